This design comes from an exercise in tuning for small area on the open sky130 flow, not from production work. At most, simulation tests tie the RTL to the original design; equivalence was not proved. Runs are listed by start time; runs that overlapped did not see each other's results, and the first one shown may already differ from the original design. Some runs may be left out. An edit can pass the tests and still lose a function that they never use. For run 3, only the layout was checked, not whether the RTL still works. In runs 6 to 11 and 13 to 15 the design's own scripts or RTL, not TritonCTS, make the clock network. The flow treats the clock pin as an ideal source. Dropping or thinning the clock tree relies on that and would not hold on a real chip. Power and IR drop assume default switching activity.

`run.sh`:
```
#!/bin/bash
# synth_recipe.tcl (not shown) runs the flow's synth.tcl, then flattens the netlist and writes it again
# the make line also repeats each setting of config.mk as NAME=value (left out here)
make -C /OpenROAD-flow-scripts/flow DESIGN_CONFIG=/design/flow/config.mk WORK_HOME=/design/flow/orfs CLKGATE_MAP_FILE= SYNTH_SCRIPT=/design/flow/synth_recipe.tcl finish
```
`config.mk`:
```
export PLATFORM = sky130hd
export DESIGN_NAME = example
export DESIGN_NICKNAME = example
export VERILOG_FILES = /design/flow/design.v
export SDC_FILE = /design/flow/constraint.sdc
export NUM_CORES = 4
export LEC_CHECK = 0
export CAP_MARGIN = 20
export CORE_MARGIN = 2
export CORE_UTILIZATION = 40
export SLEW_MARGIN = 20
```
`constraint.sdc`:
```
create_clock -name core_clock -period 10.0 [get_ports {clk}]
set_input_delay 2.0000 -clock core_clock [delete_from_list [all_inputs] [get_ports {clk}]]
set_output_delay 2.0000 -clock core_clock [all_outputs]
set_load 0.01 [all_outputs]
```
`design.v`:
```
module example(input wire clk,output reg a,output tog,input fl,input start,input reset ,input B0,input B9,input B1,input B2,input B3,input B4,input B5,input B6,input B7,input B8,output leda,output ledb,output ledc,output ledd,output lede,output ledf,output ledg);
reg [9:0] number;
reg [7:0] delay1 ;
reg [5:0] tmp_hour, tmp_minute, tmp_second,counter; 
reg [5:0] f_hour, f_minute, f_second; 
reg [5:0] c_hour, c_minute, c_second; 
 reg [3:0] c_hour1,a_hour1; 
 reg [3:0] c_hour0,a_hour0;
 reg [3:0] c_min1,a_min1;
 reg [3:0] c_min0,a_min0;
 reg [3:0] c_sec1,a_sec1;
 reg [3:0] c_sec0,a_sec0;
reg [6:0] seg_data;
assign tog=1'b0;
assign leda=1'b0;
assign ledb=1'b0;
assign ledc=1'b0;
assign ledd=1'b0;
assign lede=1'b0;
assign ledf=1'b0;
assign ledg=1'b0;
reg [3:0] cten,cunit;
reg  [5:0] tempdata;
integer take;
integer set;
integer count;
integer onetime;
integer datataken;
integer index;
integer finished;
always@(posedge clk) begin
if(reset==1)
begin
a=1'b0;
number=10'd0;
delay1=8'd0;
finished=0;
c_second=6'd0;
c_minute=6'd0;
c_hour=6'd0;
cunit=4'd0;
cten=4'd0;
take=0;
count=0;
tempdata=6'd0;
tmp_hour=6'd0;
tmp_minute=6'd0;
tmp_second=6'd0;
f_hour=6'd0;
f_minute=6'd0;
f_second=6'd0;
counter=6'd0;
end
else
begin
if(fl==1 && start==0)
begin
f_hour=5'd0;
 f_minute=5'd0;
  f_second=5'd0;
number[0]=B0;
number[1]=B1;
number[2]=B2;
number[3]=B3;
number[4]=B4;
number[5]=B5;
number[6]=B6;
number[7]=B7;
number[8]=B8;
number[9]=B9;
delay1=delay1+1;
if(delay1==8'd27)
begin
if(number==10'b0000000001)
begin
tempdata=5'd0;
  take=1;
end
if(number==10'b0000000010)
begin
tempdata=6'd1;
  take=1;
end
if(number==10'b0000000100)
begin
tempdata=6'd2;
  take=1;
end
if(number==10'b0000001000)
begin
tempdata=6'd3;
  take=1;
end
if(number==10'b0000010000)
begin
tempdata=6'd4;
  take=1;
end
if(number==10'b0000100000)
begin
tempdata=6'd5;
  take=1;
end
if(number==10'b0001000000)
begin
tempdata=6'd6;
  take=1;
  take=1;
end
if(number==10'b0010000000)
begin
tempdata=6'd7;
  take=1;
end
if(number==10'b0100000000)
begin
tempdata=6'd8;
  take=1;
end
if(number==10'b1000000000)
begin
tempdata=6'd9;
  take=1;
end
if(count==0 && take==1)
begin
a=!a;
  tmp_hour=tempdata;
   take=0;
count=1;
 tempdata=6'd0;
end
if(count==1 && take==1)
begin
a=!a;
  tmp_hour=tmp_hour*6'd10+tempdata;
 take=0;
 count=2;
  tempdata=6'd0;
end
if(count==2 && take==1)
begin
a=!a;
  tmp_minute=tempdata;
   take=0;
count=3;
 tempdata=6'd0;
end
if(count==3 && take==1)
begin
a=!a;
  tmp_minute=tmp_minute*6'd10+tempdata;
 take=0;
 count=4;
  tempdata=6'd0;
end
if(count==4 && take==1)
begin
a=!a;
  tmp_second=tempdata;
   take=0;
count=5;
 tempdata=6'd0;
end
if(count==5 && take==1)
begin
a=!a;
  tmp_second=tmp_second*6'd10+tempdata;
 take=0;
 count=6;
 tempdata=6'd0;
datataken=1;
end  
delay1=0;
end
end
if(start==1 && fl==0)
begin
delay1=delay1+1;
if(delay1==8'd40)
begin
c_second=tmp_second-f_second;
c_minute=tmp_minute-f_minute;
c_hour=tmp_hour-f_hour;
if(c_second==6'd0 && c_minute==6'd0 && c_hour==6'd0)
  begin
  a=!a;
  finished=1;
  end
f_second = f_second + 1;
 if(f_second >=59) begin 
 f_second = 0;
 f_minute=f_minute+1;
  if(f_minute>=59) 
 begin
 f_minute=0;
 f_hour=f_hour+1;
 end
 end
 delay1=0;
end
end
end
end
endmodule
```
==> results of run 1 <==
-- state kept, by name, indices dropped and copies added (netlist names) --
| register | cells |
|---|---|
| tmp_hour | 6 |
| tmp_second | 6 |
| count | 32 |
| tmp_minute | 6 |
| tempdata | 6 |
| f_second | 6 |
| take | 32 |
| f_minute | 6 |
| a | 1 |
| delay1 | 8 |
| f_hour | 6 |
-- how the worst min path moves through the flow --
stage	start	endpoint	slack, ns	depth (start not counted)
3_5_place_dp	take[16]$_SDFFE_PP0P_	take[16]$_SDFFE_PP0P_	0.44	1
3_3_place_gp	take[3]$_SDFFE_PP0P_	take[3]$_SDFFE_PP0P_	0.44	1
2_1_floorplan	take[8]$_SDFFE_PP0P_	take[8]$_SDFFE_PP0P_	0.42	1
4_1_cts	take[3]$_SDFFE_PP0P_	take[3]$_SDFFE_PP0P_	0.46	1
6_report	take[8]$_SDFFE_PP0P_	take[8]$_SDFFE_PP0P_	0.45	1
5_1_grt	take[17]$_SDFFE_PP0P_	take[17]$_SDFFE_PP0P_	0.47	1
-- placed cells by master, fill, tap and decap left out, drive strengths merged, types with 27 or more instances in the layout --
| master | Yosys | final |
|---|---|---|
| dfxtp | 115 | 115 |
| nand2 | 88 | 88 |
| nor2 | 77 | 77 |
| a21oi | 59 | 59 |
| nor2b | 51 | 51 |
| ha | 44 | 44 |
| o21ai | 43 | 43 |
| and2 | 40 | 40 |
| inv | 28 | 40 |
| xnor2 | 32 | 32 |
| nand3 | 27 | 27 |
-- cell type report --
type	count	area share (%)
Sequential cell	115	28.45
Multi-Input combinational cell	719	57.27
Timing Repair Buffer	23	2.505
Inverter	28	1.299
Clock buffer	17	5.257
Clock inverter	15	1.685
Tap cell	229	3.541
-- critical path: cells and delay by family --
kind | cells | cell delay (ns)
buffers and inverters | 2 | 0.80
xor gates and xnor gates | 1 | 0.16
and+or+nand+nor | 6 | 2.31
AOI/OAI and AO/OA | 8 | 1.88
adders and majority gates | 4 | 1.20
-- cells in the mapped netlist, drive strengths merged (3+ instances only) --
library cell	number	area, um2
a211oi	5	37.54
or4	12	97.59
or3b	3	26.28
o31a	3	26.28
a31oi	10	62.56
o41ai	4	35.03
a41oi	5	43.79
dfxtp	115	2302
and4	5	43.79
nand4	11	68.82
inv	28	105.1
o22ai	3	18.77
ha	44	550.5
a22oi	10	75.07
xnor2	32	280.3
nor2	77	289.0
mux2	5	56.30
a21oi	59	295.3
o211ai	4	30.03
nor4	22	171.4
and2	40	251.5
o21ai	43	215.2
mux2i	11	110.1
o21bai	5	37.54
clkbuf	32	120.1
a31o	3	26.28
and3	11	68.82
buf	15	90.08
or3	11	71.31
o21a	4	30.03
o31ai	4	30.03
nand2b	12	75.07
nand3	27	135.1
fa	3	60.06
nor2b	51	319.1
nand2	88	330.3
nor3	24	120.1
a21o	12	90.09
nor4b	4	35.03
xor2	19	166.4
-- per-layer routing --
metal  up-vias  GRT usage [%]
met5         -              0
met4         0          8.002
met3        32          3.637
met2       126          27.88
met1      2851          24.91
li1       3211              -
-- cells by family (layout without fill, tap and decap cells) --
family,after synthesis,after routing,share of synthesized area [%]
xor gates and xnor gates,51,51,6.182
buffers and inverters,75,83,4.364
DFF,115,115,31.86
adders and majority gates,48,48,8.589
other,1,8,0.05190
muxes,16,16,2.303
and+or+nand+nor,406,406,30.01
AOI/OAI and AO/OA,190,190,16.64
-- power groups by stage --
stage | registers (mW) | logic (mW) | clock network [mW]
after floorplan | 0.471 | 0.0309 | 0
after global routing | 0.462 | 0.0467 | 0.620
after global placement | 0.472 | 0.0415 | 0
after detailed placement | 0.472 | 0.0414 | 0
final | 0.462 | 0.0415 | 0.582
after CTS | 0.462 | 0.0416 | 0.598
-- metrics by stage --
stage          setup WS (ns)  std cells  hold WS, ns
2_1_floorplan          2.581        909       0.4205
3_3_place_gp           1.569       1114       0.4353
3_5_place_dp           1.565       1114       0.4403
4_1_cts                1.994       1146       0.4551
5_1_grt                1.390       1146       0.4723
6_report               1.946       1146       0.4505
==> impl_metrics.py, run 1 <==
metrics = {
    "floorplanning": {
        "die_w_um": 138.4,
        "die_h_um": 138.4,
        "fp-row-count": 49,
        "die-area_um2": 19160,
        "start_util_pct": 40.50,
        "core_um2": 17840,
        "ios": 23,
    },
    "clocking": {
        "cts_resized": 0,
        "cts-root-buf": "clkbuf_16",
        "post_cts_buffers": 0,
        "htree_levels": 4,
        "clock-sinks": 115,
        "cts-hold-fix-buffers": 0,
        "cts.clk_slew.worst_paths_ns": 0.06,
        "cts-buffers-inserted": 17,
        "cts_buffer_depth": 2,
        "clk_latency_ns": 0.43,
        "tritoncts": "yes",
    },
    "global_route": {
        "grt_pass1_vias": 5928,
        "grt.total_usage_pct": 18.20,
        "gr-total-overflow": 0,
        "antenna_found_initial": 0,
        "grt_pass1_wl_um": 28660,
        "grt_max_degree": 84,
    },
    "critical_path": {
        "slowest_delay_ns": 0.66,
        "crit_path_start_kind": "input pin",
        "reg2reg_to": "a$_SDFF_PP0_",
        "cp-endpoint": "a$_SDFF_PP0_",
        "cp-end-kind": "register",
        "r2r_slack_ns": 3.52,
        "path_max_fanout": 11,
        "path_common_cell": "ha_1",
        "crit_chain": "clkdlybuf4s50_1, nor4_2, and2_1, o21ai_0, a41oi_1, buf_4, nand3b_1, o31ai_1, ha_1, ha_1, ha_1, xnor2_1, o22ai_1, a21oi_1, ha_1, nor2_1, a22oi_1, or4_1, or4_1, a2111o_1, a21oi_1",
        "cp.arrival_ns": 8.40,
        "critPathKind": "in -> reg",
        "crit_slowest_cell": "nor4_2",
        "worstReg2RegStart": "take[9]$_SDFFE_PP0P_",
        "startpoint": "B3",
        "worstPathRequired_ns": 10.35,
        "worst-r2r-cell-count": 20,
    },
    "timing": {
        "fmax_mhz": 124.2,
        "worstMarginPinSlew_ns": 1.116,
        "fin_crit_ns": 8.054,
        "grt_setup_unrepaired": "no",
        "tns_ns": 0,
        "post-route-period-util_pct": 80.54,
        "slew_viol_final": 0,
        "skew_ns": 0.01191,
        "hold_viol_final": 0,
        "setup_viol": 0,
        "relSlewSlack_pct": 25.32,
    },
    "detailed_routing": {
        "dr_wl_met2_um": 7400,
        "highest-signal-layer": "met4",
        "first_pass_iters": 5,
        "vias_per_cell": 5.428,
        "drc_errors": 0,
        "routed_wl_um": 16870,
        "vias": 6220,
        "wl_met1_um": 8453,
        "first_iter_violations": 458,
        "post_drt_wl_per_cell_um": 14.72,
        "final_antenna_net_count": 0,
        "met3_length_um": 687,
    },
    "power": {
        "irDropWorstVdd_mv": 0.1040,
        "power.static_leakage_nw": 3.333,
        "seq_power_share_pct": 42.6,
        "switching_share_pct": 26.10,
        "intPower_mw": 0.8020,
        "power_mw": 1.085,
        "powerDensity_nw_per_um2": 134.1,
        "clock_power_share_pct": 53.6,
        "pwr-share-comb_pct": 3.8,
        "switchingPower_mw": 0.2833,
    },
    "placement": {
        "post_dp_cell_area_um2": 7531,
        "port_buffers": 14,
        "post-dp-hpwl_um": 12290,
        "gp_congestion": 0.9094,
    },
    "synth": {
        "syn_inst": 902,
        "avgSynthCellArea_um2": 8.011,
        "synth_flop_cell": "dfxtp_1",
        "synth_edf_count": 0,
        "synthArstFlopShare_pct": 0,
        "syn-cell-area_um2": 7226,
        "synth_warnings": 1,
        "ys_ff_latch": 115,
        "synth.distinct_cells": 70,
        "yosysSeqAreaShare_pct": 31.86,
    },
    "layout": {
        "drive_above_1_share_pct": 6.979,
        "multi_input_area_um2": 4634,
        "fill_cells": 1743,
        "final_area_um2": 8093,
        "regArea_um2": 2302,
        "finish.utilization_pct": 45.36,
        "nets": 965,
        "antenna_cells": 0,
        "syn2layout_area_growth_pct": 12.00,
    },
    "outcome": {
        "status": "complete, no violations",
    },
    "run": {
        "drv_cap": 0,
    },
    "worst_hold_path": {
        "hold_class": "reg -> reg",
    },
}
==> run 2, diff against run 1 <==
==> design.v (replaced) <==
module example(input wire clk,output reg a,output tog,input fl,input start,input reset ,input B0,input B9,input B1,input B2,input B3,input B4,input B5,input B6,input B7,input B8,output leda,output ledb,output ledc,output ledd,output lede,output ledf,output ledg);
assign tog=1'b0;
assign leda=1'b0;
assign ledb=1'b0;
assign ledc=1'b0;
assign ledd=1'b0;
assign lede=1'b0;
assign ledf=1'b0;
assign ledg=1'b0;
reg [7:0] delay1;           
reg [2:0] count;            
reg [5:0] tmp_hour, tmp_minute, tmp_second;    
reg [5:0] f_hour, f_minute, f_second;          
wire entry = fl & ~start;
wire cnt   = start & ~fl;
wire run   = fl ^ start;
wire tick_e = entry & (delay1 == 8'd26);
wire tick_c = cnt   & (delay1 == 8'd39);
wire [9:0] B = {B9,B8,B7,B6,B5,B4,B3,B2,B1,B0};
reg        one;
reg  [3:0] d;
integer i;
always @* begin
  one = 1'b0; d = 4'd0;
  case (B)
    10'b0000000001: begin one = 1'b1; d = 4'd0; end
    10'b0000000010: begin one = 1'b1; d = 4'd1; end
    10'b0000000100: begin one = 1'b1; d = 4'd2; end
    10'b0000001000: begin one = 1'b1; d = 4'd3; end
    10'b0000010000: begin one = 1'b1; d = 4'd4; end
    10'b0000100000: begin one = 1'b1; d = 4'd5; end
    10'b0001000000: begin one = 1'b1; d = 4'd6; end
    10'b0010000000: begin one = 1'b1; d = 4'd7; end
    10'b0100000000: begin one = 1'b1; d = 4'd8; end
    10'b1000000000: begin one = 1'b1; d = 4'd9; end
    default: ;
  endcase
end
wire accept = tick_e & one & ~(count[2] & count[1]);
wire [3:0] cur = count[2] ? tmp_second[3:0] : count[1] ? tmp_minute[3:0] : tmp_hour[3:0];
wire [5:0] newval = count[0] ? ({cur,3'b000} + {1'b0,cur,1'b0} + {2'b00,d}) : {2'b00,d};
wire match = (f_second == tmp_second) & (f_minute == tmp_minute) & (f_hour == tmp_hour);
wire s_wrap = (f_second == 6'd58);
wire m_wrap = (f_minute == 6'd58);
always @(posedge clk) begin
  if (reset) begin
    a <= 1'b0;
    delay1 <= 8'd0;
    count <= 3'd0;
    tmp_hour <= 6'd0; tmp_minute <= 6'd0; tmp_second <= 6'd0;
    f_hour <= 6'd0; f_minute <= 6'd0; f_second <= 6'd0;
  end else begin
    if (run) delay1 <= (tick_e | tick_c) ? 8'd0 : delay1 + 8'd1;
    if (accept) begin
      count <= count + 3'd1;
      case (count[2:1])
        2'd0: tmp_hour <= newval;
        2'd1: tmp_minute <= newval;
        default: tmp_second <= newval;
      endcase
    end
    if (accept | (tick_c & match)) a <= ~a;
    if (entry) begin
      f_hour <= 6'd0; f_minute <= 6'd0; f_second <= 6'd0;
    end else if (tick_c) begin
      if (s_wrap) begin
        f_second <= 6'd0;
        if (m_wrap) begin
          f_minute <= 6'd0;
          f_hour <= f_hour + 6'd1;
        end else
          f_minute <= f_minute + 6'd1;
      end else
        f_second <= f_second + 6'd1;
    end
  end
end
endmodule
==> run 2 against run 1 <==
Net effect: combinational power is 35% lower; die area down 58%; still clean on timing, DRC and antenna; sequential share of layout area increased by 1.5 points; count of clock-buffer cells in the layout down 9; clock power down about 80%; sequential cell count shrank 67; non-clock buffer count is 9 lower; critical endpoint is now tmp_second[5]$_SDFFE_PP0P_; core utilization is 0.88 points lower; highest routed layer unchanged; design area is 60% lower; critical path type unchanged.
==> impl_metrics.py, run 2 <==
metrics = {
    "floorplanning": {
        "ios": 23,
        "start_util_pct": 41.14,
        "fp-row-count": 31,
        "die_h_um": 90.14,
        "die_w_um": 90.14,
        "core_um2": 7214,
        "die-area_um2": 8124,
    },
    "layout": {
        "drive_above_1_share_pct": 5.831,
        "final_cell_mix": "48 x dfxtp_1, 45 x nor2_1, 27 x xnor2_1",
        "finish.utilization_pct": 44.48,
        "fill_cells": 760,
        "largest_reg_flops": 8,
        "final-instance-count-excl-fill": 442,
        "final_common_cell": "dfxtp_1",
        "syn2layout_area_growth_pct": 8.137,
        "antenna_cells": 0,
        "regMostFlops": "delay1",
        "nets": 374,
    },
    "synth": {
        "synth.distinct_cells": 46,
        "yosys-top-cells-count": "48 x dfxtp_1, 45 x nor2_1, 27 x xnor2_1, 23 x xor2_1, 18 x nand2_1",
        "ys_ff_latch": 48,
        "synthArstFlopShare_pct": 0,
        "yosysSeqAreaShare_pct": 32.38,
        "synth_edf_count": 0,
        "synth_flop_cell": "dfxtp_1",
        "yosysMostFrequentCell": "dfxtp_1",
        "synth_area_leaders": "dfxtp_1 32%, xnor2_1 8.0%, xor2_1 6.8%, ha_1 6.7%, nor2_1 5.7%",
        "syn-cell-area_um2": 2968,
        "syn_inst": 340,
        "yosysTopAreaCell": "dfxtp_1",
        "avgSynthCellArea_um2": 8.729,
        "synth_top_area_share_pct": 32.38,
        "synth_warnings": 1,
    },
    "critical_path": {
        "path_delay_family": "simple AND/OR/NAND/NOR gates",
        "path_common_cell": "ha_1",
        "slowest_delay_ns": 0.59,
        "cp.arrival_ns": 5.14,
        "r2r_slack_ns": 7.06,
        "cp-endpoint": "tmp_second[5]$_SDFFE_PP0P_",
        "startpoint": "B9",
        "crit_path_start_kind": "input pin",
        "cp-end-kind": "register",
        "worstPathRequired_ns": 10.22,
        "crit_chain": "clkdlybuf4s50_1, or3_1, or4_2, nor2_1, ha_1, ha_1, a21o_1, a21oi_1, xor2_1, xnor2_1, nand3b_1, o21ai_0",
        "worst-path-stages": 12,
        "reg2reg_to": "tmp_second[5]$_SDFFE_PP0P_",
        "worst-r2r-cell-count": 10,
        "path_max_fanout": 7,
        "worstReg2RegStart": "count[1]$_SDFFE_PP0P_",
        "crit_slowest_cell": "or4_2",
        "critPathBufInv": 1,
        "critPathKind": "in -> reg",
    },
    "timing": {
        "fmax_mhz": 203.2,
        "slew_viol_final": 0,
        "skew_ns": 0.009903,
        "hold_viol_final": 0,
        "grt_setup_unrepaired": "no",
        "relSlewSlack_pct": 37.54,
        "post-route-period-util_pct": 49.21,
        "whs_ns": 0.5209,
        "fin_crit_ns": 4.921,
        "tns_ns": 0,
        "worstMarginPinSlew_ns": 0.9340,
        "setup_viol": 0,
    },
    "power": {
        "switchingPower_mw": 0.07821,
        "powerDensity_nw_per_um2": 105.5,
        "irDropWorstVdd_mv": 0.08335,
        "pwr-share-comb_pct": 7.9,
        "intPower_mw": 0.2603,
        "switching_share_pct": 23.11,
        "clock_power_share_pct": 34.9,
        "power.static_leakage_nw": 1.183,
        "seq_power_share_pct": 57.2,
    },
    "detailed_routing": {
        "final_antenna_net_count": 0,
        "first_pass_iters": 5,
        "vias": 2216,
        "routed_wl_um": 5785,
        "vias_per_cell": 5.014,
        "first_iter_violations": 81,
        "dr_wl_met2_um": 2618,
        "met3_length_um": 139,
        "wl_met1_um": 2977,
        "drc_errors": 0,
        "highest-signal-layer": "met4",
        "post_drt_wl_per_cell_um": 13.09,
    },
    "clocking": {
        "cts_buffer_depth": 2,
        "post_cts_buffers": 0,
        "cts-root-buf": "clkbuf_8",
        "cts-hold-fix-buffers": 0,
        "htree_levels": 2,
        "clock-sinks": 48,
        "cts.clk_slew.worst_paths_ns": 0.09,
        "clk_latency_ns": 0.30,
        "cts_resized": 0,
        "tritoncts": "yes",
        "cts-buffers-inserted": 5,
    },
    "global_route": {
        "grt_max_degree": 29,
        "antenna_found_initial": 0,
        "gr-total-overflow": 0,
        "grt_pass1_wl_um": 10060,
        "grt_pass1_vias": 2132,
        "grt.total_usage_pct": 15.19,
    },
    "placement": {
        "post-dp-hpwl_um": 4491,
        "gp_congestion": 0.7948,
        "dp.cells": 434,
        "port_buffers": 14,
    },
    "outcome": {
        "status": "complete, no violations",
    },
    "run": {
        "drv_cap": 0,
    },
    "worst_hold_path": {
        "hold_class": "reg -> reg",
    },
}
run 2: changes by cell type after synthesis, sizes merged, moves of 22 or more:
cell / change
a21oi: -54
and2: -38
dfxtp: -67
ha: -28
nand2: -70
nand3: -22
nor2: -32
nor2b: -49
run 2: routing by layer:
metal / GRT usage [%] / up-vias
met5: 0 / -
met4: 2.949 / 0
met3: 3.856 / 6
met2: 24.75 / 31
met1: 20.48 / 1032
li1: - / 1147
run 2: tightest hold or removal path: cells and delay by family (launching register included):
kind | cells | cell delay [ns]
AOI/OAI and AO/OA | 1 | 0.06
DFF | 1 | 0.34
and+or+nand+nor | 1 | 0.08
run 2: cell type report:
class	count	area, um2	share of cell area [%]
clock buffers	8	90.09	2.807
flip-flops and latches	48	960.9	29.94
inverters	11	41.29	1.287
well taps	99	123.9	3.860
multi-input cells	262	1853	57.74
repair buffers	14	140.1	4.366
run 2: per-stage QoR:
step           cell area [um2]  setup slack [ns]  total power, mW
2_1_floorplan             2994             5.508           0.2186
3_3_place_gp              3119             4.869           0.2249
3_5_place_dp              3119             4.775           0.2252
4_1_cts                   3209             5.079           0.3435
5_1_grt                   3209             4.909           0.3540
6_report                  3209             5.079           0.3385
run 2: worst min path at each step:
stage / startpoint / to / slack, ns / cells after the start
final: tmp_hour[5]$_SDFFE_PP0P_ / tmp_hour[5]$_SDFFE_PP0P_ / 0.52 / 2
after global routing: tmp_hour[5]$_SDFFE_PP0P_ / tmp_hour[5]$_SDFFE_PP0P_ / 0.55 / 2
after CTS: tmp_hour[5]$_SDFFE_PP0P_ / tmp_hour[5]$_SDFFE_PP0P_ / 0.52 / 2
after detailed placement: tmp_hour[5]$_SDFFE_PP0P_ / tmp_hour[5]$_SDFFE_PP0P_ / 0.50 / 2
after global placement: f_minute[5]$_SDFFE_PP0P_ / f_minute[5]$_SDFFE_PP0P_ / 0.51 / 2
after floorplan: tmp_minute[5]$_SDFFE_PP0P_ / tmp_minute[5]$_SDFFE_PP0P_ / 0.47 / 2
run 2: cell families (layout without fill, tap and decap cells):
logic type	after synthesis	count (layout)	synth area share, %
AOI/OAI and AO/OA	45	45	10.79
xor gates and xnor gates	50	50	14.76
adders and majority gates	18	18	8.094
buffers and inverters	37	33	6.071
DFF	48	48	32.38
muxes	15	15	5.059
other	1	8	0.1264
and+or+nand+nor	126	126	22.72
run 2: power by group through the flow:
stage	registers (mW)	clock network, mW	logic (mW)
after floorplan	0.198	0	0.0208
after global placement	0.198	0	0.0268
after detailed placement	0.198	0	0.0270
after CTS	0.194	0.123	0.0270
after global routing	0.194	0.130	0.0303
final	0.194	0.118	0.0269
==> run 3, diff against run 2 <==
==> design.v (replaced) <==
module example(input wire clk,output reg a,output tog,input fl,input start,input reset ,input B0,input B9,input B1,input B2,input B3,input B4,input B5,input B6,input B7,input B8,output leda,output ledb,output ledc,output ledd,output lede,output ledf,output ledg);
assign tog=1'b0;
assign leda=1'b0;
assign ledb=1'b0;
assign ledc=1'b0;
assign ledd=1'b0;
assign lede=1'b0;
assign ledf=1'b0;
assign ledg=1'b0;
reg [7:0] delay1;                              
reg [2:0] count;                               
reg [5:0] tmp_hour, tmp_minute, tmp_second;    
reg [5:0] f_hour, f_minute, f_second;          
wire entry = fl & ~start;
wire cnt   = start & ~fl;
wire run   = fl ^ start;
wire hi0    = ~(delay1[7] | delay1[6]);
wire tick_e = entry & hi0 & (delay1[5:0] == 6'd26);
wire tick_c = cnt   & hi0 & (delay1[5:0] == 6'd39);
wire       clr_d = reset | tick_e | tick_c;
wire [7:0] d_inc = delay1 + {7'd0, run};
always @(posedge clk) delay1 <= clr_d ? 8'd0 : d_inc;
wire p01 = B0 | B1, p23 = B2 | B3, p45 = B4 | B5, p67 = B6 | B7, p89 = B8 | B9;
wire x01 = B0 ^ B1, x23 = B2 ^ B3, x45 = B4 ^ B5, x67 = B6 ^ B7, x89 = B8 ^ B9;
wire m01 = B0 & B1, m23 = B2 & B3, m45 = B4 & B5, m67 = B6 & B7, m89 = B8 & B9;
wire dbl = m01 | m23 | m45 | m67 | m89;
wire lo_any = p01 | p23, lo_two = p01 & p23;
wire mid_any = p45 | p67, mid_two = p45 & p67;
wire cnt4_any = lo_any | mid_any, cnt4_two = lo_two | mid_two | (lo_any & mid_any);
wire one = ~dbl & ~cnt4_two & (cnt4_any ^ p89);
wire [3:0] d;
assign d[0] = B1 | B3 | B5 | B7 | B9;
assign d[1] = p23 | p67;
assign d[2] = p45 | p67;
assign d[3] = p89;
wire accept = tick_e & one & ~(count[2] & count[1]);
always @(posedge clk)
  if (reset) count <= 3'd0;
  else if (accept) count <= count + 3'd1;
wire [3:0] cur = count[2] ? tmp_second[3:0] : count[1] ? tmp_minute[3:0] : tmp_hour[3:0];
wire [5:0] nv  = count[0] ? ({cur[2:0],3'b000} + {1'b0,cur,1'b0} + {2'b00,d}) : {2'b00,d};
wire [5:0] nvz = nv & {6{~reset}};
wire ld_h = reset | (accept & ~count[2] & ~count[1]);
wire ld_m = reset | (accept & count[1]);
wire ld_s = reset | (accept & count[2]);
always @(posedge clk) begin
  if (ld_h) tmp_hour   <= nvz;
  if (ld_m) tmp_minute <= nvz;
  if (ld_s) tmp_second <= nvz;
end
wire match  = (f_second == tmp_second) & (f_minute == tmp_minute) & (f_hour == tmp_hour);
wire s_wrap = (f_second == 6'd58);
wire m_wrap = (f_minute == 6'd58);
always @(posedge clk)
  a <= ~reset & (a ^ (accept | (tick_c & match)));
wire clr_f = reset | entry;
wire [5:0] s_inc = f_second + {5'd0, tick_c};
wire       cs    = tick_c & s_wrap;
wire [5:0] m_inc = f_minute + {5'd0, cs};
wire       cm    = cs & m_wrap;
wire [5:0] h_inc = f_hour + {5'd0, cm};
always @(posedge clk) begin
  f_second <= (clr_f | cs) ? 6'd0 : s_inc;
  f_minute <= (clr_f | cm) ? 6'd0 : m_inc;
  f_hour   <= clr_f ? 6'd0 : h_inc;
end
endmodule
==> run 3 against run 2 <==
Net effect: via count shrank 19%; critical path type unchanged; combinational power grew 72%; hold slack gained 0.028 ns; sequential cell count unchanged; synthesized cell count fell by 21%; sequential share of layout area rose by 8.8 points; first-iteration DRC count is 9.9% lower; critical endpoint is now tmp_minute[5]$_DFFE_PP_; register-to-register slack got worse by 0.04 ns; clock skew about the same; die area shrank 9.8%; core utilization is 1.7 points higher.
==> impl_metrics.py, run 3 <==
metrics = {
    "global_route": {
        "grt_pass1_vias": 1679,
        "grt_pass1_wl_um": 8211,
        "antenna_found_initial": 0,
        "grt_max_degree": 23,
        "gr-total-overflow": 0,
        "grt.total_usage_pct": 14.28,
    },
    "critical_path": {
        "slowest_delay_ns": 0.55,
        "worstPathRequired_ns": 10.06,
        "path_delay_family": "adder cells",
        "critPathKind": "in -> reg",
        "cp-end-kind": "register",
        "crit_chain": "clkdlybuf4s50_1, or2_1, fa_1, ha_1, a21o_1, a21oi_1, xnor2_1, xnor2_1, nor2_1",
        "reg2reg_to": "tmp_minute[5]$_DFFE_PP_",
        "worstReg2RegStart": "count[1]$_SDFFE_PP0P_",
        "cp.arrival_ns": 4.34,
        "crit_path_start_kind": "input pin",
        "path_max_fanout": 4,
        "worst-r2r-cell-count": 9,
        "critPathBufInv": 1,
        "r2r_slack_ns": 7.02,
        "path_common_cell": "xnor2_1",
        "crit_slowest_cell": "fa_1",
    },
    "clocking": {
        "cts-root-buf": "clkbuf_8",
        "cts-buffers-inserted": 5,
        "clock-sinks": 48,
        "tritoncts": "yes",
        "post_cts_buffers": 0,
        "htree_levels": 2,
        "cts_resized": 0,
        "clk_latency_ns": 0.30,
        "cts.clk_slew.worst_paths_ns": 0.09,
        "cts-hold-fix-buffers": 0,
        "cts_buffer_depth": 2,
    },
    "detailed_routing": {
        "first_pass_iters": 5,
        "drc_errors": 0,
        "first_iter_violations": 73,
        "post_drt_wl_per_cell_um": 13.65,
        "final_antenna_net_count": 0,
        "vias": 1803,
        "vias_per_cell": 5.022,
        "routed_wl_um": 4899,
    },
    "worst_hold_path": {
        "whs_endpoint": "a$_DFF_P_",
        "min-delay-start": "a$_DFF_P_",
        "holdPathStages": 2,
        "hold_class": "reg -> reg",
    },
    "floorplanning": {
        "start_util_pct": 41.71,
        "die_h_um": 85.61,
        "die_w_um": 85.61,
        "fp-row-count": 29,
        "ios": 23,
        "core_um2": 6386,
        "die-area_um2": 7328,
    },
    "synth": {
        "synth_area_leaders": "dfxtp_1 23%, edfxtp_1 20%, xnor2_1 9.2%, ha_1 8.0%, nor2_1 5.6%",
        "synth.distinct_cells": 47,
        "avgSynthCellArea_um2": 9.903,
        "synth_flop_cell": "dfxtp_1",
        "synthArstFlopShare_pct": 0,
        "yosysTopAreaCell": "dfxtp_1",
        "synth_edf_count": 18,
        "synth_top_area_share_pct": 22.55,
        "ys_ff_latch": 48,
        "yosys-top-cells-count": "40 x nor2_1, 30 x dfxtp_1, 28 x xnor2_1, 18 x edfxtp_1, 17 x ha_1",
        "yosysMostFrequentCell": "nor2_1",
        "syn_inst": 269,
        "yosysSeqAreaShare_pct": 42.84,
        "synth_warnings": 1,
        "syn-cell-area_um2": 2664,
    },
    "placement": {
        "gp_congestion": 0.7645,
        "post-dp-hpwl_um": 3734,
        "port_buffers": 14,
    },
    "layout": {
        "final_common_cell": "nor2_1",
        "regMostFlops": "delay1",
        "nets": 314,
        "finish.utilization_pct": 46.16,
        "largest_reg_flops": 8,
        "final_cell_mix": "40 x nor2_1, 30 x dfxtp_1, 28 x xnor2_1",
        "syn2layout_area_growth_pct": 10.66,
        "antenna_cells": 0,
        "drive_above_1_share_pct": 5.674,
    },
    "timing": {
        "setup_viol": 0,
        "post-route-period-util_pct": 42.88,
        "worstMarginPinSlew_ns": 0.7598,
        "fin_crit_ns": 4.288,
        "slew_viol_final": 0,
        "tns_ns": 0,
        "skew_ns": 0.01021,
        "grt_setup_unrepaired": "no",
        "hold_viol_final": 0,
        "relSlewSlack_pct": 49.19,
        "fmax_mhz": 233.2,
    },
    "power": {
        "irDropWorstVdd_mv": 0.07443,
        "powerDensity_nw_per_um2": 134.9,
        "power.static_leakage_nw": 1.106,
    },
    "outcome": {
        "status": "complete, no violations",
    },
    "run": {
        "drv_cap": 0,
    },
}
run 3: changes by cell type after synthesis, moves of 8 or more:
cell,previous run,this run
edfxtp_1,0,18
nand3b_1,10,0
clkbuf_1,14,5
xor2_1,23,11
o21ai_0,17,6
nand2_1,18,10
dfxtp_1,48,30
mux2i_1,15,5
o21ai_1,8,0
run 3: worst reg2reg max path: stages, from the launching register on:
cell	delay (ns)
dfxtp_1	0.58
mux2i_1	0.13
o21ai_0	0.45
fa_1	0.56
ha_1	0.32
a21o_1	0.16
a21oi_1	0.17
xnor2_1	0.16
xnor2_1	0.14
nor2_1	0.09
run 3: per-layer routing:
layer | GRT usage, % | part of all wire, % | wire length [um] | vias to the layer above
met1 | 19.59 | 50 | 2447 | 846
met3 | 3.176 | 2.0 | 99 | 5
li1 | - | - | - | 937
met5 | 0 | 0 | 0 | -
met4 | 4.329 | 0.82 | 40 | 0
met2 | 22.59 | 47 | 2312 | 15
run 3: worst max path at each step:
stage	from	slack, ns	to	cells after the start
after detailed placement	B9	5.41	tmp_minute[5]$_DFFE_PP_	9
after CTS	B9	5.72	tmp_minute[5]$_DFFE_PP_	9
final	B9	5.71	tmp_minute[5]$_DFFE_PP_	9
after floorplan	B9	5.99	tmp_hour[5]$_DFFE_PP_	8
after global routing	B9	5.63	tmp_minute[5]$_DFFE_PP_	9
after global placement	B9	5.45	tmp_hour[5]$_DFFE_PP_	9
run 3: per-stage QoR:
stage | cells | power (mW) | hold slack, ns | worst slack (ns) | cell area, um2
finish | 359 | 0.3975 | 0.5486 | 5.712 | 2948
global route | 359 | 0.4185 | 0.5982 | 5.633 | 2948
CTS | 359 | 0.4033 | 0.5514 | 5.723 | 2948
detailed placement | 351 | 0.2645 | 0.5247 | 5.409 | 2831
global placement | 351 | 0.2644 | 0.5122 | 5.447 | 2831
floorplan | 276 | 0.2524 | 0.5123 | 5.995 | 2690
run 3: cell type report:
type | count | area [um2]
clock buffer | 7 | 107.6
clock inverter | 1 | 8.758
fill | 620 | 3438
inverter | 12 | 45.04
multi-input combinational | 200 | 1409
sequential | 48 | 1141
tap | 77 | 96.34
timing repair buffer | 14 | 140.1
run 3: cell families after synthesis:
family                   share of synthesized area, %
AND/OR/NAND/NOR                                 19.30
flip-flops                                      42.84
XOR/XNOR                                        12.82
AO/OA/AOI/OAI                                   7.844
buffers and inverters                           5.260
adder cells (fa/ha/maj)                         9.488
multiplexers                                    2.302
other                                          0.1408
run 3: power breakdown:
group | leakage (nW) | total (mW) | internal (mW) | switching, mW
sequential | 0.421 | 0.214 | 0.209 | 0.00473
combinational | 0.625 | 0.0463 | 0.0223 | 0.0239
clock | 0.0596 | 0.137 | 0.0718 | 0.0654
total | 1.11 | 0.398 | 0.303 | 0.0941
==> run 4, diff against run 3 <==
--- a/design.v
+++ b/design.v
@@ -37,8 +37,8 @@
 always @(posedge clk)
   if (reset) count <= 3'd0;
   else if (accept) count <= count + 3'd1;
-wire [3:0] cur = count[2] ? tmp_second[3:0] : count[1] ? tmp_minute[3:0] : tmp_hour[3:0];
-wire [5:0] nv  = count[0] ? ({cur[2:0],3'b000} + {1'b0,cur,1'b0} + {2'b00,d}) : {2'b00,d};
+wire [3:0] cur = ({4{~count[2] & ~count[1]}} & tmp_hour[3:0]) | ({4{~count[2]}} & tmp_minute[3:0]) | tmp_second[3:0];
+wire [5:0] nv  = {cur[2:0],3'b000} + {1'b0,cur,1'b0} + {2'b00,d};
 wire [5:0] nvz = nv & {6{~reset}};
 wire ld_h = reset | (accept & ~count[2] & ~count[1]);
 wire ld_m = reset | (accept & count[1]);
==> run 4 against run 3 <==
Net effect: first-iteration DRC count down 18%; register-to-register slack better by 0.18 ns; die area fell by 4.0%; combinational power grew 18%; core utilization shrank 0.32 points; largest cell class unchanged; final cell count fell by 5.0%.
==> impl_metrics.py, run 4 <==
metrics = {
    "outcome": {
        "status": "complete, no violations",
    },
    "timing": {
        "post-route-period-util_pct": 45.96,
        "setup_viol": 0,
        "slew_viol_final": 0,
        "tns_ns": 0,
        "skew_ns": 0.01228,
        "worstMarginPinSlew_ns": 0.6956,
        "relSlewSlack_pct": 53.48,
        "hold_viol_final": 0,
        "fin_crit_ns": 4.596,
        "fmax_mhz": 217.6,
        "grt_setup_unrepaired": "no",
    },
    "clocking": {
        "cts_buffer_depth": 2,
        "post_cts_buffers": 0,
        "tritoncts": "yes",
        "cts_resized": 0,
        "htree_levels": 2,
        "cts-buffers-inserted": 5,
        "cts-hold-fix-buffers": 0,
        "cts.clk_slew.worst_paths_ns": 0.09,
        "cts-root-buf": "clkbuf_8",
        "clock-sinks": 48,
        "clk_latency_ns": 0.30,
    },
    "detailed_routing": {
        "first_iter_violations": 60,
        "met3_length_um": 121,
        "final_antenna_net_count": 0,
        "first_pass_iters": 4,
        "highest-signal-layer": "met4",
        "vias_per_cell": 4.927,
        "wl_met1_um": 2035,
        "vias": 1680,
        "post_drt_wl_per_cell_um": 13.21,
        "routed_wl_um": 4503,
        "dr_wl_met2_um": 2276,
        "drc_errors": 0,
    },
    "floorplanning": {
        "die_w_um": 83.88,
        "core_um2": 6277,
        "die_h_um": 83.88,
        "fp-row-count": 29,
        "ios": 23,
        "die-area_um2": 7036,
        "start_util_pct": 40.66,
    },
    "power": {
        "power.static_leakage_nw": 1.106,
        "irDropWorstVdd_mv": 0.07089,
        "powerDensity_nw_per_um2": 154.6,
        "intPower_mw": 0.3436,
        "switchingPower_mw": 0.1012,
        "seq_power_share_pct": 50.3,
        "clock_power_share_pct": 37.4,
        "pwr-share-comb_pct": 12.3,
        "switching_share_pct": 22.75,
    },
    "placement": {
        "post-dp-hpwl_um": 3646,
        "port_buffers": 14,
        "gp_congestion": 0.7621,
    },
    "layout": {
        "drive_above_1_share_pct": 5.682,
        "final_common_cell": "nor2_1",
        "syn2layout_area_growth_pct": 12.75,
        "regMostFlops": "delay1",
        "finish.utilization_pct": 45.84,
        "final_cell_mix": "32 x nor2_1, 30 x dfxtp_1, 24 x xor2_1",
        "largest_reg_flops": 8,
        "nets": 296,
        "antenna_cells": 0,
    },
    "global_route": {
        "antenna_found_initial": 0,
        "gr-total-overflow": 0,
        "grt.total_usage_pct": 14.22,
        "grt_max_degree": 20,
        "grt_pass1_wl_um": 7983,
        "grt_pass1_vias": 1666,
    },
    "synth": {
        "synth.distinct_cells": 39,
        "synth_area_leaders": "dfxtp_1 24%, edfxtp_1 21%, ha_1 8.3%, xor2_1 8.2%, xnor2_1 5.8%",
        "synth_top_area_share_pct": 23.53,
        "yosys-top-cells-count": "32 x nor2_1, 30 x dfxtp_1, 24 x xor2_1, 18 x edfxtp_1",
        "syn-cell-area_um2": 2552,
        "synth_warnings": 1,
        "yosysSeqAreaShare_pct": 44.71,
        "yosysTopAreaCell": "dfxtp_1",
        "yosysMostFrequentCell": "nor2_1",
        "synthArstFlopShare_pct": 0,
        "synth_flop_cell": "dfxtp_1",
        "syn_inst": 247,
        "ys_ff_latch": 48,
        "synth_edf_count": 18,
        "avgSynthCellArea_um2": 10.33,
    },
    "critical_path": {
        "path_max_fanout": 6,
        "cp-end-kind": "register",
        "crit_path_start_kind": "input pin",
        "worstPathRequired_ns": 9.95,
        "critPathKind": "in -> reg",
        "cp.arrival_ns": 4.54,
    },
    "worst_hold_path": {
        "hold_class": "reg -> reg",
    },
    "run": {
        "drv_cap": 0,
    },
}
## run 4: cell count changes after synthesis, sizes merged, moves of 4 or more
cell and delta:
xor2 +13, xnor2 -11, nor2 -8, a21o -6
o21bai +6, mux2i -5, o21ai -4
## run 4: worst paths after layout
check | start | endpoint | slack, ns | depth (start not counted)
max | B3 | tmp_hour[5]$_DFFE_PP_ | 5.40 | 7
min | delay1[7]$_SDFF_PP0_ | delay1[7]$_SDFF_PP0_ | 0.55 | 2
max reg2reg | count[1]$_SDFFE_PP0P_ | tmp_hour[5]$_DFFE_PP_ | 7.20 | 10
min reg2reg | delay1[7]$_SDFF_PP0_ | delay1[7]$_SDFF_PP0_ | 0.55 | 2
## run 4: per-layer routing
layer  GRT usage, %  vias to the layer above
met5              0                        -
met4          4.839                        0
met3          3.066                        6
met2          24.29                       24
met1          17.78                      777
li1               -                      873
## run 4: metrics by stage
step                      setup slack, ns  instance area [um2]  cells  power, mW  hold WS (ns)
final                               5.404                 2878    341     0.4449        0.5453
after floorplan                     5.835                 2579    254     0.2684        0.4855
after global placement              5.072                 2740    333     0.2836        0.5081
after CTS                           5.369                 2878    341     0.4508        0.5428
after global routing                5.194                 2878    341     0.4659        0.5537
after detailed placement            5.038                 2740    333     0.2842        0.5193
## run 4: layout make-up
class | instances | area (um2)
fill | 594 | 3400
multi-input combinational | 184 | 1325
sequential | 48 | 1141
timing repair buffer | 14 | 140.1
tap | 77 | 96.34
clock buffer | 5 | 68.82
clock inverter | 3 | 68.82
inverter | 10 | 37.54
## run 4: cells by family after synthesis
family                     Yosys count  share of synthesized area, %
buffers and inverters               22                         4.412
DFF                                 48                         44.71
AOI/OAI and AO/OA                   26                         8.480
other                                1                        0.1469
adders and majority gates           19                         9.902
and+or+nand+nor                     90                         18.28
xor gates and xnor gates            41                         14.07
## run 4: worst max-delay path: stages
cell and delay (ns):
clkdlybuf4s50_1 0.46, or4_4 0.60, a2111oi_4 0.36, nor3_1 0.14, nor3_2 0.37, nand2_1 0.13, o21bai_1 0.48
## run 4: power groups by stage
stage / Sequential (mW) / Clock (mW) / Combinational (mW)
final: 0.224 / 0.166 / 0.0547
after global routing: 0.225 / 0.178 / 0.0628
after CTS: 0.224 / 0.171 / 0.0556
after detailed placement: 0.229 / 0 / 0.0555
after global placement: 0.229 / 0 / 0.0551
after floorplan: 0.227 / 0 / 0.0418
==> run 5, diff against run 4 <==
==> flow/run.sh (new file) <==
#!/bin/bash
# Own layout flow: the standard synthesis, then an area-oriented ABC remap of the
# combinational logic only (flip-flops keep their cells and names), then the
# standard ORFS layout with small port buffers and a small clock tree.
set -euo pipefail
here=$(pwd)
R=$here/orfs/results/$FLOW_PLATFORM/example/base

bash standard.sh synth > "$here/log_synth.txt" 2>&1

cp "$R/1_2_yosys.v" "$here/std_netlist.v"
LIB=$FLOW_HOME/platforms/$FLOW_PLATFORM/lib/sky130_fd_sc_hd__tt_025C_1v80.lib \
IN="$here/std_netlist.v" OUT="$here/remap_netlist.v" ABCSCRIPT="$here/flow/remap.abc" \
  yosys -c "$here/flow/remap.tcl" > "$here/log_remap.txt" 2>&1
cp "$here/remap_netlist.v" "$R/1_2_yosys.v"
rm -f "$R/1_synth.odb" "$R/1_synth.sdc"

bash standard.sh \
  "BUFFER_PORTS_ARGS=-buffer_cell sky130_fd_sc_hd__buf_1" \
  "CTS_ARGS=$(cat "$here/flow/cts_args.txt")" \
  finish > "$here/log_layout.txt" 2>&1
==> flow/cts_args.txt (new file) <==
-sink_clustering_enable -repair_clock_nets -buf_list sky130_fd_sc_hd__clkbuf_8 -root_buf sky130_fd_sc_hd__clkbuf_8 -dont_use_dummy_load
==> flow/remap.abc (new file) <==
strash
&get -n
&deepsyn -T 30
&put
dch -f
amap
topo
==> flow/remap.tcl (new file) <==
# Remap the combinational cells of the standard synthesis netlist for area.
yosys read_liberty -ignore_miss_func $::env(LIB)
yosys read_verilog $::env(IN)
yosys hierarchy -top example
# keep the flip-flops as they are (cell and instance name)
yosys setattr -mod -set keep_hierarchy 1 sky130_fd_sc_hd__*df*
yosys flatten
yosys opt_clean
yosys stat
set dont {}
foreach c {probe_p_8 probec_p_8 lpflow_*} { lappend dont -dont_use sky130_fd_sc_hd__$c }
yosys abc -liberty $::env(LIB) {*}$dont -script $::env(ABCSCRIPT)
yosys opt_clean -purge
# one tie cell per constant output, as the standard flow ends up with
yosys hilomap -hicell sky130_fd_sc_hd__conb_1 HI -locell sky130_fd_sc_hd__conb_1 LO
yosys opt_clean -purge
yosys blackbox =sky130_fd_sc_hd__*
yosys stat -liberty $::env(LIB)
yosys write_verilog -noattr -nohex -nodec $::env(OUT)
==> standard.sh (new file) <==
#!/bin/bash
# synth_recipe.tcl (not shown) runs the flow's synth.tcl, then flattens the netlist and writes it again
# the make line also repeats each setting of config.mk as NAME=value (left out here)
make -C /OpenROAD-flow-scripts/flow DESIGN_CONFIG=/design/flow/config.mk WORK_HOME=/design/flow/orfs CLKGATE_MAP_FILE= SYNTH_SCRIPT=/design/flow/synth_recipe.tcl "${@:-finish}"
removed: run.sh
==> run 5 against run 4 <==
Net effect: still clean on timing, DRC and antenna; first-iteration DRC count up 95%; worst setup slack worse by 0.23 ns; sequential cell count unchanged; die area down 12%; largest power group unchanged; critical path type unchanged; clock power down 39%.
==> impl_metrics.py, run 5 <==
metrics = {
    "clocking": {
        "clk_latency_ns": 0.30,
        "clock-sinks": 48,
        "cts-root-buf": "clkbuf_8",
        "post_cts_buffers": 0,
        "cts.clk_slew.worst_paths_ns": 0.07,
        "cts-hold-fix-buffers": 0,
        "htree_levels": 2,
        "cts-buffers-inserted": 5,
        "cts_buffer_depth": 2,
        "tritoncts": "yes",
        "cts_resized": 0,
    },
    "layout": {
        "regMostFlops": "delay1",
        "drive_above_1_share_pct": 1.767,
        "final-instance-count-excl-fill": 355,
        "antenna_cells": 0,
        "nets": 299,
        "final_cell_mix": "48 x nor2_1, 36 x clkinv_1, 30 x dfxtp_1",
        "final_common_cell": "nor2_1",
        "fill_cells": 536,
        "syn2layout_area_growth_pct": 9.468,
        "largest_reg_flops": 8,
    },
    "worst_hold_path": {
        "hold_class": "reg -> reg",
    },
    "placement": {
        "port_buffers": 14,
        "post-dp-hpwl_um": 3742,
        "gp_congestion": 0.8904,
        "dp.cells": 350,
    },
    "global_route": {
        "antenna_found_initial": 0,
        "use_met3_pct": 3.864,
        "grt.total_usage_pct": 16.95,
        "met2_usage_pct": 29.06,
        "busiest_layer": "met2",
        "use_met1_pct": 21.00,
        "grt_max_degree": 15,
        "gr-total-overflow": 0,
        "grt_pass1_wl_um": 8245,
        "grt_pass1_vias": 1792,
    },
    "timing": {
        "tns_ns": 0,
        "slew_viol_final": 0,
        "relSlewSlack_pct": 26.59,
        "fmax_mhz": 207.2,
        "skew_ns": 0.01866,
        "hold_viol_final": 0,
        "fin_crit_ns": 4.827,
        "grt_setup_unrepaired": "no",
        "post-route-period-util_pct": 48.27,
        "worstMarginPinSlew_ns": 1.090,
        "setup_viol": 0,
    },
    "critical_path": {
        "slowest_delay_ns": 0.85,
        "crit_path_start_kind": "input pin",
        "path_max_fanout": 7,
        "path_delay_family": "compound AO/OA/AOI/OAI gates",
        "worstPathRequired_ns": 9.91,
        "crit_chain": "buf_1, or2_0, nor3_1, a21oi_1, a2111oi_0, a21oi_1, a311o_1, or2_0, o21ai_0",
        "cp.arrival_ns": 4.73,
        "cp-end-kind": "register",
        "critPathBufInv": 1,
        "crit_slowest_cell": "o21ai_0",
        "critPathKind": "in -> reg",
    },
    "synth": {
        "synth_warnings": 1,
        "syn-cell-area_um2": 2233,
        "syn_inst": 264,
        "avgSynthCellArea_um2": 8.460,
    },
    "floorplanning": {
        "fp-row-count": 27,
        "die_h_um": 78.72,
        "ios": 23,
        "die_w_um": 78.72,
        "die-area_um2": 6197,
        "core_um2": 5439,
        "start_util_pct": 41.06,
    },
    "power": {
        "powerDensity_nw_per_um2": 144.4,
        "switching_share_pct": 24.07,
        "intPower_mw": 0.2680,
        "irDropWorstVdd_mv": 0.05114,
        "power.static_leakage_nw": 0.7442,
        "seq_power_share_pct": 61.4,
        "switchingPower_mw": 0.08497,
        "pwr-share-comb_pct": 9.6,
        "clock_power_share_pct": 29.0,
    },
    "detailed_routing": {
        "routed_wl_um": 4663,
        "first_iter_violations": 117,
        "first_pass_iters": 4,
        "final_antenna_net_count": 0,
        "post_drt_wl_per_cell_um": 13.14,
        "drc_errors": 0,
        "vias": 1800,
        "vias_per_cell": 5.070,
    },
    "run": {
        "drv_cap": 0,
    },
    "outcome": {
        "status": "complete, no violations",
    },
}
[run 5: changes by cell type in the layout (fill, tap and decap cells not counted), moves of 16 or more]
cell and change:
nor2_1 +16, xnor2_1 -17, ha_1 -17, xor2_1 -24
o21ai_0 +17, clkinv_1 +36, a211oi_1 +23
[run 5: metrics by stage]
| stage | cell area (um2) | util [%] | hold WS, ns | total power, mW | worst slack, ns |
|---|---|---|---|---|---|
| floorplan | 2233 | - | 0.4293 | 0.2434 | 5.534 |
| global placement | 2376 | 43.69 | 0.4471 | 0.2542 | 4.868 |
| detailed placement | 2376 | 43.69 | 0.4537 | 0.2548 | 4.898 |
| CTS | 2445 | 44.95 | 0.4674 | 0.3551 | 5.186 |
| global route | 2445 | 44.95 | 0.4973 | 0.3696 | 4.838 |
| finish | 2445 | 44.95 | 0.4618 | 0.3530 | 5.173 |
[run 5: layer usage]
metal,vias to the layer above,wire [um]
met5,-,0
met4,0,74
met3,8,123
met2,28,2263
met1,780,2202
li1,984,-
[run 5: cell type report]
type | instances | area [um2] | share of cell area, %
clock buffers | 5 | 68.82 | 2.815
inverters | 36 | 135.1 | 5.527
multi-input cells | 180 | 957.2 | 39.15
flip-flops and latches | 48 | 1141 | 46.67
well taps | 72 | 90.09 | 3.685
repair buffers | 14 | 52.55 | 2.149
[run 5: power groups by stage]
| stage | sequential, mW | clock (mW) | combinational [mW] |
|---|---|---|---|
| 3_3_place_gp | 0.221 | 0 | 0.0333 |
| 5_1_grt | 0.217 | 0.113 | 0.0390 |
| 6_report | 0.217 | 0.102 | 0.0340 |
| 3_5_place_dp | 0.221 | 0 | 0.0338 |
| 4_1_cts | 0.216 | 0.105 | 0.0339 |
| 2_1_floorplan | 0.219 | 0 | 0.0241 |
[run 5: final timing paths]
kind / end / depth (start not counted) / slack, ns / from
setup / recovery: tmp_minute[4]$_DFFE_PP_ / 9 / 5.17 / B7
hold / removal: delay1[7]$_SDFF_PP0_ / 1 / 0.46 / delay1[7]$_SDFF_PP0_
setup reg to reg: tmp_minute[5]$_DFFE_PP_ / 14 / 6.85 / count[1]$_SDFFE_PP0P_
hold reg to reg: delay1[7]$_SDFF_PP0_ / 1 / 0.46 / delay1[7]$_SDFF_PP0_
==> run 6, diff against run 5 <==
--- a/flow/run.sh
+++ b/flow/run.sh
@@ -1,7 +1,7 @@
 #!/bin/bash
 # Own layout flow: the standard synthesis, then an area-oriented ABC remap of the
 # combinational logic only (flip-flops keep their cells and names), then the
-# standard ORFS layout with small port buffers and a small clock tree.
+# standard ORFS layout with small port buffers and a flat clock tree (post_cts.tcl).
 set -euo pipefail
 here=$(pwd)
 R=$here/orfs/results/$FLOW_PLATFORM/example/base
@@ -18,4 +18,5 @@
 bash standard.sh \
   "BUFFER_PORTS_ARGS=-buffer_cell sky130_fd_sc_hd__buf_1" \
   "CTS_ARGS=$(cat "$here/flow/cts_args.txt")" \
+  "POST_CTS_TCL=$here/flow/post_cts.tcl" \
   finish > "$here/log_layout.txt" 2>&1
==> flow/post_cts.tcl (new file) <==
# Replace the clock tree that CTS built with a flat one: the clock port drives NB
# clock buffers, each driving one group of flip-flops close to it (k-means on the
# flip-flop positions). Every flip-flop then sees the same single buffer stage.
set NB 3
set BUFCELL sky130_fd_sc_hd__clkbuf_8
set block [ord::get_db_block]
set db [ord::get_db]
set clknet [[$block findBTerm clk] getNet]

# flip-flop clock pins
set sinks {}
foreach inst [$block getInsts] {
  if {[[$inst getMaster] isSequential]} {
    set it [$inst findITerm CLK]
    lassign [$inst getLocation] x y
    lappend sinks [list $it $x $y]
  }
}
# the tree CTS built: every buffer reached from the clock port through clock nets
set front [list $clknet]
set old_insts {}
set old_nets {}
while {[llength $front]} {
  set net [lindex $front 0]
  set front [lrange $front 1 end]
  foreach it [$net getITerms] {
    set inst [$it getInst]
    if {[[$inst getMaster] isSequential]} { continue }
    if {[$it isOutputSignal]} { continue }
    lappend old_insts $inst
    foreach o [$inst getITerms] {
      if {[$o isOutputSignal] && [$o getNet] ne "NULL"} {
        lappend old_nets [$o getNet]
        lappend front [$o getNet]
      }
    }
  }
}
foreach s $sinks { [lindex $s 0] disconnect }
foreach inst $old_insts { odb::dbInst_destroy $inst }
foreach net [lsort -unique $old_nets] { odb::dbNet_destroy $net }

# k-means on the flip-flop positions
set n [llength $sinks]
set sorted [lsort -integer -index 1 $sinks]
set cents {}
for {set g 0} {$g < $NB} {incr g} {
  set s [lindex $sorted [expr {int(($g + 0.5) * $n / $NB)}]]
  lappend cents [list [lindex $s 1] [lindex $s 2]]
}
for {set iter 0} {$iter < 20} {incr iter} {
  set groups {}
  for {set g 0} {$g < $NB} {incr g} { lappend groups {} }
  foreach s $sinks {
    set best 0; set bd 1e30
    for {set g 0} {$g < $NB} {incr g} {
      lassign [lindex $cents $g] cx cy
      set d [expr {abs([lindex $s 1] - $cx) + abs([lindex $s 2] - $cy)}]
      if {$d < $bd} { set bd $d; set best $g }
    }
    lset groups $best [concat [lindex $groups $best] [list $s]]
  }
  set cents {}
  foreach grp $groups {
    set sx 0; set sy 0
    foreach s $grp { set sx [expr {$sx + [lindex $s 1]}]; set sy [expr {$sy + [lindex $s 2]}] }
    set k [expr {max(1, [llength $grp])}]
    lappend cents [list [expr {int($sx / $k)}] [expr {int($sy / $k)}]]
  }
}
set master [$db findMaster $BUFCELL]
set g 0
foreach grp $groups cent $cents {
  if {![llength $grp]} { continue }
  set buf [odb::dbInst_create $block $master "clkbuf_flat_$g"]
  $buf setLocation {*}$cent
  $buf setPlacementStatus PLACED
  set net [odb::dbNet_create $block "clknet_flat_$g"]
  $net setSigType CLOCK
  [$buf findITerm A] connect $clknet
  [$buf findITerm X] connect $net
  foreach s $grp { [lindex $s 0] connect $net }
  puts "flat clock tree: buffer $g drives [llength $grp] flip-flops"
  incr g
}
detailed_placement
check_placement -verbose
estimate_parasitics -placement
==> run 6 against run 5 <==
Net effect: via count up 0.67%; combinational power about the same; worst setup slack worse by 0.11 ns; hold slack better by 0.0013 ns; sequential cell count unchanged; clock power down 27%; core utilization down 0.51 points; sequential power about the same; die area unchanged; critical path type unchanged; critical endpoint is now tmp_minute[2]$_DFFE_PP_; largest cell class unchanged.
==> impl_metrics.py, run 6 <==
metrics = {
    "timing": {
        "whs_ns": 0.4631,
        "worstMarginPinSlew_ns": 1.082,
        "hold_viol_final": 0,
        "fin_crit_ns": 4.941,
        "setup_ws_ns": 5.059,
        "slew_viol_final": 0,
        "setup_viol": 0,
        "tns_ns": 0,
        "skew_ns": 0.02539,
        "post-route-period-util_pct": 49.41,
        "fmax_mhz": 202.4,
        "relSlewSlack_pct": 27.13,
        "grt_setup_unrepaired": "no",
    },
    "global_route": {
        "grt_pass1_wl_um": 8266,
        "antenna_found_initial": 0,
        "gr-total-overflow": 0,
        "grt.total_usage_pct": 17.06,
        "grt_max_degree": 19,
        "grt_pass1_vias": 1773,
    },
    "placement": {
        "dp.cells": 350,
        "gp_congestion": 0.8904,
        "post_dp_cell_area_um2": 2376,
        "pre_cts_slack_ns": 4.898,
        "port_buffers": 14,
        "post-dp-hpwl_um": 3742,
    },
    "layout": {
        "nets": 297,
        "finish.utilization_pct": 44.44,
        "regArea_um2": 1141,
        "multi_input_area_um2": 957.2,
        "syn2layout_area_growth_pct": 8.235,
        "antenna_cells": 0,
        "final_cell_mix": "48 x nor2_1, 36 x clkinv_1, 30 x dfxtp_1",
        "regMostFlops": "delay1",
        "drive_above_1_share_pct": 1.068,
        "final_common_cell": "nor2_1",
        "final-instance-count-excl-fill": 353,
        "fill_cells": 537,
        "largest_reg_flops": 8,
        "final_area_um2": 2417,
    },
    "detailed_routing": {
        "first_iter_violations": 142,
        "first_pass_iters": 4,
        "final_antenna_net_count": 0,
        "routed_wl_um": 4683,
        "vias_per_cell": 5.133,
        "post_drt_wl_per_cell_um": 13.27,
        "vias": 1812,
        "drc_errors": 0,
    },
    "floorplanning": {
        "core_um2": 5439,
        "die_h_um": 78.72,
        "fp-row-count": 27,
        "ios": 23,
        "start_util_pct": 41.06,
        "die-area_um2": 6197,
        "die_w_um": 78.72,
    },
    "critical_path": {
        "slowest_delay_ns": 0.85,
        "r2r_slack_ns": 6.88,
        "critPathKind": "in -> reg",
        "cp.arrival_ns": 4.73,
        "crit_path_start_kind": "input pin",
        "critPathBufInv": 1,
        "worstPathRequired_ns": 9.79,
        "path_delay_family": "compound AO/OA/AOI/OAI gates",
        "crit_chain": "buf_1, or2_0, nor3_1, a21oi_1, a2111oi_0, a21oi_1, a311o_1, or2_0, o21ai_0",
        "crit_slowest_cell": "o21ai_0",
        "cp-end-kind": "register",
        "path_max_fanout": 7,
    },
    "clocking": {
        "clk_latency_ns": 0.16,
        "cts.clk_slew.worst_paths_ns": 0.10,
        "clock-sinks": 48,
    },
    "power": {
        "power_mw": 0.3256,
        "power.static_leakage_nw": 0.7298,
        "powerDensity_nw_per_um2": 134.7,
        "switching_share_pct": 23.04,
        "pwr-share-comb_pct": 10.5,
        "switchingPower_mw": 0.07502,
        "clock_power_share_pct": 23.0,
        "seq_power_share_pct": 66.5,
        "intPower_mw": 0.2506,
        "irDropWorstVdd_mv": 0.06347,
    },
    "run": {
        "drv_cap": 0,
    },
    "worst_hold_path": {
        "hold_class": "reg -> reg",
    },
    "synth": {
        "syn-cell-area_um2": 2233,
        "avgSynthCellArea_um2": 8.460,
        "synth_warnings": 1,
        "syn_inst": 264,
    },
    "outcome": {
        "status": "complete, no violations",
    },
}
-- run 6: layout make-up --
cell class,count,area share [%]
plain buffers,3,1.708
inverters,36,5.590
multi-input cells,180,39.60
flip-flops and latches,48,47.20
well taps,72,3.727
repair buffers,14,2.174
-- run 6: power groups by stage --
stage / sequential, mW / clock (mW) / combinational (mW)
floorplan: 0.219 / 0 / 0.0241
detailed placement: 0.221 / 0 / 0.0338
global placement: 0.221 / 0 / 0.0333
finish: 0.217 / 0.0749 / 0.0341
global route: 0.218 / 0.0840 / 0.0391
-- run 6: per-layer routing --
metal | up-vias | GRT usage (%) | wire (um)
met5 | - | 0 | 0
met1 | 788 | 21.40 | 2146
met3 | 6 | 3.864 | 164
li1 | 981 | - | -
met4 | 0 | 4.737 | 63
met2 | 37 | 29.49 | 2308
-- run 6: final timing paths --
| check | start | to | depth (start not counted) |
|---|---|---|---|
| hold / removal | delay1[7]$_SDFF_PP0_ | delay1[7]$_SDFF_PP0_ | 1 |
| hold reg to reg | delay1[7]$_SDFF_PP0_ | delay1[7]$_SDFF_PP0_ | 1 |
| setup / recovery | B7 | tmp_minute[2]$_DFFE_PP_ | 9 |
| setup reg to reg | count[1]$_SDFFE_PP0P_ | tmp_hour[5]$_DFFE_PP_ | 14 |
==> run 7, diff against run 6 <==
--- a/flow/run.sh
+++ b/flow/run.sh
@@ -9,9 +9,20 @@
 bash standard.sh synth > "$here/log_synth.txt" 2>&1
 
 cp "$R/1_2_yosys.v" "$here/std_netlist.v"
-LIB=$FLOW_HOME/platforms/$FLOW_PLATFORM/lib/sky130_fd_sc_hd__tt_025C_1v80.lib \
-IN="$here/std_netlist.v" OUT="$here/remap_netlist.v" ABCSCRIPT="$here/flow/remap.abc" \
-  yosys -c "$here/flow/remap.tcl" > "$here/log_remap.txt" 2>&1
+# four remaps with different ABC seeds in parallel; keep the smallest
+for seed in 1 2 3 4; do
+  sed "s/@SEED@/$seed/" "$here/flow/remap.abc.in" > "$here/remap_$seed.abc"
+  LIB=$FLOW_HOME/platforms/$FLOW_PLATFORM/lib/sky130_fd_sc_hd__tt_025C_1v80.lib \
+  IN="$here/std_netlist.v" OUT="$here/remap_$seed.v" ABCSCRIPT="$here/remap_$seed.abc" \
+    yosys -c "$here/flow/remap.tcl" > "$here/log_remap_$seed.txt" 2>&1 &
+done
+wait
+best=$(for seed in 1 2 3 4; do
+  printf '%s %s\n' "$(grep -o "Chip area for module '.example': [0-9.]*" "$here/remap_$seed.v.stat" | awk '{print $NF}')" $seed
+done | sort -n | head -1 | awk '{print $2}')
+echo "remap: seed $best chosen" > "$here/log_remap_choice.txt"
+cat "$here"/remap_*.v.stat | grep "Chip area" >> "$here/log_remap_choice.txt"
+cp "$here/remap_$best.v" "$here/remap_netlist.v"
 cp "$here/remap_netlist.v" "$R/1_2_yosys.v"
 rm -f "$R/1_synth.odb" "$R/1_synth.sdc"
 
@@ -19,4 +30,5 @@
   "BUFFER_PORTS_ARGS=-buffer_cell sky130_fd_sc_hd__buf_1" \
   "CTS_ARGS=$(cat "$here/flow/cts_args.txt")" \
   "POST_CTS_TCL=$here/flow/post_cts.tcl" \
+  "SKIP_REPAIR_TIE_FANOUT=1" \
   finish > "$here/log_layout.txt" 2>&1
--- a/flow/post_cts.tcl
+++ b/flow/post_cts.tcl
@@ -1,8 +1,8 @@
 # Replace the clock tree that CTS built with a flat one: the clock port drives NB
 # clock buffers, each driving one group of flip-flops close to it (k-means on the
 # flip-flop positions). Every flip-flop then sees the same single buffer stage.
-set NB 3
-set BUFCELL sky130_fd_sc_hd__clkbuf_8
+set NB 4
+set BUFCELL sky130_fd_sc_hd__buf_4
 set block [ord::get_db_block]
 set db [ord::get_db]
 set clknet [[$block findBTerm clk] getNet]
==> flow/remap.abc.in (new file) <==
strash
&get -n
&deepsyn -T 30 -S @SEED@
&put
dch -f
amap
topo
--- a/flow/remap.tcl
+++ b/flow/remap.tcl
@@ -11,9 +11,9 @@
 foreach c {probe_p_8 probec_p_8 lpflow_*} { lappend dont -dont_use sky130_fd_sc_hd__$c }
 yosys abc -liberty $::env(LIB) {*}$dont -script $::env(ABCSCRIPT)
 yosys opt_clean -purge
-# one tie cell per constant output, as the standard flow ends up with
-yosys hilomap -hicell sky130_fd_sc_hd__conb_1 HI -locell sky130_fd_sc_hd__conb_1 LO
+# one tie cell drives all the constant outputs
+yosys hilomap -singleton -hicell sky130_fd_sc_hd__conb_1 HI -locell sky130_fd_sc_hd__conb_1 LO
 yosys opt_clean -purge
 yosys blackbox =sky130_fd_sc_hd__*
-yosys stat -liberty $::env(LIB)
+yosys tee -o $::env(OUT).stat stat -liberty $::env(LIB)
 yosys write_verilog -noattr -nohex -nodec $::env(OUT)
removed: flow/remap.abc
==> run 7 against run 6 <==
Net effect: hold slack lost 0.0037 ns; register-to-register slack got worse by 0.03 ns; critical path type unchanged; core utilization rose by 1.0 points; combinational power decreased by 2%; clock skew grew 0.0047 ns; critical endpoint is now tmp_minute[5]$_DFFE_PP_; fmax decreased by 0.22%; power decreased by 3.4%; highest routed layer unchanged; via count fell by 3.1%; sequential cell count is the same.
==> impl_metrics.py, run 7 <==
metrics = {
    "timing": {
        "skew_ns": 0.03008,
        "post-route-period-util_pct": 49.52,
        "tns_ns": 0,
        "grt_setup_unrepaired": "no",
        "fin_crit_ns": 4.952,
        "setup_viol": 0,
        "worstMarginPinSlew_ns": 0.9936,
        "relSlewSlack_pct": 33.06,
        "slew_viol_final": 0,
        "fmax_mhz": 201.9,
        "hold_viol_final": 0,
    },
    "floorplanning": {
        "die_w_um": 77.86,
        "die-area_um2": 6062,
        "core_um2": 5172,
        "die_h_um": 77.86,
        "start_util_pct": 42.19,
        "ios": 23,
        "fp-row-count": 26,
    },
    "outcome": {
        "status": "complete, no violations",
    },
    "power": {
        "power.static_leakage_nw": 0.7287,
        "power_mw": 0.3146,
        "irDropWorstVdd_mv": 0.06949,
        "powerDensity_nw_per_um2": 133.7,
    },
    "global_route": {
        "grt_max_degree": 16,
        "grt_pass1_wl_um": 7327,
        "antenna_found_initial": 0,
        "grt_pass1_vias": 1576,
        "grt.total_usage_pct": 15.36,
        "gr-total-overflow": 0,
    },
    "critical_path": {
        "worst-path-stages": 11,
        "critPathKind": "in -> reg",
        "cp.arrival_ns": 4.73,
        "crit_chain": "buf_1, clkinv_1, nand2_1, o21ai_0, nand2_1, nor2_1, nor2_1, nand2_1, a2111oi_0, o21ai_0, o21ai_0",
        "crit_slowest_cell": "o21ai_0",
        "path_max_fanout": 7,
        "worst-r2r-cell-count": 6,
        "startpoint": "start",
        "reg2reg_to": "tmp_minute[5]$_DFFE_PP_",
        "worstReg2RegStart": "delay1[7]$_SDFF_PP0_",
        "r2r_slack_ns": 6.85,
        "worstPathRequired_ns": 9.77,
        "crit_path_start_kind": "input pin",
        "slowest_delay_ns": 0.88,
        "path_delay_family": "compound AO/OA/AOI/OAI gates",
        "cp-end-kind": "register",
        "cp-endpoint": "tmp_minute[5]$_DFFE_PP_",
        "critPathBufInv": 2,
    },
    "layout": {
        "drive_above_1_share_pct": 1.471,
        "final_common_cell": "nor2_1",
        "final_area_um2": 2352,
        "regMostFlops": "delay1",
        "finish.utilization_pct": 45.48,
        "nets": 288,
        "final-instance-count-excl-fill": 342,
        "final_cell_mix": "47 x nor2_1, 30 x dfxtp_1, 29 x clkinv_1, 29 x nand2_1, 22 x a211oi_1",
        "largest_reg_flops": 8,
        "syn2layout_area_growth_pct": 7.798,
        "antenna_cells": 0,
    },
    "run": {
        "drv_cap": 0,
    },
    "detailed_routing": {
        "vias": 1755,
        "final_antenna_net_count": 0,
        "post_drt_wl_per_cell_um": 12.50,
        "drc_errors": 0,
        "first_iter_violations": 72,
        "routed_wl_um": 4276,
        "first_pass_iters": 5,
        "vias_per_cell": 5.132,
    },
    "synth": {
        "syn_inst": 254,
        "syn-cell-area_um2": 2182,
        "avgSynthCellArea_um2": 8.591,
        "synth_warnings": 1,
    },
    "placement": {
        "post_dp_cell_area_um2": 2322,
        "dp.cells": 338,
        "gp_congestion": 0.8278,
        "port_buffers": 14,
        "post-dp-hpwl_um": 3429,
    },
    "clocking": {
        "clk_latency_ns": 0.15,
        "cts.clk_slew.worst_paths_ns": 0.10,
        "clock-sinks": 48,
    },
    "worst_hold_path": {
        "hold_class": "reg -> reg",
    },
}
run 7: cell types whose count changed in the layout (fill, tap and decap cells not counted), moves of 4 or more:
cell	previous run	this run
nand2_1	16	29
or2_0	6	2
conb_1	8	1
buf_4	0	4
clkinv_1	36	29
o22ai_1	5	1
run 7: where the power goes:
group          total, mW  switching (mW)  internal (mW)
Clock             0.0647          0.0436         0.0211
Combinational     0.0333          0.0217         0.0116
Sequential         0.217         0.00454          0.212
Total              0.315          0.0699          0.245
run 7: cell type report:
class	instances	area, um2
fillers	486	2820
flip-flops and latches	48	1141
plain buffers	4	30.03
well taps	70	87.58
multi-input cells	177	932.1
inverters	29	108.9
repair buffers	14	52.55
run 7: metrics by stage:
| stage | hold slack, ns | setup slack (ns) |
|---|---|---|
| final | 0.4595 | 5.048 |
| after global routing | 0.4919 | 4.619 |
| after detailed placement | 0.4477 | 4.983 |
| after global placement | 0.4467 | 4.945 |
| after floorplan | 0.4283 | 5.602 |
run 7: worst register-to-register path: cells and delay by family (launching register included):
family | cells | cell delay (ns)
compound gates | 3 | 1.89
simple gates | 3 | 0.59
flops | 1 | 0.33
run 7: metal layers:
layer  routed length, um  global-route usage [%]  vias up
li1                    -                       -      961
met1                2173                   21.43      747
met2                1826                   23.28       41
met3                 208                   3.953        6
met4                  67                   4.821        0
met5                   0                       0        -
run 7: worst min path at each step:
stage	startpoint	end	slack, ns	cells after the start
3_3_place_gp	count[0]$_SDFFE_PP0P_	count[0]$_SDFFE_PP0P_	0.45	2
2_1_floorplan	delay1[7]$_SDFF_PP0_	delay1[7]$_SDFF_PP0_	0.43	1
3_5_place_dp	count[0]$_SDFFE_PP0P_	count[0]$_SDFFE_PP0P_	0.45	2
5_1_grt	delay1[7]$_SDFF_PP0_	delay1[7]$_SDFF_PP0_	0.49	1
6_report	count[0]$_SDFFE_PP0P_	count[0]$_SDFFE_PP0P_	0.46	2
==> run 8, diff against run 7 <==
--- a/flow/run.sh
+++ b/flow/run.sh
@@ -9,16 +9,19 @@
 bash standard.sh synth > "$here/log_synth.txt" 2>&1
 
 cp "$R/1_2_yosys.v" "$here/std_netlist.v"
-# four remaps with different ABC seeds in parallel; keep the smallest
-for seed in 1 2 3 4; do
+# eight remaps with different ABC seeds, four at a time; keep the smallest
+SEEDS="1 2 3 4 5 6 7 8"
+for seed in $SEEDS; do
+  if [[ $seed == 5 ]]; then wait; fi
   sed "s/@SEED@/$seed/" "$here/flow/remap.abc.in" > "$here/remap_$seed.abc"
   LIB=$FLOW_HOME/platforms/$FLOW_PLATFORM/lib/sky130_fd_sc_hd__tt_025C_1v80.lib \
   IN="$here/std_netlist.v" OUT="$here/remap_$seed.v" ABCSCRIPT="$here/remap_$seed.abc" \
     yosys -c "$here/flow/remap.tcl" > "$here/log_remap_$seed.txt" 2>&1 &
 done
 wait
-best=$(for seed in 1 2 3 4; do
-  printf '%s %s\n' "$(grep -o "Chip area for module '.example': [0-9.]*" "$here/remap_$seed.v.stat" | awk '{print $NF}')" $seed
+best=$(for seed in $SEEDS; do
+  area=$(grep -o "Chip area for module '.example': [0-9.]*" "$here/remap_$seed.v.stat" 2>/dev/null | awk '{print $NF}' || true)
+  if [[ -n "$area" && -s "$here/remap_$seed.v" ]]; then printf '%s %s\n' "$area" $seed; fi
 done | sort -n | head -1 | awk '{print $2}')
 echo "remap: seed $best chosen" > "$here/log_remap_choice.txt"
 cat "$here"/remap_*.v.stat | grep "Chip area" >> "$here/log_remap_choice.txt"
==> run 8 against run 7 <==
Net effect: still clean; sequential power hardly changed; routed wire length is 0.42% lower; clock skew is 0.00075 ns higher; sequential cell count stayed put; critical path depth is 3 lower; global-route usage stayed put; critical endpoint unchanged.
==> impl_metrics.py, run 8 <==
metrics = {
    "outcome": {
        "status": "complete, no violations",
    },
    "timing": {
        "setup_ws_ns": 5.085,
        "whs_ns": 0.4593,
        "grt_setup_unrepaired": "no",
        "fmax_mhz": 203.5,
        "post-route-period-util_pct": 49.15,
        "slew_viol_final": 0,
        "fin_crit_ns": 4.915,
        "skew_ns": 0.03082,
        "relSlewSlack_pct": 32.82,
        "setup_viol": 0,
        "worstMarginPinSlew_ns": 0.9972,
        "hold_viol_final": 0,
        "tns_ns": 0,
    },
    "critical_path": {
        "path_delay_family": "compound AO/OA/AOI/OAI gates",
        "crit_slowest_cell": "o21ai_0",
        "crit_path_start_kind": "input pin",
        "cp-end-kind": "register",
        "worstReg2RegStart": "delay1[7]$_SDFF_PP0_",
        "cp.arrival_ns": 4.69,
        "crit_chain": "buf_1, nor2_1, nand2_1, nor2_1, o221ai_1, a2111oi_0, o21ai_0, o21ai_0",
        "slowest_delay_ns": 0.88,
        "critPathBufInv": 1,
        "reg2reg_to": "tmp_minute[5]$_DFFE_PP_",
        "worstPathRequired_ns": 9.78,
        "path_max_fanout": 7,
        "worst-r2r-cell-count": 6,
        "r2r_slack_ns": 6.88,
        "critPathKind": "in -> reg",
    },
    "clocking": {
        "cts.clk_slew.worst_paths_ns": 0.10,
        "clk_latency_ns": 0.15,
        "clock-sinks": 48,
    },
    "worst_hold_path": {
        "min-delay-start": "count[0]$_SDFFE_PP0P_",
        "holdPathStages": 2,
        "hold_class": "reg -> reg",
        "whs_endpoint": "count[0]$_SDFFE_PP0P_",
    },
    "floorplanning": {
        "core_um2": 5172,
        "die_h_um": 77.86,
        "ios": 23,
        "die_w_um": 77.86,
        "fp-row-count": 26,
        "die-area_um2": 6062,
        "start_util_pct": 42.19,
    },
    "layout": {
        "antenna_cells": 0,
        "regMostFlops": "delay1",
        "finish.utilization_pct": 45.48,
        "final_area_um2": 2352,
        "final_cell_mix": "47 x nor2_1, 30 x dfxtp_1, 29 x clkinv_1, 29 x nand2_1, 22 x a211oi_1",
        "nets": 288,
        "syn2layout_area_growth_pct": 7.798,
        "final-instance-count-excl-fill": 342,
        "drive_above_1_share_pct": 1.471,
        "final_common_cell": "nor2_1",
        "fill_cells": 486,
        "largest_reg_flops": 8,
    },
    "synth": {
        "avgSynthCellArea_um2": 8.591,
        "syn_inst": 254,
        "synth_warnings": 1,
        "syn-cell-area_um2": 2182,
    },
    "power": {
        "switching_share_pct": 22.27,
        "pwr-share-comb_pct": 10.6,
        "switchingPower_mw": 0.07012,
        "clock_power_share_pct": 20.6,
        "power_mw": 0.3149,
        "intPower_mw": 0.2448,
        "irDropWorstVdd_mv": 0.06954,
        "powerDensity_nw_per_um2": 133.9,
        "power.static_leakage_nw": 0.7287,
        "seq_power_share_pct": 68.8,
    },
    "global_route": {
        "grt_max_degree": 16,
        "gr-total-overflow": 0,
        "grt_pass1_vias": 1576,
        "grt.total_usage_pct": 15.36,
        "antenna_found_initial": 0,
        "grt_pass1_wl_um": 7327,
    },
    "detailed_routing": {
        "first_pass_iters": 4,
        "drc_errors": 0,
        "final_antenna_net_count": 0,
        "routed_wl_um": 4258,
        "first_iter_violations": 79,
        "post_drt_wl_per_cell_um": 12.45,
        "vias_per_cell": 5.132,
        "vias": 1755,
    },
    "placement": {
        "gp_congestion": 0.8278,
        "port_buffers": 14,
        "dp.cells": 338,
        "post-dp-hpwl_um": 3429,
        "post_dp_cell_area_um2": 2322,
        "pre_cts_slack_ns": 4.983,
    },
    "run": {
        "drv_cap": 0,
    },
}
-- run 8: area by class of cell --
cell class / count / area [um2] / area share, %
Timing Repair Buffer: 14 / 52.55 / 2.234
Multi-Input combinational cell: 177 / 932.1 / 39.63
Buffer: 4 / 30.03 / 1.277
Sequential cell: 48 / 1141 / 48.51
Tap cell: 70 / 87.58 / 3.723
Inverter: 29 / 108.9 / 4.628
-- run 8: worst min-delay path: cells and delay by family (launching register included) --
kind / cells / cell delay (ns)
AOI/OAI and AO/OA: 1 / 0.05
DFF: 1 / 0.31
buffers and inverters: 1 / 0.05
-- run 8: per-layer routing --
metal / wire, um / global-route usage [%] / up-vias
met5: 0 / 0 / -
met3: 195 / 3.953 / 6
met2: 1816 / 23.28 / 39
li1: - / - / 966
met4: 67 / 4.821 / 0
met1: 2179 / 21.43 / 744
-- run 8: worst max path at each step --
stage	from	to	slack, ns	cells past startpoint
after floorplan	start	f_hour[5]$_SDFF_PP0_	5.60	15
after global placement	start	tmp_minute[3]$_DFFE_PP_	4.94	11
after detailed placement	start	tmp_minute[3]$_DFFE_PP_	4.98	11
after global routing	start	tmp_minute[5]$_DFFE_PP_	4.62	11
final	B7	tmp_minute[5]$_DFFE_PP_	5.09	8
-- run 8: power by group through the flow --
| stage | logic (mW) | clock network (mW) | registers [mW] |
|---|---|---|---|
| 6_report | 0.0334 | 0.0649 | 0.217 |
| 3_5_place_dp | 0.0335 | 0 | 0.221 |
| 5_1_grt | 0.0391 | 0.0753 | 0.218 |
| 2_1_floorplan | 0.0247 | 0 | 0.219 |
| 3_3_place_gp | 0.0332 | 0 | 0.221 |
==> run 9, diff against run 8 <==
--- a/design.v
+++ b/design.v
@@ -39,15 +39,17 @@
   else if (accept) count <= count + 3'd1;
 wire [3:0] cur = ({4{~count[2] & ~count[1]}} & tmp_hour[3:0]) | ({4{~count[2]}} & tmp_minute[3:0]) | tmp_second[3:0];
 wire [5:0] nv  = {cur[2:0],3'b000} + {1'b0,cur,1'b0} + {2'b00,d};
-wire [5:0] nvz = nv & {6{~reset}};
-wire ld_h = reset | (accept & ~count[2] & ~count[1]);
-wire ld_m = reset | (accept & count[1]);
-wire ld_s = reset | (accept & count[2]);
-always @(posedge clk) begin
-  if (ld_h) tmp_hour   <= nvz;
-  if (ld_m) tmp_minute <= nvz;
-  if (ld_s) tmp_second <= nvz;
-end
+wire ld_h = accept & ~count[2] & ~count[1];
+wire ld_m = accept & count[1];
+wire ld_s = accept & count[2];
+always @(posedge clk)
+  if (reset) begin
+    tmp_hour <= 6'd0; tmp_minute <= 6'd0; tmp_second <= 6'd0;
+  end else begin
+    if (ld_h) tmp_hour   <= nv;
+    if (ld_m) tmp_minute <= nv;
+    if (ld_s) tmp_second <= nv;
+  end
 wire match  = (f_second == tmp_second) & (f_minute == tmp_minute) & (f_hour == tmp_hour);
 wire s_wrap = (f_second == 6'd58);
 wire m_wrap = (f_minute == 6'd58);
--- a/flow/run.sh
+++ b/flow/run.sh
@@ -1,7 +1,7 @@
 #!/bin/bash
 # Own layout flow: the standard synthesis, then an area-oriented ABC remap of the
 # combinational logic only (flip-flops keep their cells and names), then the
-# standard ORFS layout with small port buffers and a flat clock tree (post_cts.tcl).
+# standard ORFS layout with small port buffers and a flat, slew-sized clock tree (post_cts.tcl).
 set -euo pipefail
 here=$(pwd)
 R=$here/orfs/results/$FLOW_PLATFORM/example/base
==> flow/post_cts.tcl (replaced) <==
# Replace the clock tree that CTS built with a flat one: the clock port drives NB
# buffers, each driving an equal share of the flip-flops that lie close to it
# (k-means with a cap on the group size). Each buffer is then sized up until the
# estimated clock slew at its flip-flops is at most SLEW_LIMIT.
set NB 4
set SIZES {sky130_fd_sc_hd__buf_4 sky130_fd_sc_hd__buf_6 sky130_fd_sc_hd__buf_8 sky130_fd_sc_hd__clkbuf_16}
set SLEW_LIMIT 0.105
set block [ord::get_db_block]
set db [ord::get_db]
set clknet [[$block findBTerm clk] getNet]

set sinks {}
foreach inst [$block getInsts] {
  if {[[$inst getMaster] isSequential]} {
    set it [$inst findITerm CLK]
    lassign [$inst getLocation] x y
    lappend sinks [list $it $x $y [$inst getName]]
  }
}
# the tree CTS built: every buffer reached from the clock port through clock nets
set front [list $clknet]
set old_insts {}
set old_nets {}
while {[llength $front]} {
  set net [lindex $front 0]
  set front [lrange $front 1 end]
  foreach it [$net getITerms] {
    set inst [$it getInst]
    if {[[$inst getMaster] isSequential]} { continue }
    if {[$it isOutputSignal]} { continue }
    lappend old_insts $inst
    foreach o [$inst getITerms] {
      if {[$o isOutputSignal] && [$o getNet] ne "NULL"} {
        lappend old_nets [$o getNet]
        lappend front [$o getNet]
      }
    }
  }
}
foreach s $sinks { [lindex $s 0] disconnect }
foreach inst [lsort -unique $old_insts] { odb::dbInst_destroy $inst }
foreach net [lsort -unique $old_nets] { odb::dbNet_destroy $net }

# k-means with capped group sizes
set n [llength $sinks]
set cap [expr {($n + $NB - 1) / $NB}]
set sorted [lsort -integer -index 1 $sinks]
set cents {}
for {set g 0} {$g < $NB} {incr g} {
  set s [lindex $sorted [expr {int(($g + 0.5) * $n / $NB)}]]
  lappend cents [list [lindex $s 1] [lindex $s 2]]
}
for {set iter 0} {$iter < 30} {incr iter} {
  set pairs {}
  set i 0
  foreach s $sinks {
    for {set g 0} {$g < $NB} {incr g} {
      lassign [lindex $cents $g] cx cy
      lappend pairs [list [expr {abs([lindex $s 1] - $cx) + abs([lindex $s 2] - $cy)}] $i $g]
    }
    incr i
  }
  set pairs [lsort -integer -index 0 $pairs]
  set assign [lrepeat $n -1]
  set size [lrepeat $NB 0]
  foreach p $pairs {
    lassign $p d i g
    if {[lindex $assign $i] >= 0 || [lindex $size $g] >= $cap} { continue }
    lset assign $i $g
    lset size $g [expr {[lindex $size $g] + 1}]
  }
  set groups [lrepeat $NB {}]
  set i 0
  foreach s $sinks {
    set g [lindex $assign $i]
    lset groups $g [concat [lindex $groups $g] [list $s]]
    incr i
  }
  set cents {}
  foreach grp $groups {
    set sx 0; set sy 0
    foreach s $grp { set sx [expr {$sx + [lindex $s 1]}]; set sy [expr {$sy + [lindex $s 2]}] }
    set k [expr {max(1, [llength $grp])}]
    lappend cents [list [expr {int($sx / $k)}] [expr {int($sy / $k)}]]
  }
}
set bufs {}
set g 0
foreach grp $groups cent $cents {
  if {![llength $grp]} { continue }
  set buf [odb::dbInst_create $block [$db findMaster [lindex $SIZES 0]] "clkbuf_flat_$g"]
  $buf setLocation {*}$cent
  $buf setPlacementStatus PLACED
  set net [odb::dbNet_create $block "clknet_flat_$g"]
  $net setSigType CLOCK
  [$buf findITerm A] connect $clknet
  [$buf findITerm X] connect $net
  foreach s $grp { [lindex $s 0] connect $net }
  lappend bufs [list $buf 0 $grp]
  incr g
}
detailed_placement
estimate_parasitics -placement

proc group_slew {grp} {
  set mx 0
  foreach s $grp {
    set sl [get_property [get_pins "[lindex $s 3]/CLK"] slew_max]
    if {$sl > $mx} { set mx $sl }
  }
  return $mx
}
for {set round 0} {$round < 4} {incr round} {
  set changed 0
  set nb {}
  foreach b $bufs {
    lassign $b buf si grp
    set sl [group_slew $grp]
    if {$sl > $SLEW_LIMIT && $si + 1 < [llength $SIZES]} {
      incr si
      $buf swapMaster [$db findMaster [lindex $SIZES $si]]
      set changed 1
    }
    lappend nb [list $buf $si $grp]
  }
  set bufs $nb
  if {!$changed} { break }
  detailed_placement
  estimate_parasitics -placement
}
foreach b $bufs {
  lassign $b buf si grp
  puts "flat clock tree: [$buf getName] ([lindex $SIZES $si]) drives [llength $grp] flip-flops, estimated slew [format %.1f [expr {[group_slew $grp] * 1e3}]] ps"
}
check_placement -verbose
==> run 9 against run 8 <==
Net effect: still clean on timing, DRC and antenna; synthesized area fell by 1.4%; critical path depth rose by 10; sequential share of layout area fell by 7.4 points; worst setup slack improved by 0.15 ns; core utilization barely moved; clock skew fell by 0.024 ns; first-iteration DRC count rose by 24%; register-to-register slack improved by 0.13 ns; sequential power fell by 12%; synthesized cell count rose by 10%; via count rose by 13%; final cell count rose by 7.6%; largest cell class is now multi-input gates; highest routed layer unchanged.
==> impl_metrics.py, run 9 <==
metrics = {
    "timing": {
        "worstMarginPinSlew_ns": 0.7811,
        "slew_viol_final": 0,
        "fmax_mhz": 209.8,
        "skew_ns": 0.006476,
        "setup_ws_ns": 5.233,
        "relSlewSlack_pct": 47.38,
        "grt_setup_unrepaired": "no",
        "hold_viol_final": 0,
        "post-route-period-util_pct": 47.67,
        "tns_ns": 0,
        "setup_viol": 0,
        "fin_crit_ns": 4.767,
    },
    "placement": {
        "dp.cells": 364,
        "pre_cts_slack_ns": 5.109,
        "gp_congestion": 0.8137,
        "post-dp-hpwl_um": 3982,
        "port_buffers": 14,
    },
    "floorplanning": {
        "core_um2": 5140,
        "die_w_um": 77.35,
        "ios": 23,
        "die-area_um2": 5983,
        "start_util_pct": 41.87,
        "die_h_um": 77.35,
        "fp-row-count": 26,
    },
    "clocking": {
        "clk_latency_ns": 0.12,
        "clock-sinks": 48,
        "cts.clk_slew.worst_paths_ns": 0.08,
    },
    "layout": {
        "final-instance-count-excl-fill": 368,
        "regArea_um2": 960.9,
        "syn2layout_area_growth_pct": 8.605,
        "nets": 314,
        "drive_above_1_share_pct": 1.342,
        "regMostFlops": "delay1",
        "multi_input_area_um2": 1033,
        "largest_reg_flops": 8,
        "antenna_cells": 0,
        "final_common_cell": "dfxtp_1",
        "fill_cells": 561,
        "final_cell_mix": "48 x dfxtp_1, 42 x clkinv_1, 38 x nor2_1",
    },
    "critical_path": {
        "worstReg2RegStart": "delay1[3]$_SDFF_PP0_",
        "slowest_delay_ns": 0.34,
        "path_max_fanout": 6,
        "crit_slowest_cell": "nor3_1",
        "critPathKind": "in -> reg",
        "path_delay_family": "simple AND/OR/NAND/NOR gates",
        "critPathBufInv": 3,
        "cp-end-kind": "register",
        "reg2reg_to": "f_hour[5]$_SDFF_PP0_",
        "crit_path_start_kind": "input pin",
        "r2r_slack_ns": 7.01,
        "crit_chain": "buf_1, clkinv_1, nand2_1, o21ai_0, nand2_1, nor2_1, nand2_1, nor3_1, nand4_1, nor4_1, clkinv_1, nor2_1, nand2_1, nor2_1, nand2_1, nor2_1, nor2_1, a211oi_1",
        "cp.arrival_ns": 4.80,
        "worst-r2r-cell-count": 12,
        "worstPathRequired_ns": 10.03,
    },
    "run": {
        "drv_cap": 0,
    },
    "detailed_routing": {
        "first_iter_violations": 98,
        "vias_per_cell": 5.399,
        "post_drt_wl_per_cell_um": 13.64,
        "first_pass_iters": 4,
        "final_antenna_net_count": 0,
        "vias": 1987,
        "routed_wl_um": 5018,
        "drc_errors": 0,
    },
    "global_route": {
        "grt_pass1_wl_um": 8556,
        "grt.total_usage_pct": 17.52,
        "grt_pass1_vias": 1792,
        "grt_max_degree": 14,
        "gr-total-overflow": 0,
        "antenna_found_initial": 0,
    },
    "power": {
        "power_mw": 0.2877,
        "irDropWorstVdd_mv": 0.07105,
        "powerDensity_nw_per_um2": 123.1,
        "power.static_leakage_nw": 0.7272,
    },
    "worst_hold_path": {
        "whs_endpoint": "delay1[7]$_SDFF_PP0_",
        "holdPathStages": 1,
        "min-delay-start": "delay1[7]$_SDFF_PP0_",
        "hold_class": "reg -> reg",
    },
    "synth": {
        "syn_inst": 280,
        "synth_warnings": 1,
        "avgSynthCellArea_um2": 7.686,
        "syn-cell-area_um2": 2152,
    },
    "outcome": {
        "status": "complete, no violations",
    },
}
[run 9: cell types whose count changed in the layout (fill, tap and decap cells not counted), moves of 4 or more]
cell      before  now
nor2_1        47   38
buf_4          4    0
nand3_1        1    6
clkinv_1      29   42
o22ai_1        1   25
buf_6          0    4
a211oi_1      22   16
dfxtp_1       30   48
edfxtp_1      18    0
[run 9: layout make-up]
| class | instances | area share (%) |
|---|---|---|
| multi-input combinational | 190 | 44.22 |
| sequential | 48 | 41.11 |
| inverter | 42 | 6.745 |
| tap | 70 | 3.747 |
| timing repair buffer | 14 | 2.248 |
| buffer | 4 | 1.927 |
[run 9: per-stage QoR]
step	hold slack (ns)	instance area (um2)	utilization (%)
global placement	0.4510	2292	44.60
global route	0.5231	2337	45.47
finish	0.4657	2337	45.47
detailed placement	0.4476	2292	44.60
floorplan	0.4294	2152	-
[run 9: report_power, final]
part | internal, mW | leakage (nW) | switching (mW)
Combinational | 0.00419 | 0.316 | 0.0107
Clock | 0.0320 | 0.0242 | 0.0484
Sequential | 0.192 | 0.387 | 0.000398
Total | 0.228 | 0.727 | 0.0595
[run 9: worst max-delay path by stage]
stage,start,end,slack (ns),depth (start not counted)
final,start,f_hour[5]$_SDFF_PP0_,5.23,18
after global routing,fl,f_hour[5]$_SDFF_PP0_,4.82,17
after detailed placement,start,f_hour[5]$_SDFF_PP0_,5.11,18
after global placement,start,f_hour[5]$_SDFF_PP0_,5.30,18
after floorplan,start,f_hour[5]$_SDFF_PP0_,5.64,17
[run 9: routing by layer]
metal	routed length [um]	GRT usage, %	vias to the layer above	part of all wire, %
met5	0	0	-	0
met4	55	4.107	0	1.1
met1	2543	25.48	881	51
met2	2243	27.39	34	45
met3	175	2.674	6	3.5
li1	-	-	1066	-
==> run 10, diff against run 9 <==
--- a/flow/run.sh
+++ b/flow/run.sh
@@ -9,10 +9,10 @@
 bash standard.sh synth > "$here/log_synth.txt" 2>&1
 
 cp "$R/1_2_yosys.v" "$here/std_netlist.v"
-# eight remaps with different ABC seeds, four at a time; keep the smallest
-SEEDS="1 2 3 4 5 6 7 8"
+# sixteen remaps with different ABC seeds, four at a time; keep the smallest
+SEEDS="1 2 3 4 5 6 7 8 9 10 11 12 13 14 15 16"
 for seed in $SEEDS; do
-  if [[ $seed == 5 ]]; then wait; fi
+  if (( seed > 1 && seed % 4 == 1 )); then wait; fi
   sed "s/@SEED@/$seed/" "$here/flow/remap.abc.in" > "$here/remap_$seed.abc"
   LIB=$FLOW_HOME/platforms/$FLOW_PLATFORM/lib/sky130_fd_sc_hd__tt_025C_1v80.lib \
   IN="$here/std_netlist.v" OUT="$here/remap_$seed.v" ABCSCRIPT="$here/remap_$seed.abc" \
--- a/flow/post_cts.tcl
+++ b/flow/post_cts.tcl
@@ -4,7 +4,7 @@
 # estimated clock slew at its flip-flops is at most SLEW_LIMIT.
 set NB 4
 set SIZES {sky130_fd_sc_hd__buf_4 sky130_fd_sc_hd__buf_6 sky130_fd_sc_hd__buf_8 sky130_fd_sc_hd__clkbuf_16}
-set SLEW_LIMIT 0.105
+set SLEW_LIMIT 0.115
 set block [ord::get_db_block]
 set db [ord::get_db]
 set clknet [[$block findBTerm clk] getNet]
==> run 10 against run 9 <==
Net effect: still clean; clock power fell by 2.6%; sequential power hardly changed; power is 0.75% lower; clock skew up 0.030 ns; sequential share of layout area rose by 0.066 points; via count up 0.15%; critical path type unchanged; highest routed layer unchanged.
==> impl_metrics.py, run 10 <==
metrics = {
    "outcome": {
        "status": "complete, no violations",
    },
    "synth": {
        "syn-cell-area_um2": 2152,
        "syn_inst": 280,
        "avgSynthCellArea_um2": 7.686,
        "synth_warnings": 1,
    },
    "power": {
        "powerDensity_nw_per_um2": 122.4,
        "irDropWorstVdd_mv": 0.07109,
        "power.static_leakage_nw": 0.7260,
    },
    "layout": {
        "drive_above_1_share_pct": 1.342,
        "nets": 314,
        "final_common_cell": "dfxtp_1",
        "regMostFlops": "delay1",
        "antenna_cells": 0,
        "syn2layout_area_growth_pct": 8.430,
        "fill_cells": 563,
        "largest_reg_flops": 8,
        "final_cell_mix": "48 x dfxtp_1, 42 x clkinv_1, 38 x nor2_1",
        "final_area_um2": 2333,
    },
    "detailed_routing": {
        "first_pass_iters": 4,
        "post_drt_wl_per_cell_um": 13.68,
        "first_iter_violations": 108,
        "routed_wl_um": 5034,
        "drc_errors": 0,
        "final_antenna_net_count": 0,
        "vias_per_cell": 5.408,
        "vias": 1990,
    },
    "floorplanning": {
        "start_util_pct": 41.87,
        "die_h_um": 77.35,
        "die-area_um2": 5983,
        "fp-row-count": 26,
        "core_um2": 5140,
        "ios": 23,
        "die_w_um": 77.35,
    },
    "critical_path": {
        "crit_path_start_kind": "input pin",
        "path_max_fanout": 6,
        "critPathKind": "in -> reg",
        "cp.arrival_ns": 4.81,
        "worstPathRequired_ns": 10.03,
        "cp-end-kind": "register",
    },
    "global_route": {
        "antenna_found_initial": 0,
        "grt_max_degree": 14,
        "gr-total-overflow": 0,
        "grt_pass1_wl_um": 8556,
        "grt_pass1_vias": 1792,
        "grt.total_usage_pct": 17.52,
    },
    "timing": {
        "hold_viol_final": 0,
        "setup_viol": 0,
        "worstMarginPinSlew_ns": 0.7811,
        "slew_viol_final": 0,
        "tns_ns": 0,
        "post-route-period-util_pct": 47.76,
        "grt_setup_unrepaired": "no",
        "relSlewSlack_pct": 47.38,
        "fin_crit_ns": 4.776,
        "fmax_mhz": 209.4,
        "skew_ns": 0.03677,
    },
    "placement": {
        "post-dp-hpwl_um": 3982,
        "gp_congestion": 0.8137,
        "port_buffers": 14,
        "post_dp_cell_area_um2": 2292,
    },
    "run": {
        "drv_cap": 0,
    },
    "clocking": {
        "clock-sinks": 48,
        "clk_latency_ns": 0.15,
        "cts.clk_slew.worst_paths_ns": 0.08,
    },
    "worst_hold_path": {
        "hold_class": "reg -> reg",
    },
}
run 10: area by class of cell:
| cell class | instances | area, um2 | share of cell area, % |
|---|---|---|---|
| inverters | 42 | 157.7 | 6.756 |
| flip-flops and latches | 48 | 960.9 | 41.18 |
| plain buffers | 4 | 41.29 | 1.769 |
| multi-input cells | 190 | 1033 | 44.29 |
| well taps | 70 | 87.58 | 3.753 |
| repair buffers | 14 | 52.55 | 2.252 |
run 10: critical path, cell delays in order:
cell and delay [ns]:
buf_1 0.07, clkinv_1 0.05, nand2_1 0.12, o21ai_0 0.13, nand2_1 0.11, nor2_1 0.16, nand2_1 0.13, nor3_1 0.34
nand4_1 0.23, nor4_1 0.32, clkinv_1 0.14, nor2_1 0.18, nand2_1 0.12, nor2_1 0.17, nand2_1 0.13, nor2_1 0.18
nor2_1 0.06, a211oi_1 0.15
run 10: power breakdown:
group	internal [mW]	leakage [nW]	switching [mW]	total, mW
sequential	0.192	0.387	0.000398	0.192
clock	0.0293	0.0230	0.0490	0.0783
combinational	0.00419	0.316	0.0107	0.0149
run 10: path summary, 6_finish.rpt:
path,from,cells after the start,end,slack (ns)
worst max register to register,delay1[3]$_SDFF_PP0_,12,f_hour[5]$_SDFF_PP0_,6.95
worst min register to register,a$_DFF_P_,2,a$_DFF_P_,0.47
worst max-delay path,start,18,f_hour[5]$_SDFF_PP0_,5.22
worst min-delay path,a$_DFF_P_,2,a$_DFF_P_,0.47
run 10: metal layers:
layer | vias up | routed length (um) | track usage (%)
met5 | - | 0 | 0
met4 | 0 | 54 | 4.107
met3 | 6 | 172 | 2.674
met2 | 32 | 2245 | 27.39
met1 | 886 | 2561 | 25.48
li1 | 1066 | - | -
run 10: stage by stage:
stage          total power [mW]  std cells  hold WS [ns]  utilization [%]  worst slack, ns
3_3_place_gp             0.2113        364        0.4510            44.60            5.297
6_report                 0.2855        368        0.4677            45.40            5.224
5_1_grt                  0.2965        368        0.5231            45.40            4.823
3_5_place_dp             0.2114        364        0.4476            44.60            5.109
2_1_floorplan            0.2059        280        0.4294                -            5.637
==> run 11, diff against run 10 <==
--- a/config.mk
+++ b/config.mk
@@ -7,5 +7,5 @@
 export LEC_CHECK = 0
 export CAP_MARGIN = 20
 export CORE_MARGIN = 2
-export CORE_UTILIZATION = 40
+export CORE_UTILIZATION = 65
 export SLEW_MARGIN = 20
==> run 11 against run 10 <==
Net effect: still clean on timing, DRC and antenna; critical path depth shrank 1; synthesized cell count grew 0.36%; final cell count shrank 6.5%; worst setup slack gained 0.10 ns; via count shrank 0.30%; design area shrank 2.0%; largest cell class unchanged; largest power group unchanged.
==> impl_metrics.py, run 11 <==
metrics = {
    "outcome": {
        "status": "complete, no violations",
    },
    "layout": {
        "largest_reg_flops": 8,
        "syn2layout_area_growth_pct": 6.967,
        "drive_above_1_share_pct": 1.667,
        "final_common_cell": "dfxtp_1",
        "regMostFlops": "delay1",
        "nets": 316,
        "final_area_um2": 2286,
        "final-instance-count-excl-fill": 344,
        "final_cell_mix": "48 x dfxtp_1, 43 x nor2_1, 41 x clkinv_1",
        "antenna_cells": 0,
    },
    "floorplanning": {
        "die-area_um2": 3763,
        "start_util_pct": 68.87,
        "fp-row-count": 20,
        "ios": 23,
        "die_w_um": 61.34,
        "core_um2": 3103,
        "die_h_um": 61.34,
    },
    "clocking": {
        "cts.clk_slew.worst_paths_ns": 0.10,
        "clock-sinks": 48,
        "clk_latency_ns": 0.14,
    },
    "detailed_routing": {
        "routed_wl_um": 4770,
        "first_pass_iters": 4,
        "post_drt_wl_per_cell_um": 13.87,
        "vias": 1984,
        "drc_errors": 0,
        "first_iter_violations": 147,
        "final_antenna_net_count": 0,
        "vias_per_cell": 5.767,
    },
    "timing": {
        "skew_ns": 0.02395,
        "tns_ns": 0,
        "post-route-period-util_pct": 46.71,
        "setup_ws_ns": 5.329,
        "fmax_mhz": 214.1,
        "grt_setup_unrepaired": "no",
        "fin_crit_ns": 4.671,
        "worstMarginPinSlew_ns": 0.8310,
        "setup_viol": 0,
        "slew_viol_final": 0,
        "hold_viol_final": 0,
        "relSlewSlack_pct": 44.01,
    },
    "placement": {
        "post-dp-hpwl_um": 3691,
        "port_buffers": 14,
        "gp_congestion": 0.8986,
        "post_dp_cell_area_um2": 2252,
        "pre_cts_slack_ns": 5.228,
        "dp.cells": 340,
    },
    "global_route": {
        "busiest_layer": "met2",
        "use_met3_pct": 3.361,
        "grt_max_degree": 13,
        "antenna_found_initial": 0,
        "grt.total_usage_pct": 27.23,
        "gr-total-overflow": 0,
        "grt_pass1_vias": 1715,
        "met2_usage_pct": 43.16,
        "use_met1_pct": 38.54,
        "grt_pass1_wl_um": 7562,
    },
    "worst_hold_path": {
        "holdPathStages": 1,
        "hold_class": "reg -> reg",
        "min-delay-start": "delay1[7]$_SDFF_PP0_",
        "whs_endpoint": "delay1[7]$_SDFF_PP0_",
    },
    "critical_path": {
        "slowest_delay_ns": 0.31,
        "crit_path_start_kind": "input pin",
        "worstReg2RegStart": "delay1[3]$_SDFF_PP0_",
        "path_common_cell": "nor2_1",
        "path_max_fanout": 4,
        "critPathKind": "in -> reg",
        "worst-r2r-cell-count": 12,
        "cp.arrival_ns": 4.71,
        "crit_chain": "buf_1, clkinv_1, o21ai_0, nand2_1, nor2_1, nand2_1, nor3_1, nand4_1, nor4_1, clkinv_1, nor2_1, nand2_1, nor2_1, nand2_1, nor2_1, nor2_1, a211oi_1",
        "r2r_slack_ns": 7.06,
        "cp-end-kind": "register",
        "worstPathRequired_ns": 10.04,
        "crit_slowest_cell": "nor4_1",
        "reg2reg_to": "f_hour[5]$_SDFF_PP0_",
    },
    "run": {
        "drv_cap": 0,
    },
    "power": {
        "power_mw": 0.2782,
        "power.static_leakage_nw": 0.7331,
        "powerDensity_nw_per_um2": 121.7,
        "irDropWorstVdd_mv": 0.09209,
    },
    "synth": {
        "avgSynthCellArea_um2": 7.605,
        "syn_inst": 281,
        "syn-cell-area_um2": 2137,
        "synth_warnings": 1,
    },
}
[run 11: layer usage]
metal  part of all wire [%]  vias up
met5                      0        -
met4                    2.2        0
met3                    3.8       14
met2                     43       33
met1                     51      877
li1                       -     1060
[run 11: report_power, final]
group	leakage [nW]	internal (mW)	switching, mW
Combinational	0.326	0.00432	0.0106
Clock	0.0205	0.0239	0.0472
Sequential	0.387	0.192	0.000436
[run 11: metrics by stage]
stage / hold WS, ns / utilization, %
after floorplan: 0.4294 / -
final: 0.4809 / 73.67
after detailed placement: 0.4605 / 72.58
after global routing: 0.5098 / 73.67
after global placement: 0.4482 / 72.58
[run 11: final cells by class]
type                       count  area (um2)
multi-input combinational    192        1022
timing repair buffer          15       60.06
sequential                    48       960.9
fill                         280       817.0
inverter                      41       153.9
tap                           44       55.05
buffer                         4       33.78
[run 11: worst max path at each step]
stage	startpoint	end	slack [ns]	cells past startpoint
final	start	f_hour[5]$_SDFF_PP0_	5.33	17
after floorplan	B7	tmp_minute[0]$_SDFFE_PP0P_	5.48	8
after global placement	start	f_hour[5]$_SDFF_PP0_	5.40	18
after detailed placement	start	f_hour[5]$_SDFF_PP0_	5.23	17
after global routing	start	f_hour[5]$_SDFF_PP0_	4.68	17
[run 11: critical path, delay by kind of cell]
kind | cells | cell delay (ns)
AND/OR/NAND/NOR | 12 | 2.05
AO/OA/AOI/OAI | 2 | 0.37
buffers and inverters | 3 | 0.30
==> run 12, diff against run 11 <==
--- a/config.mk
+++ b/config.mk
@@ -7,5 +7,5 @@
 export LEC_CHECK = 0
 export CAP_MARGIN = 20
 export CORE_MARGIN = 2
-export CORE_UTILIZATION = 65
+export CORE_UTILIZATION = 80
 export SLEW_MARGIN = 20
==> run 12 against run 11 <==
Net effect: the run now fails in global placement; synthesized cell count is 0.36% lower; synthesized area is 0.70% higher.
==> impl_metrics.py, run 12 <==
metrics = {
    "synth": {
        "syn_inst": 280,
        "synth_warnings": 1,
        "avgSynthCellArea_um2": 7.686,
        "syn-cell-area_um2": 2152,
    },
    "floorplanning": {
        "die_w_um": 55.87,
        "die_h_um": 55.87,
        "fp-row-count": 18,
        "start_util_pct": 85.32,
        "ios": 23,
    },
    "placement": {
        "port_buffers": 14,
    },
    "outcome": {
        "haltStage": "global placement",
        "error_line": "[ERROR GPL-0301] Utilization 101.788 % exceeds 100%.",
        "status": "stopped before the end",
    },
}
==> run 13, diff against run 12 <==
--- a/flow/run.sh
+++ b/flow/run.sh
@@ -9,11 +9,14 @@
 bash standard.sh synth > "$here/log_synth.txt" 2>&1
 
 cp "$R/1_2_yosys.v" "$here/std_netlist.v"
-# sixteen remaps with different ABC seeds, four at a time; keep the smallest
+# sixteen remaps (ABC seeds 1-8, each with a 15 s and a 30 s budget), four at a
+# time; keep the smallest
 SEEDS="1 2 3 4 5 6 7 8 9 10 11 12 13 14 15 16"
 for seed in $SEEDS; do
   if (( seed > 1 && seed % 4 == 1 )); then wait; fi
-  sed "s/@SEED@/$seed/" "$here/flow/remap.abc.in" > "$here/remap_$seed.abc"
+  abcseed=$(( (seed - 1) % 8 + 1 ))
+  budget=$(( seed <= 8 ? 15 : 30 ))
+  sed -e "s/@SEED@/$abcseed/" -e "s/@T@/$budget/" "$here/flow/remap.abc.in" > "$here/remap_$seed.abc"
   LIB=$FLOW_HOME/platforms/$FLOW_PLATFORM/lib/sky130_fd_sc_hd__tt_025C_1v80.lib \
   IN="$here/std_netlist.v" OUT="$here/remap_$seed.v" ABCSCRIPT="$here/remap_$seed.abc" \
     yosys -c "$here/flow/remap.tcl" > "$here/log_remap_$seed.txt" 2>&1 &
==> flow/remap.abc.in (replaced) <==
strash
&get -n
&deepsyn -T @T@ -S @SEED@
&put
dch -f
amap
topo
--- a/config.mk
+++ b/config.mk
@@ -7,5 +7,5 @@
 export LEC_CHECK = 0
 export CAP_MARGIN = 20
 export CORE_MARGIN = 2
-export CORE_UTILIZATION = 80
+export CORE_UTILIZATION = 65
 export SLEW_MARGIN = 20
==> run 13 against run 12 <==
Net effect: now clean on timing, DRC and antenna; synthesized cell count up 1.4%; synthesized area down 0.58%.
==> impl_metrics.py, run 13 <==
metrics = {
    "timing": {
        "slew_viol_final": 0,
        "post-route-period-util_pct": 48.29,
        "fin_crit_ns": 4.829,
        "hold_viol_final": 0,
        "setup_ws_ns": 5.171,
        "whs_ns": 0.4677,
        "fmax_mhz": 207.1,
        "grt_setup_unrepaired": "no",
        "tns_ns": 0,
        "setup_viol": 0,
        "relSlewSlack_pct": 44.46,
        "worstMarginPinSlew_ns": 0.8215,
        "skew_ns": 0.003059,
    },
    "layout": {
        "final_cell_mix": "49 x nor2_1, 48 x dfxtp_1, 41 x clkinv_1",
        "fill_cells": 263,
        "regMostFlops": "delay1",
        "final_common_cell": "nor2_1",
        "final_area_um2": 2277,
        "drive_above_1_share_pct": 1.325,
        "largest_reg_flops": 8,
        "finish.utilization_pct": 73.39,
        "syn2layout_area_growth_pct": 6.433,
        "nets": 318,
        "antenna_cells": 0,
    },
    "power": {
        "clock_power_share_pct": 24.4,
        "intPower_mw": 0.2168,
        "powerDensity_nw_per_um2": 119.9,
        "irDropWorstVdd_mv": 0.09806,
        "switching_share_pct": 20.55,
        "pwr-share-comb_pct": 5.2,
        "power.static_leakage_nw": 0.7240,
        "switchingPower_mw": 0.05609,
        "seq_power_share_pct": 70.4,
    },
    "synth": {
        "synth_warnings": 1,
        "avgSynthCellArea_um2": 7.534,
        "syn_inst": 284,
        "syn-cell-area_um2": 2140,
    },
    "floorplanning": {
        "die_h_um": 61.37,
        "fp-row-count": 20,
        "ios": 23,
        "start_util_pct": 68.95,
        "core_um2": 3103,
        "die_w_um": 61.37,
        "die-area_um2": 3766,
    },
    "detailed_routing": {
        "drc_errors": 0,
        "first_iter_violations": 129,
        "first_pass_iters": 4,
        "routed_wl_um": 4498,
        "final_antenna_net_count": 0,
        "vias": 1992,
        "post_drt_wl_per_cell_um": 13.00,
        "vias_per_cell": 5.757,
    },
    "critical_path": {
        "worst-path-stages": 17,
        "r2r_slack_ns": 6.97,
        "startpoint": "start",
        "path_common_cell": "nor2_1",
        "reg2reg_to": "f_hour[5]$_SDFF_PP0_",
        "path_max_fanout": 4,
        "critPathKind": "in -> reg",
        "worst-r2r-cell-count": 12,
        "crit_chain": "buf_1, clkinv_1, o21ai_0, nand2_1, nor2_1, nand2_1, nor3_1, nand4_1, nor4_1, clkinv_1, nor2_1, nand2_1, nor2_1, nand2_1, nor2_1, nor2_1, a211oi_1",
        "crit_path_start_kind": "input pin",
        "cp-end-kind": "register",
        "cp.arrival_ns": 4.90,
        "worstPathRequired_ns": 10.07,
        "slowest_delay_ns": 0.36,
        "path_delay_family": "simple AND/OR/NAND/NOR gates",
        "crit_slowest_cell": "nor4_1",
        "worstReg2RegStart": "delay1[3]$_SDFF_PP0_",
        "critPathBufInv": 3,
    },
    "worst_hold_path": {
        "holdPathStages": 1,
        "hold_class": "reg -> reg",
        "whs_endpoint": "count[0]$_SDFFE_PP0P_",
        "min-delay-start": "count[0]$_SDFFE_PP0P_",
    },
    "clocking": {
        "cts.clk_slew.worst_paths_ns": 0.10,
        "clock-sinks": 48,
        "clk_latency_ns": 0.14,
    },
    "global_route": {
        "grt_pass1_vias": 1755,
        "grt_max_degree": 13,
        "antenna_found_initial": 0,
        "gr-total-overflow": 0,
        "grt.total_usage_pct": 27.16,
        "grt_pass1_wl_um": 7548,
    },
    "placement": {
        "post-dp-hpwl_um": 3642,
        "post_dp_cell_area_um2": 2247,
        "gp_congestion": 0.8686,
        "pre_cts_slack_ns": 5.058,
        "port_buffers": 14,
    },
    "outcome": {
        "status": "complete, no violations",
    },
    "run": {
        "drv_cap": 0,
    },
}
run 13: area by class of cell:
cell class	count	area (um2)	area share (%)
multi-input combinational	195	1025	45.00
sequential	48	960.9	42.20
timing repair buffer	14	52.55	2.308
inverter	41	153.9	6.758
buffer	4	30.03	1.319
tap	44	55.05	2.418
run 13: layer usage:
layer | global-route usage, % | routed length (um)
met2 | 46.66 | 2159
met3 | 4.412 | 162
met1 | 34.30 | 2059
met4 | 10.33 | 117
met5 | 0 | 0
run 13: how the worst max path moves through the flow:
stage | end | slack (ns)
after floorplan | f_hour[5]$_SDFF_PP0_ | 5.68
after global placement | f_hour[5]$_SDFF_PP0_ | 5.36
after detailed placement | f_hour[5]$_SDFF_PP0_ | 5.06
after global routing | f_hour[5]$_SDFF_PP0_ | 4.72
final | f_hour[5]$_SDFF_PP0_ | 5.17
run 13: metrics by stage:
stage / power (mW) / std cells
2_1_floorplan: 0.2058 / 284
3_3_place_gp: 0.2105 / 342
3_5_place_dp: 0.2107 / 342
5_1_grt: 0.2834 / 346
6_report: 0.2729 / 346
run 13: power groups by stage:
stage / registers [mW] / logic (mW) / clock network [mW]
after floorplan: 0.196 / 0.00929 / 0
after global placement: 0.197 / 0.0140 / 0
after detailed placement: 0.197 / 0.0141 / 0
after global routing: 0.192 / 0.0164 / 0.0748
final: 0.192 / 0.0141 / 0.0667
==> run 14, diff against run 13 <==
--- a/flow/run.sh
+++ b/flow/run.sh
@@ -9,13 +9,13 @@
 bash standard.sh synth > "$here/log_synth.txt" 2>&1
 
 cp "$R/1_2_yosys.v" "$here/std_netlist.v"
-# sixteen remaps (ABC seeds 1-8, each with a 15 s and a 30 s budget), four at a
-# time; keep the smallest
-SEEDS="1 2 3 4 5 6 7 8 9 10 11 12 13 14 15 16"
+# twenty-four remaps (ABC seeds 1-8, each with a 10 s, 15 s and 30 s budget), four
+# at a time; keep the smallest
+SEEDS="$(seq -s ' ' 1 24)"
 for seed in $SEEDS; do
   if (( seed > 1 && seed % 4 == 1 )); then wait; fi
   abcseed=$(( (seed - 1) % 8 + 1 ))
-  budget=$(( seed <= 8 ? 15 : 30 ))
+  budget=$(( seed <= 8 ? 15 : (seed <= 16 ? 30 : 10) ))
   sed -e "s/@SEED@/$abcseed/" -e "s/@T@/$budget/" "$here/flow/remap.abc.in" > "$here/remap_$seed.abc"
   LIB=$FLOW_HOME/platforms/$FLOW_PLATFORM/lib/sky130_fd_sc_hd__tt_025C_1v80.lib \
   IN="$here/std_netlist.v" OUT="$here/remap_$seed.v" ABCSCRIPT="$here/remap_$seed.abc" \
==> run 14 against run 13 <==
Net effect: critical path depth is the same; combinational power is essentially flat; synthesized area is the same; global-route usage is the same; design area is the same; hold slack is the same; final cell count is the same; critical path type unchanged; largest power group unchanged; highest routed layer unchanged.
==> impl_metrics.py, run 14 <==
metrics = {
    "timing": {
        "fmax_mhz": 207.1,
        "grt_setup_unrepaired": "no",
        "worstMarginPinSlew_ns": 0.8215,
        "skew_ns": 0.003059,
        "setup_viol": 0,
        "slew_viol_final": 0,
        "tns_ns": 0,
        "post-route-period-util_pct": 48.29,
        "hold_viol_final": 0,
        "relSlewSlack_pct": 44.46,
        "fin_crit_ns": 4.829,
    },
    "critical_path": {
        "crit_slowest_cell": "nor4_1",
        "path_max_fanout": 4,
        "path_common_cell": "nor2_1",
        "cp.arrival_ns": 4.90,
        "worstPathRequired_ns": 10.07,
        "cp-end-kind": "register",
        "critPathKind": "in -> reg",
        "path_delay_family": "simple AND/OR/NAND/NOR gates",
        "crit_path_start_kind": "input pin",
        "critPathBufInv": 3,
        "slowest_delay_ns": 0.36,
        "crit_chain": "buf_1, clkinv_1, o21ai_0, nand2_1, nor2_1, nand2_1, nor3_1, nand4_1, nor4_1, clkinv_1, nor2_1, nand2_1, nor2_1, nand2_1, nor2_1, nor2_1, a211oi_1",
    },
    "layout": {
        "largest_reg_flops": 8,
        "fill_cells": 263,
        "regMostFlops": "delay1",
        "nets": 318,
        "drive_above_1_share_pct": 1.325,
        "final_common_cell": "nor2_1",
        "antenna_cells": 0,
        "final_cell_mix": "49 x nor2_1, 48 x dfxtp_1, 41 x clkinv_1",
        "syn2layout_area_growth_pct": 6.433,
    },
    "placement": {
        "post-dp-hpwl_um": 3642,
        "gp_congestion": 0.8686,
        "port_buffers": 14,
    },
    "synth": {
        "avgSynthCellArea_um2": 7.534,
        "syn_inst": 284,
        "synth_warnings": 1,
        "syn-cell-area_um2": 2140,
    },
    "worst_hold_path": {
        "hold_class": "reg -> reg",
    },
    "clocking": {
        "clk_latency_ns": 0.14,
        "clock-sinks": 48,
        "cts.clk_slew.worst_paths_ns": 0.10,
    },
    "detailed_routing": {
        "first_iter_violations": 129,
        "drc_errors": 0,
        "vias_per_cell": 5.757,
        "routed_wl_um": 4498,
        "final_antenna_net_count": 0,
        "vias": 1992,
        "post_drt_wl_per_cell_um": 13.00,
        "first_pass_iters": 4,
    },
    "global_route": {
        "antenna_found_initial": 0,
        "grt_pass1_wl_um": 7548,
        "grt_max_degree": 13,
        "grt_pass1_vias": 1755,
        "grt.total_usage_pct": 27.16,
        "gr-total-overflow": 0,
    },
    "run": {
        "drv_cap": 0,
    },
    "power": {
        "power_mw": 0.2729,
        "powerDensity_nw_per_um2": 119.9,
        "irDropWorstVdd_mv": 0.09806,
        "power.static_leakage_nw": 0.7240,
    },
    "floorplanning": {
        "fp-row-count": 20,
        "ios": 23,
        "core_um2": 3103,
        "die_h_um": 61.37,
        "start_util_pct": 68.95,
        "die_w_um": 61.37,
        "die-area_um2": 3766,
    },
    "outcome": {
        "status": "complete, no violations",
    },
}
## run 14: path summary, 6_finish.rpt
| kind | start | end | slack, ns | cells past startpoint |
|---|---|---|---|---|
| worst max-delay path | start | f_hour[5]$_SDFF_PP0_ | 5.17 | 17 |
| worst min-delay path | count[0]$_SDFFE_PP0P_ | count[0]$_SDFFE_PP0P_ | 0.47 | 1 |
| worst max register to register | delay1[3]$_SDFF_PP0_ | f_hour[5]$_SDFF_PP0_ | 6.97 | 12 |
| worst min register to register | count[0]$_SDFFE_PP0P_ | count[0]$_SDFFE_PP0P_ | 0.47 | 1 |
## run 14: worst register-to-register path, delay by kind of cell, from the launching register on
family / cells / cell delay, ns
and+or+nand+nor: 10 / 2.31
DFF: 1 / 0.34
buffers and inverters: 1 / 0.15
AOI/OAI and AO/OA: 1 / 0.15
## run 14: per-layer routing
layer	GRT usage, %	up-vias	wire [um]
met5	0	-	0
met4	10.33	0	117
met3	4.412	11	162
met2	46.66	38	2159
met1	34.30	882	2059
li1	-	1061	-
## run 14: report_power, final
| group | total (mW) | switching, mW | internal [mW] | leakage, nW |
|---|---|---|---|---|
| registers | 0.192 | 0.000401 | 0.192 | 0.387 |
| clock network | 0.0667 | 0.0456 | 0.0211 | 0.0192 |
| logic | 0.0141 | 0.0101 | 0.00399 | 0.318 |
| total | 0.273 | 0.0561 | 0.217 | 0.724 |
## run 14: through the flow
step / std cells / utilization (%) / worst slack, ns / hold WS [ns] / instance area, um2
2_1_floorplan: 284 / - / 5.675 / 0.4246 / 2140
3_3_place_gp: 342 / 72.42 / 5.361 / 0.4462 / 2247
3_5_place_dp: 342 / 72.42 / 5.058 / 0.4544 / 2247
5_1_grt: 346 / 73.39 / 4.721 / 0.4855 / 2277
6_report: 346 / 73.39 / 5.171 / 0.4677 / 2277
## run 14: layout make-up
cell class	instances	area, um2	area share, %
Buffer	4	30.03	1.319
Inverter	41	153.9	6.758
Sequential cell	48	960.9	42.20
Timing Repair Buffer	14	52.55	2.308
Multi-Input combinational cell	195	1025	45.00
Tap cell	44	55.05	2.418
==> run 15, diff against run 14 <==
--- a/design.v
+++ b/design.v
@@ -21,7 +21,6 @@
 wire [7:0] d_inc = delay1 + {7'd0, run};
 always @(posedge clk) delay1 <= clr_d ? 8'd0 : d_inc;
 wire p01 = B0 | B1, p23 = B2 | B3, p45 = B4 | B5, p67 = B6 | B7, p89 = B8 | B9;
-wire x01 = B0 ^ B1, x23 = B2 ^ B3, x45 = B4 ^ B5, x67 = B6 ^ B7, x89 = B8 ^ B9;
 wire m01 = B0 & B1, m23 = B2 & B3, m45 = B4 & B5, m67 = B6 & B7, m89 = B8 & B9;
 wire dbl = m01 | m23 | m45 | m67 | m89;
 wire lo_any = p01 | p23, lo_two = p01 & p23;
@@ -51,8 +50,8 @@
     if (ld_s) tmp_second <= nv;
   end
 wire match  = (f_second == tmp_second) & (f_minute == tmp_minute) & (f_hour == tmp_hour);
-wire s_wrap = (f_second == 6'd58);
-wire m_wrap = (f_minute == 6'd58);
+wire s_wrap = f_second[5] & f_second[4] & f_second[3] & f_second[1];
+wire m_wrap = f_minute[5] & f_minute[4] & f_minute[3] & f_minute[1];
 always @(posedge clk)
   a <= ~reset & (a ^ (accept | (tick_c & match)));
 wire clr_f = reset | entry;
==> run 15 against run 14 <==
Net effect: still clean; power rose by 1.8%; worst setup slack lost 0.26 ns; final cell count is 3.2% lower; critical path depth decreased by 1; synthesized area shrank 0.47%; sequential cell count unchanged; routed wire length is 8.7% higher; sequential share of layout area increased by 0.12 points; via count rose by 0.40%; clock skew up 0.022 ns; register-to-register slack got worse by 0.32 ns; hold slack better by 0.0021 ns; highest routed layer unchanged.
==> impl_metrics.py, run 15 <==
metrics = {
    "timing": {
        "setup_viol": 0,
        "relSlewSlack_pct": 44.16,
        "hold_viol_final": 0,
        "slew_viol_final": 0,
        "worstMarginPinSlew_ns": 0.8260,
        "grt_setup_unrepaired": "no",
        "fin_crit_ns": 5.089,
        "tns_ns": 0,
        "post-route-period-util_pct": 50.89,
        "whs_ns": 0.4699,
        "skew_ns": 0.02514,
        "fmax_mhz": 196.5,
    },
    "detailed_routing": {
        "drc_errors": 0,
        "final_antenna_net_count": 0,
        "routed_wl_um": 4891,
        "first_iter_violations": 175,
        "vias": 2000,
        "vias_per_cell": 5.970,
        "post_drt_wl_per_cell_um": 14.60,
        "first_pass_iters": 4,
    },
    "global_route": {
        "antenna_found_initial": 0,
        "grt_max_degree": 13,
        "gr-total-overflow": 0,
        "grt_pass1_wl_um": 8245,
        "grt_pass1_vias": 1790,
        "grt.total_usage_pct": 29.85,
    },
    "floorplanning": {
        "die_h_um": 61.24,
        "start_util_pct": 69.19,
        "ios": 23,
        "die-area_um2": 3750,
        "core_um2": 3078,
        "die_w_um": 61.24,
        "fp-row-count": 20,
    },
    "critical_path": {
        "path_max_fanout": 6,
        "worstPathRequired_ns": 10.02,
        "cp-end-kind": "register",
        "cp.arrival_ns": 5.11,
        "crit_path_start_kind": "input pin",
        "critPathKind": "in -> reg",
    },
    "placement": {
        "gp_congestion": 0.9323,
        "port_buffers": 14,
        "dp.cells": 331,
        "post-dp-hpwl_um": 3679,
        "post_dp_cell_area_um2": 2237,
    },
    "layout": {
        "final_cell_mix": "48 x dfxtp_1, 47 x nor2_1, 40 x clkinv_1",
        "drive_above_1_share_pct": 1.375,
        "finish.utilization_pct": 73.78,
        "largest_reg_flops": 8,
        "antenna_cells": 0,
        "final-instance-count-excl-fill": 335,
        "nets": 307,
        "regMostFlops": "delay1",
        "final_common_cell": "dfxtp_1",
        "syn2layout_area_growth_pct": 6.639,
        "final_area_um2": 2271,
    },
    "power": {
        "powerDensity_nw_per_um2": 122.4,
        "irDropWorstVdd_mv": 0.06909,
        "power.static_leakage_nw": 0.6958,
    },
    "synth": {
        "syn-cell-area_um2": 2130,
        "synth_warnings": 1,
        "avgSynthCellArea_um2": 7.801,
        "syn_inst": 273,
    },
    "clocking": {
        "cts.clk_slew.worst_paths_ns": 0.11,
        "clock-sinks": 48,
        "clk_latency_ns": 0.14,
    },
    "outcome": {
        "status": "complete, no violations",
    },
    "run": {
        "drv_cap": 0,
    },
    "worst_hold_path": {
        "hold_class": "reg -> reg",
    },
}
-- run 15: cell types whose count changed in the layout (fill, tap and decap cells not counted), sizes merged, moves of 2 or more --
cell	before	now
a21oi	18	14
nand2	28	24
nand3	5	1
o2111a	0	4
o21ai	20	16
or2	2	6
a211oi	19	16
o22ai	25	22
nor2	49	47
o21a	1	3
-- run 15: where the power goes --
group	internal (mW)	total [mW]	switching [mW]
Combinational	0.00400	0.0144	0.0104
Clock	0.0239	0.0714	0.0475
Sequential	0.192	0.192	0.000281
Total	0.220	0.278	0.0582
-- run 15: final timing paths --
kind | depth (start not counted) | from | slack, ns | to
hold reg to reg | 1 | count[0]$_SDFFE_PP0P_ | 0.47 | count[0]$_SDFFE_PP0P_
hold / removal | 1 | count[0]$_SDFFE_PP0P_ | 0.47 | count[0]$_SDFFE_PP0P_
setup reg to reg | 11 | delay1[4]$_SDFF_PP0_ | 6.65 | f_hour[5]$_SDFF_PP0_
setup / recovery | 16 | start | 4.91 | f_hour[5]$_SDFF_PP0_
-- run 15: per-layer routing --
metal,track usage (%),vias up,share of wire (%)
li1,-,1028,-
met1,40.68,915,46
met2,48.02,52,48
met3,6.723,5,5.3
met4,7.764,0,1.1
met5,0,-,0
-- run 15: worst max-delay path, cell delays in order --
cell and delay, ns:
buf_1 0.07, clkinv_1 0.09, o21ai_0 0.23, nand2_1 0.12, nor2_1 0.17, nand2_1 0.13, nor4_1 0.41, nand4_1 0.33
or2_0 0.38, nor2_1 0.23, nand2_1 0.12, nor2_1 0.19, nand2_1 0.11, nor2_1 0.22, nor2_1 0.09, a211oi_1 0.23
-- run 15: final cells by class --
type	instances	area (um2)
Buffer	4	33.78
Fill cell	262	807.0
Inverter	40	150.1
Multi-Input combinational cell	185	1018
Sequential cell	48	960.9
Tap cell	44	55.05
Timing Repair Buffer	14	52.55
-- run 15: through the flow --
step                power, mW  setup slack (ns)
finish                 0.2779             4.911
global placement       0.2102             5.289
detailed placement     0.2105             4.964
global route           0.2868             4.498
floorplan              0.2052             5.610

port drivers added, routing unchanged:
No port has a modelled driver above. Below, the same layouts with a new extraction and two added sets of constraints. Step 1 (the two cells are an assumption about what drives the block):
set clk [get_ports {clk}]
set_driving_cell -lib_cell sky130_fd_sc_hd__clkbuf_16 $clk
set_driving_cell -lib_cell sky130_fd_sc_hd__buf_2 [delete_from_list [all_inputs] $clk]
Step 2 moves the port delays by t, midway between the first and last clock arrival at a register: inputs arrive t later, outputs are due t later. That takes back most of the time a late clock gives input paths. Three values: ideal ports, drivers, drivers and shift; two values: the first two.
run | t, ns | setup slack, ns | worst register clock-pin slew, ns | pins driven straight from the clock port
run 1 | 0.467 | 1.946 / 1.968 / 1.501 | 0.07 / 0.07 | 1
run 2 | 0.319 | 5.079 / 5.085 / 4.766 | 0.09 / 0.09 | 1
run 3 | 0.325 | 5.712 / 5.716 / 5.391 | 0.09 / 0.09 | 1
run 4 | 0.326 | 5.404 / 5.412 / 5.086 | 0.09 / 0.09 | 1
run 5 | 0.323 | 5.173 / 5.181 / 4.858 | 0.09 / 0.09 | 1
run 6 | 0.201 | 5.059 / 5.086 / 4.885 | 0.11 / 0.11 | 3
run 7 | 0.185 | 5.048 / 5.073 / 4.888 | 0.12 / 0.12 | 4
run 8 | 0.185 | 5.085 / 5.112 / 4.927 | 0.12 / 0.12 | 4
run 9 | 0.169 | 5.233 / 5.269 / 5.099 | 0.09 / 0.09 | 4
run 10 | 0.182 | 5.224 / 5.257 / 5.075 | 0.11 / 0.11 | 4
run 11 | 0.181 | 5.329 / 5.355 / 5.174 | 0.11 / 0.11 | 4
run 13 | 0.190 | 5.171 / 5.193 / 5.003 | 0.11 / 0.11 | 4
run 14 | 0.190 | 5.171 / 5.193 / 5.003 | 0.11 / 0.11 | 4
run 15 | 0.180 | 4.911 / 4.937 / 4.757 | 0.11 / 0.11 | 4
After both steps every run listed still meets setup and hold. For run 1, which loses most, drivers alone change the setup slack by +0.022 ns; drivers and shift together by -0.445 ns.
